This is an optimization exercise on Yosys and OpenROAD, whose aim is small area, not a production implementation.
At most, simulation tests tie the RTL to the original design; equivalence was not proved.
Runs are listed by start time; runs that overlapped did not see each other's results, and the first one shown may already differ from the original design.
Some runs may be left out. An edit can pass the tests and still lose a function that they never use.
No functional check of the RTL was part of runs 1 to 3.
No driver is modelled on the clock port, so clocking that relies on it looks cheaper here than on a real chip.
Power figures rest on the tool's default switching activity, not on a simulated workload.

File: flow/config.mk
export PLATFORM = sky130hd
export DESIGN_NAME = Uart_Wrapper
export DESIGN_NICKNAME = Uart_Wrapper
export VERILOG_FILES = /design/flow/design.v
export SDC_FILE = /design/flow/constraint.sdc
export NUM_CORES = 4
export LEC_CHECK = 0
export CAP_MARGIN = 20
export CORE_MARGIN = 2
export CORE_UTILIZATION = 40
export SLEW_MARGIN = 20
File: flow/constraint.sdc
create_clock -name core_clock -period 10.0 [get_ports {clk}]
set_input_delay 2.0000 -clock core_clock [delete_from_list [all_inputs] [get_ports {clk}]]
set_output_delay 2.0000 -clock core_clock [all_outputs]
set_load 0.01 [all_outputs]
File: flow/design.v
`timescale 1ns / 1ps
module Uart_Wrapper (
    input        clk,
    input        rst,
    input        nwrite_fifo_btn,
    input        nread_fifo_btn,
    input        nreset_button,
    input        rx_i,
    output       tx_o,
    output [6:0] fifo_state_segs,
    output [6:0] Counter_Display,
    output [7:0] Value_out_led
);
    reg [2:0] c_nrst;    
    reg [2:0] c_rf;      
    reg [2:0] c_rd;      
    reg [2:0] c_wr;      
    wire nreset_dbnc = &c_nrst;
    wire ureset      = ~nreset_dbnc;        
    wire reset_fifo  = &c_rf;
    wire rd_db       = &c_rd;
    wire wr_db       = &c_wr;
    always @(posedge clk) begin
        if (rst) begin
            c_nrst <= 3'd0;
            c_rf   <= 3'd0;
            c_rd   <= 3'd0;
            c_wr   <= 3'd0;
        end else begin
            c_nrst <= nreset_button    ? (nreset_dbnc ? 3'd7 : c_nrst + 3'd1) : 3'd0;
            c_rf   <= ureset           ? (reset_fifo  ? 3'd7 : c_rf   + 3'd1) : 3'd0;
            c_rd   <= !nread_fifo_btn  ? (rd_db       ? 3'd7 : c_rd   + 3'd1) : 3'd0;
            c_wr   <= !nwrite_fifo_btn ? (wr_db       ? 3'd7 : c_wr   + 3'd1) : 3'd0;
        end
    end
    reg [3:0] div;
    wire tick = (div == 4'd6);
    always @(posedge clk) begin
        if (rst || div == 4'd11) div <= 4'd0;
        else                     div <= div + 4'd1;
    end
    reg [1:0] stage;
    always @(posedge clk) begin
        if (rst || reset_fifo) stage <= 2'b00;
        else                   stage <= {wr_db, rd_db};
    end
    reg [2:0] cnt;        
    reg [2:0] cnt_d;      
    reg       empty_led, filled_led;
    reg [7:0] vout;
    reg [7:0] mem0, mem1, mem2, mem3, mem4;
    reg [7:0] rx_hold;    
    wire cnt_zero = (cnt == 3'd0);
    wire cnt_full = (cnt == 3'd5);
    wire step     = tick && !reset_fifo;
    wire push     = step && stage == 2'b10 && !cnt_full;
    wire pop      = step && stage == 2'b01 && !cnt_zero;
    reg [7:0] oldest;
    always @(*) begin
        case (cnt)
            3'd1:    oldest = mem0;
            3'd2:    oldest = mem1;
            3'd3:    oldest = mem2;
            3'd4:    oldest = mem3;
            default: oldest = mem4;
        endcase
    end
    always @(posedge clk) begin
        if (push) begin
            mem0 <= rx_hold;
            mem1 <= mem0;
            mem2 <= mem1;
            mem3 <= mem2;
            mem4 <= mem3;
        end
    end
    always @(posedge clk) begin
        if (rst) begin
            cnt        <= 3'd0;
            empty_led  <= 1'b0;
            filled_led <= 1'b0;
            vout       <= 8'd0;
        end else if (tick) begin
            if (reset_fifo) begin
                cnt        <= 3'd0;
                empty_led  <= 1'b1;
                filled_led <= 1'b0;
            end else begin
                if (stage == 2'b11) begin
                    empty_led  <= 1'b0;
                    filled_led <= 1'b0;
                end else begin
                    empty_led  <= cnt_zero;
                    filled_led <= cnt_full;
                end
                if (stage == 2'b00 || (stage == 2'b01 && cnt_zero))
                    vout <= 8'd0;
                else if (pop)
                    vout <= oldest;
                if (push) cnt <= cnt + 3'd1;
                if (pop)  cnt <= cnt - 3'd1;
            end
        end
    end
    always @(posedge clk) begin
        cnt_d <= rst ? 3'd7 : cnt;
    end
    wire just_rst = (cnt_d == 3'd7);
    reg [6:0] cdisp;
    always @(*) begin
        case (cnt_d)
            3'd0:    cdisp = 7'h40;
            3'd1:    cdisp = 7'h79;
            3'd2:    cdisp = 7'h24;
            3'd3:    cdisp = 7'h30;
            3'd4:    cdisp = 7'h19;
            3'd5:    cdisp = 7'h12;
            3'd6:    cdisp = 7'h02;
            default: cdisp = 7'h00;
        endcase
    end
    assign Counter_Display = cdisp;
    reg [6:0] segs;
    always @(*) begin
        if (just_rst) segs = 7'h00;
        else case (stage)
            2'b00: segs = 7'h40;
            2'b01: segs = 7'h79;
            2'b10: segs = 7'h24;
            default: segs = 7'h30;
        endcase
    end
    assign fifo_state_segs = segs;
    assign Value_out_led   = vout;
    localparam [12:0] BAUD_DONE = 13'd5207, BAUD_LAST = 13'd5208;
    reg [12:0] baud;
    wire baud_done = (baud == BAUD_DONE);
    wire baud_last = (baud == BAUD_LAST);
    always @(posedge clk) begin
        if (rst || ureset || baud_last) baud <= 13'd0;
        else                            baud <= baud + 13'd1;
    end
    localparam S_IDLE = 2'd0, S_START = 2'd1, S_DATA = 2'd3, S_STOP = 2'd2;
    reg [1:0] rs;
    reg [2:0] rbc;
    reg [7:0] rbank;
    reg       rcap;
    always @(posedge clk) begin
        if (rst || ureset) rs <= S_IDLE;
        else case (rs)
            S_IDLE:  if (!rx_i)                   rs <= S_START;
            S_START: if (baud_done)               rs <= S_DATA;
            S_DATA:  if (baud_done && rbc == 3'd7) rs <= S_STOP;
            default: if (baud_done)               rs <= S_IDLE;
        endcase
    end
    always @(posedge clk) begin
        if (baud_done) rbc <= (rs == S_DATA) ? rbc + 3'd1 : 3'd0;
        if (rs == S_DATA) rbank[0] <= rx_i;
        if (baud_done && rbc != 3'd7) rbank[7:1] <= rbank[6:0];
        rcap <= !rst && rs == S_STOP && baud_last;
        if (rst)       rx_hold <= 8'd0;
        else if (rcap) rx_hold <= rbank;
    end
    reg       tvalid, tfull;
    reg [1:0] ts;
    reg [2:0] tbc;
    reg       tsel;
    always @(posedge clk) begin
        tvalid <= !rst && (empty_led || filled_led);
        tfull  <= filled_led;
        if (ts == S_IDLE) tsel <= tfull;
        if (baud_done) tbc <= (ts == S_DATA) ? tbc + 3'd1 : 3'd0;
        if (rst || ureset) ts <= S_IDLE;
        else case (ts)
            S_IDLE:  if (tvalid)                  ts <= S_START;
            S_START: if (baud_done)               ts <= S_DATA;
            S_DATA:  if (baud_done && tbc == 3'd7) ts <= S_STOP;
            default: if (baud_done)               ts <= S_IDLE;
        endcase
    end
    reg tx_bit;
    always @(*) begin
        case (tbc)
            3'd0:    tx_bit = !tsel;
            3'd1:    tx_bit = tsel;
            3'd2:    tx_bit = 1'b1;
            3'd6:    tx_bit = 1'b1;
            default: tx_bit = 1'b0;
        endcase
    end
    assign tx_o = (ts == S_START) ? 1'b0 : (ts == S_DATA) ? tx_bit : 1'b1;
endmodule
File: flow/run.sh
#!/bin/bash
# synth_recipe.tcl (not shown) runs the flow's synth.tcl, then flattens the netlist and writes it again
# the make line also repeats each setting of config.mk as NAME=value (left out here)
make -C /OpenROAD-flow-scripts/flow DESIGN_CONFIG=/design/flow/config.mk WORK_HOME=/design/flow/orfs CLKGATE_MAP_FILE= SYNTH_SCRIPT=/design/flow/synth_recipe.tcl finish
==> impl_metrics.ini, run 1 <==
[status]
outcome = complete, no violations

[timing]
rsz0062_at_grt = no
period_share_pct = 40.6
finClkSkew_ns = 0.00698
fmax_mhz = 246
setup_tns_ns = 0
final_hold_viol_count = 0
setup_viol = 0
slew_viol_final = 0
slew_headroom_pct = 39.7
worstMarginPinSlew_ns = 0.903
min_period_ns = 4.06

[synth]
yosysWarnings = 1
yosys.area_share.simple_pct = 15.3
synth_mux_area_share_pct = 2.33
synth_flop_cell = dfxtp_1
yosys_register_bits = 117
synthXorXnorAreaFrac_pct = 2.39
ys_seq_area_share_pct = 60.7
async_flop_share_pct = 0
synth_nets = 440
synth_compound_area_share_pct = 10.5
synth.avg_cell_area_um2 = 11.5
syn_inst = 413
synthAdderAreaFrac_pct = 5.51
yosysUniqueCellTypes = 52
netlist_area_um2 = 4770
synth_top_family_by_area = simple AND/OR/NAND/NOR gates
synth_edf_count = 55

[floorplanning]
dieArea_um2 = 12800
initial_core_util_pct = 41.4
die_h_um = 113
die_w_um = 113
fp.coreArea_um2 = 11500
rows = 39
top_level_ports = 29

[critical_path]
critPathSlowestCell = clkdlybuf4s50_1
endpoint_kind = output pin
path_class = reg2out
required_ns = 8.00
worstPathArrival_ns = 2.06
cp_max_fo = 4
cp_cell_sequence = inv_1, ha_1, mux2_2, o2111ai_1, nand2_1, clkdlybuf4s50_1
reg2reg_depth = 3
r2r_slack_ns = 7.55
r2r-start = baud[10]$_SDFF_PP0_
startpoint = tbc[0]$_SDFFCE_PP0P_
startpoint_type = flop
max_stage_delay_ns = 0.48

[flow_run]
maxCapViolations = 0

[global_route]
overflow = 0
antenna_found_initial = 0
grt_pass1_vias = 3063
grtUsageTotal_pct = 14.1
grt_max_degree = 41
grt_pass1_wl_mm = 14.3

[routing]
via_count = 3099
remaining_drc_errors = 0
routed_wirelength_mm = 8.32
first_pass_iters = 16
wl_per_cell_um = 13.9
ant_nets = 0
drt_iter0_markers = 169
via_per_inst = 5.17

[layout]
multi_input_area_um2 = 1730
n_fill_cell = 988
area_delta_synth_final_pct = 21.9
n_antenna_cell = 0
drive_above_1_share_pct = 8.97
area.sequential_um2 = 2890
fin_nets = 471

[clocking]
clk_latency_ns = 0.41
clk_pin_slew_ns = 0.05
cts.htree.levels = 4
cts_setup_buffers = 0
cts_tree = yes
cts_root_buf = clkbuf_16
hold_buffers = 0
cts_buffers = 17
cts_num_sinks = 117
ctsResizeCount = 0
cts_buffer_depth = 2

[worst_hold_path]
hold-path-cell-count = 0
hold_start = filled_led$_SDFFE_PP0N_
worst_hold_path_type = reg2reg

[placement]
hpwl_mm = 5.53
place.gp.congestion = 0.774
port_buffers = 27

[pwr]
vdd_drop_max_mv = 0.195
power.total_mw = 1.20
leakagePower_nw = 2.02
power_density_nw_per_um2 = 207
-- Yosys cell counts (2+ instances only) --
master / count / share of area [%]
nand3_1: 9 / 0.94
nand2_1: 27 / 2.1
nor2_1: 55 / 4.3
o32ai_1: 8 / 1.5
buf_1: 3 / 0.24
and3_1: 10 / 1.3
nor2b_1: 8 / 1.0
o21a_1: 2 / 0.31
a21oi_1: 20 / 2.1
buf_2: 2 / 0.21
nand3b_1: 4 / 0.63
inv_1: 19 / 1.5
a211oi_1: 14 / 2.2
a31o_2: 2 / 0.37
nand4_1: 3 / 0.39
xnor2_1: 9 / 1.7
buf_4: 3 / 0.47
edfxtp_1: 55 / 35
dfxtp_1: 62 / 26
and2_1: 3 / 0.39
a2111oi_0: 2 / 0.37
clkbuf_1: 8 / 0.63
nor3_1: 14 / 1.5
mux2i_1: 10 / 2.1
a221oi_1: 8 / 1.5
ha_1: 21 / 5.5
a31oi_1: 2 / 0.26
xor2_1: 4 / 0.73
nand2b_1: 3 / 0.39
-- cells by family (layout without fill, tap and decap cells) --
logic type	Yosys count	after routing
compound gates	68	68
flops	117	117
other cells	1	1
mux	11	11
fa+ha+maj	21	21
simple gates	146	146
xor+xnor	13	13
buf+inv	36	80
-- worst max-delay path, delay by kind of cell (launching register included) --
family / cells / cell delay [ns]
AOI/OAI and AO/OA: 1 / 0.17
DFF: 1 / 0.40
buffers and inverters: 2 / 0.57
muxes: 1 / 0.25
and+or+nand+nor: 1 / 0.07
adders and majority gates: 1 / 0.20
-- state kept, by name (all words and copies together) (netlist names), 4 cells and up --
register  count
baud         13
div           4
mem0          8
mem1          8
mem2          8
mem3          8
mem4          8
rbank         8
rx_hold       8
vout          8
-- report_power, final --
part | leakage (nW) | switching, mW | total (mW) | internal (mW)
Clock | 0.301 | 0.209 | 0.647 | 0.438
Combinational | 0.731 | 0.0282 | 0.0497 | 0.0214
Sequential | 0.990 | 0.00407 | 0.506 | 0.502
-- stage by stage --
stage	utilization, %	setup slack, ns	instance area (um2)	hold slack (ns)	std cells
after detailed placement	44.7	6.28	5150	0.389	567
after floorplan	-	6.80	4770	0.352	413
after CTS	50.2	5.91	5790	0.399	599
after global routing	50.5	5.80	5810	0.403	600
final	50.5	5.94	5810	0.396	600
after global placement	44.7	6.36	5150	0.379	567
-- cell usage in the layout (no fill, tap or decap), drive strengths merged, types with 5 or more instances in the layout --
cell           Yosys  final
clkdlybuf4s50      0     27
ha                21     21
nand2             28     28
clkbuf             8     17
clkinv             0      7
nand3              9      9
dfxtp             62     62
o32ai              8      8
a21oi             20     20
edfxtp            55     55
a221oi             8      8
mux2i             10     10
nor2b              8      8
and3              10     10
bufinv             0      5
nor2              55     55
a211oi            14     14
inv               19     19
xnor2              9      9
nor3              14     14
-- path summary, 6_finish.rpt --
path	endpoint
max reg2reg	rbank[5]$_DFFE_PP_
max	tx_o
min reg2reg	tfull$_DFF_P_
min	tfull$_DFF_P_
-- layer usage --
| layer | GRT usage (%) | vias up | share of wire [%] |
|---|---|---|---|
| li1 | - | 1561 | - |
| met1 | 17.5 | 1456 | 47 |
| met2 | 21.7 | 69 | 47 |
| met3 | 4.39 | 13 | 4.2 |
| met4 | 8.05 | 0 | 1.7 |
| met5 | 0 | - | 0 |
-- cell type report --
class                           instances  area share (%)
Multi-Input combinational cell        260            29.7
Sequential cell                       117            49.8
Clock inverter                         15            3.64
Tap cell                              143            3.08
Inverter                               19            1.23
Timing Repair Buffer                   29            5.25
Clock buffer                           17            7.32
==> run 2, diff against run 1 <==
--- a/flow/design.v
+++ b/flow/design.v
@@ -132,14 +132,8 @@
     end
     assign fifo_state_segs = segs;
     assign Value_out_led   = vout;
-    localparam [12:0] BAUD_DONE = 13'd5207, BAUD_LAST = 13'd5208;
-    reg [12:0] baud;
-    wire baud_done = (baud == BAUD_DONE);
-    wire baud_last = (baud == BAUD_LAST);
-    always @(posedge clk) begin
-        if (rst || ureset || baud_last) baud <= 13'd0;
-        else                            baud <= baud + 13'd1;
-    end
+    wire baud_done, baud_last;
+    baud_timer baud_timer (.clk(clk), .clr(rst || ureset), .done(baud_done), .last(baud_last));
     localparam S_IDLE = 2'd0, S_START = 2'd1, S_DATA = 2'd3, S_STOP = 2'd2;
     reg [1:0] rs;
     reg [2:0] rbc;
@@ -191,3 +185,19 @@
     end
     assign tx_o = (ts == S_START) ? 1'b0 : (ts == S_DATA) ? tx_bit : 1'b1;
 endmodule
+module baud_timer (
+    input  clk,
+    input  clr,
+    output done,      
+    output last       
+);
+    localparam [12:0] SEED = 13'd2413;
+    reg [12:0] b;
+    wire run0 = ~|{b[9:3]};
+    assign done = run0 & b[0] & ~b[2];
+    assign last = run0 & b[1] & ~b[10];
+    always @(posedge clk) begin
+        if (clr || last) b <= SEED;
+        else             b <= {b[11:0], b[12] ^ b[10] ^ b[1] ^ b[0]};
+    end
+endmodule
--- a/flow/config.mk
+++ b/flow/config.mk
@@ -8,4 +8,7 @@
 export CAP_MARGIN = 20
 export CORE_MARGIN = 2
 export CORE_UTILIZATION = 40
+export CTS_BUF_LIST = sky130_fd_sc_hd__clkbuf_4
+export CTS_CLUSTER_DIAMETER = 100
+export CTS_CLUSTER_SIZE = 40
 export SLEW_MARGIN = 20
==> run 2 against run 1 <==
Effect of this change: still clean on timing, DRC and antenna; synthesized cell count fell by 8.5%; sequential share of layout area up 4.8 points; flip-flop and latch count unchanged; critical path type unchanged; highest routed layer unchanged.
==> impl_metrics.ini, run 2 <==
[status]
outcome = complete, no violations

[pwr]
power_density_nw_per_um2 = 165
vdd_drop_max_mv = 0.0944
leakagePower_nw = 1.92

[synth]
syn_inst = 378
synth_flop_cell = dfxtp_1
synthAdderAreaFrac_pct = 5.12
yosysWarnings = 2
yosys_register_bits = 117
yosys.area_share.simple_pct = 13.2
async_flop_share_pct = 0
synth_compound_area_share_pct = 11.6
synthTopCellsByArea = edfxtp_1, dfxtp_1, ha_1, nor2_1, o32ai_2
yosysUniqueCellTypes = 51
netlist.area_leader.share_pct = 35.6
yosysMostFrequentCell = dfxtp_1
synth_mux_area_share_pct = 3.10
synth_edf_count = 55
ys_seq_area_share_pct = 62.4
netlist_area_um2 = 4640
yosysTopAreaCell = edfxtp_1
synth.avg_cell_area_um2 = 12.3
synth_common_cells = dfxtp_1, edfxtp_1, nor2_1
synth_nets = 403
synth_top_family_by_area = simple AND/OR/NAND/NOR gates
synthXorXnorAreaFrac_pct = 1.13

[timing]
slew_viol_final = 0
finClkSkew_ns = 0.0115
min_period_ns = 4.18
fmax_mhz = 239
setup_tns_ns = 0
setup_ws_ns = 5.82
worstMarginPinSlew_ns = 0.875
setup_viol = 0
period_share_pct = 41.8
final_hold_viol_count = 0
whs_ns = 0.398
rsz0062_at_grt = no
slew_headroom_pct = 41.6

[layout]
area_delta_synth_final_pct = 14.2
layout.cells.most_common_list = dfxtp_1, edfxtp_1, nor2_1
fin_nets = 434
n_antenna_cell = 0
fin_area_um2 = 5300
multi_input_area_um2 = 1590
n_fill_cell = 1051
area.sequential_um2 = 2890
final_common_cell = dfxtp_1
drive_above_1_share_pct = 12.3
regMostFlops = baud_timer.b
largest_reg_flops = 13

[floorplanning]
top_level_ports = 29
die_h_um = 112
dieArea_um2 = 12500
rows = 39
initial_core_util_pct = 40.8
fp.coreArea_um2 = 11400
die_w_um = 112

[routing]
routed_wirelength_mm = 7.58
wl_per_cell_um = 13.4
drt_iter0_markers = 134
first_pass_iters = 4
via_per_inst = 5.00
via_count = 2827
remaining_drc_errors = 0
ant_nets = 0

[placement]
hpwl_mm = 4.92
place.gp.congestion = 0.758
dp_slack_ns = 6.16
post_dp_cell_area_um2 = 5020
port_buffers = 27

[global_route]
grt_pass1_vias = 2657
grt_pass1_wl_mm = 12.8
grtUsageTotal_pct = 13.0
antenna_found_initial = 0
grt_max_degree = 41
overflow = 0

[critical_path]
startpoint_type = flop
max_stage_delay_ns = 0.48
cp_top_family = buffers and inverters
cp_cell_sequence = inv_1, ha_1, mux2_2, o2111ai_1, nand2_1, clkdlybuf4s50_1
cp_max_fo = 4
path_class = reg2out
worstPathArrival_ns = 2.18
endpoint_kind = output pin
required_ns = 8.00
critPathSlowestCell = clkdlybuf4s50_1
cp.buffers_inverters = 2

[flow_run]
maxCapViolations = 0

[clocking]
cts_buffers = 17
cts_buffer_depth = 2
cts_setup_buffers = 0
hold_buffers = 0
clk_latency_ns = 0.50
cts_tree = yes
cts_root_buf = clkbuf_4
cts_num_sinks = 117
cts.htree.levels = 4
clk_pin_slew_ns = 0.10
ctsResizeCount = 0

[worst_hold_path]
worst_hold_path_type = reg2reg
## run 2: cell type report
| cell class | instances | share of cell area (%) |
|---|---|---|
| clock inverter | 13 | 2.17 |
| timing repair buffer | 29 | 5.62 |
| clock buffer | 19 | 2.69 |
| sequential | 117 | 54.6 |
| tap | 143 | 3.38 |
| multi-input combinational | 223 | 30.1 |
| inverter | 21 | 1.49 |
## run 2: routing by layer
layer	up-vias	GRT usage, %	routed length (um)
met2	47	19.2	3470
met4	0	6.34	95
met1	1347	16.9	3710
met3	7	4.95	305
met5	-	0	0
li1	1426	-	-
## run 2: per-stage QoR
| stage | total power [mW] | instances | utilization (%) |
|---|---|---|---|
| 3_5_place_dp | 0.569 | 532 | 44.2 |
| 6_report | 0.874 | 565 | 46.6 |
| 2_1_floorplan | 0.552 | 378 | - |
| 5_1_grt | 0.916 | 565 | 46.6 |
| 3_3_place_gp | 0.567 | 532 | 44.2 |
| 4_1_cts | 0.887 | 564 | 46.4 |
## run 2: worst paths after layout
path / from / to / slack (ns) / depth (start not counted)
max: tbc[0]$_SDFFCE_PN0P_ / tx_o / 5.82 / 6
min: filled_led$_SDFFE_PP0N_ / tfull$_DFF_P_ / 0.40 / 0
max reg2reg: cnt[2]$_SDFFE_PP0P_ / vout[0]$_SDFFE_PP0P_ / 7.63 / 4
min reg2reg: filled_led$_SDFFE_PP0N_ / tfull$_DFF_P_ / 0.40 / 0
## run 2: where the power goes
part	switching (mW)	internal (mW)	leakage, nW	total (mW)
combinational	0.0288	0.0227	0.780	0.0514
sequential	0.00483	0.501	0.995	0.506
clock	0.168	0.148	0.142	0.317
total	0.202	0.672	1.92	0.874
## run 2: cells by family after synthesis
group                      count (synthesis)
other                                      1
adders and majority gates                 19
buffers and inverters                     38
xor gates and xnor gates                   6
DFF                                      117
muxes                                     14
AOI/OAI and AO/OA                         64
and+or+nand+nor                          119
==> run 3, diff against run 2 <==
--- a/flow/config.mk
+++ b/flow/config.mk
@@ -8,7 +8,7 @@
 export CAP_MARGIN = 20
 export CORE_MARGIN = 2
 export CORE_UTILIZATION = 40
-export CTS_BUF_LIST = sky130_fd_sc_hd__clkbuf_4
-export CTS_CLUSTER_DIAMETER = 100
-export CTS_CLUSTER_SIZE = 40
+export CTS_BUF_LIST = sky130_fd_sc_hd__clkbuf_8
+export CTS_CLUSTER_DIAMETER = 200
+export CTS_CLUSTER_SIZE = 100
 export SLEW_MARGIN = 20
==> run 3 against run 2 <==
Effect of this change: power up 8.7%; sequential share of layout area shrank 1.0 points; die area stayed put; critical path depth stayed put; non-clock buffer count is the same; largest cell class unchanged.
==> impl_metrics.ini, run 3 <==
[floorplanning]
die_w_um = 112
initial_core_util_pct = 40.8
rows = 39
die_h_um = 112
top_level_ports = 29
dieArea_um2 = 12500
fp.coreArea_um2 = 11400

[critical_path]
endpoint_kind = output pin
worstPathArrival_ns = 2.10
startpoint_type = flop
required_ns = 8.00
cp_max_fo = 4
critPathSlowestCell = clkdlybuf4s50_1
max_stage_delay_ns = 0.48
path_class = reg2out
cp_cell_sequence = inv_1, ha_1, mux2_2, o2111ai_1, nand2_1, clkdlybuf4s50_1
r2r_slack_ns = 7.69

[clocking]
cts_tree = yes
cts_setup_buffers = 0
cts_buffer_depth = 2
cts_num_sinks = 117
cts_root_buf = clkbuf_8
ctsResizeCount = 0
hold_buffers = 0
clk_latency_ns = 0.42
cts.htree.levels = 4
clk_pin_slew_ns = 0.07
cts_buffers = 17

[synth]
async_flop_share_pct = 0
syn_inst = 378
ys_seq_area_share_pct = 62.4
synth_edf_count = 55
synth_flop_cell = dfxtp_1
synth_common_cells = dfxtp_1, edfxtp_1, nor2_1
yosysMostFrequentCell = dfxtp_1
yosys_register_bits = 117
netlist.area_leader.share_pct = 35.6
yosysUniqueCellTypes = 51
synth_nets = 403
synth.avg_cell_area_um2 = 12.3
synthTopCellsByArea = edfxtp_1, dfxtp_1, ha_1, nor2_1, o32ai_2
yosysWarnings = 2
netlist_area_um2 = 4640
yosysTopAreaCell = edfxtp_1

[placement]
place.gp.congestion = 0.758
placed_cells = 532
port_buffers = 27
hpwl_mm = 4.92

[pwr]
p_int_mw = 0.737
power_frac_seq_pct = 53.3
power_density_nw_per_um2 = 176
pwr-share-comb_pct = 5.4
power.switching_mw = 0.212
leakagePower_nw = 1.96
switching_share_pct = 22.4
vdd_drop_max_mv = 0.111
clkPwrFrac_pct = 41.3

[routing]
routed_wirelength_mm = 7.65
remaining_drc_errors = 0
via_per_inst = 4.93
ant_nets = 0
wl_per_cell_um = 13.5
drt_iter0_markers = 112
via_count = 2786
first_pass_iters = 4

[timing]
slew_headroom_pct = 43.5
min_period_ns = 4.10
slew_viol_final = 0
rsz0062_at_grt = no
period_share_pct = 41.0
setup_tns_ns = 0
worstMarginPinSlew_ns = 0.846
fmax_mhz = 244
finClkSkew_ns = 0.00617
final_hold_viol_count = 0
setup_viol = 0

[global_route]
antenna_found_initial = 0
grt_pass1_vias = 2642
grtUsageTotal_pct = 13.0
overflow = 0
grt_max_degree = 41
grt_pass1_wl_mm = 12.8

[layout]
n_fill_cell = 1041
drive_above_1_share_pct = 11.8
final_common_cell = dfxtp_1
largest_reg_flops = 13
area_delta_synth_final_pct = 16.3
final_cells = 565
layout.cells.most_common_list = dfxtp_1, edfxtp_1, nor2_1
fin_nets = 434
n_antenna_cell = 0
regMostFlops = baud_timer.b

[status]
outcome = complete, no violations

[flow_run]
maxCapViolations = 0

[worst_hold_path]
worst_hold_path_type = reg2reg
## run 3: cell count changes in the layout (fill, tap and decap cells not counted), sizes merged
cell	change
clkbuf	-2
inv	+2
## run 3: kinds of logic after synthesis
family          after synthesis  synth area share [%]
compound gates               64                  11.6
xor+xnor                      6                  1.13
fa+ha+maj                    19                  5.12
buf+inv                      38                  3.48
flops                       117                  62.4
mux                          14                  3.10
other cells                   1                0.0808
simple gates                119                  13.2
## run 3: metal layers
| metal | routed length (um) | global-route usage, % | vias to the layer above |
|---|---|---|---|
| li1 | - | - | 1422 |
| met1 | 3780 | 16.8 | 1326 |
| met2 | 3550 | 19.3 | 34 |
| met3 | 262 | 4.95 | 4 |
| met4 | 59 | 6.09 | 0 |
| met5 | 0 | 0 | - |
## run 3: layout make-up
cell class,count,area [um2],share of cell area (%)
clock buffers,17,234,4.33
well taps,143,179,3.31
clock inverters,15,123,2.27
repair buffers,29,298,5.52
multi-input cells,223,1590,29.5
inverters,21,78.8,1.46
flip-flops and latches,117,2890,53.6
## run 3: final timing paths
path | start | to | cells past startpoint
worst max-delay path | tbc[0]$_SDFFCE_PN0P_ | tx_o | 6
worst max register to register | cnt[2]$_SDFFE_PP0P_ | vout[0]$_SDFFE_PP0P_ | 4
worst min-delay path | filled_led$_SDFFE_PP0N_ | tfull$_DFF_P_ | 0
worst min register to register | filled_led$_SDFFE_PP0N_ | tfull$_DFF_P_ | 0
## run 3: worst max-delay path, delay by kind of cell, from the launching register on
kind	cells	cell delay, ns
adder cells (fa/ha/maj)	1	0.20
AO/OA/AOI/OAI	1	0.17
multiplexers	1	0.26
buffers and inverters	2	0.58
AND/OR/NAND/NOR	1	0.07
flip-flops	1	0.40
## run 3: power groups by stage
| stage | sequential, mW | combinational, mW | clock (mW) |
|---|---|---|---|
| 2_1_floorplan | 0.515 | 0.0364 | 0 |
| 3_3_place_gp | 0.517 | 0.0504 | 0 |
| 3_5_place_dp | 0.517 | 0.0518 | 0 |
| 4_1_cts | 0.506 | 0.0520 | 0.406 |
| 5_1_grt | 0.507 | 0.0576 | 0.425 |
| 6_report | 0.506 | 0.0513 | 0.392 |
## run 3: stage by stage
step | setup slack (ns) | power (mW) | utilization, % | area [um2] | hold slack [ns]
6_report | 5.90 | 0.950 | 47.5 | 5400 | 0.390
3_5_place_dp | 6.16 | 0.569 | 44.2 | 5020 | 0.379
4_1_cts | 5.87 | 0.964 | 47.3 | 5380 | 0.392
5_1_grt | 5.80 | 0.990 | 47.5 | 5400 | 0.402
2_1_floorplan | 6.79 | 0.552 | - | 4640 | 0.352
3_3_place_gp | 6.24 | 0.567 | 44.2 | 5020 | 0.379
==> run 4, diff against run 3 <==
--- a/flow/design.v
+++ b/flow/design.v
@@ -33,31 +33,38 @@
             c_wr   <= !nwrite_fifo_btn ? (wr_db       ? 3'd7 : c_wr   + 3'd1) : 3'd0;
         end
     end
-    reg [3:0] div;
-    wire tick = (div == 4'd6);
-    always @(posedge clk) begin
-        if (rst || div == 4'd11) div <= 4'd0;
-        else                     div <= div + 4'd1;
+    reg [1:0] m3;    
+    reg [1:0] m4;    
+    wire tick = (m3 == 2'b00) && (m4 == 2'b11);
+    always @(posedge clk) begin
+        if (rst) begin
+            m3 <= 2'b00;
+            m4 <= 2'b00;
+        end else begin
+            m3 <= {m3[0], ~(m3[0] | m3[1])};
+            m4 <= {m4[0], ~m4[1]};
+        end
     end
     reg [1:0] stage;
     always @(posedge clk) begin
         if (rst || reset_fifo) stage <= 2'b00;
         else                   stage <= {wr_db, rd_db};
     end
-    reg [2:0] cnt;        
-    reg [2:0] cnt_d;      
+    reg [2:0] cnt_d;
+    reg [1:0] op;         
+    localparam OP_NONE = 2'd0, OP_INC = 2'd1, OP_DEC = 2'd2, OP_CLR = 2'd3;
     reg       empty_led, filled_led;
     reg [7:0] vout;
     reg [7:0] mem0, mem1, mem2, mem3, mem4;
     reg [7:0] rx_hold;    
-    wire cnt_zero = (cnt == 3'd0);
-    wire cnt_full = (cnt == 3'd5);
+    wire cnt_zero = (cnt_d == 3'd0);
+    wire cnt_full = (cnt_d == 3'd5);
     wire step     = tick && !reset_fifo;
     wire push     = step && stage == 2'b10 && !cnt_full;
     wire pop      = step && stage == 2'b01 && !cnt_zero;
     reg [7:0] oldest;
     always @(*) begin
-        case (cnt)
+        case (cnt_d)
             3'd1:    oldest = mem0;
             3'd2:    oldest = mem1;
             3'd3:    oldest = mem2;
@@ -75,14 +82,26 @@
         end
     end
     always @(posedge clk) begin
+        if (rst)                   op <= OP_CLR;
+        else if (tick && reset_fifo) op <= OP_CLR;
+        else if (push)             op <= OP_INC;
+        else if (pop)              op <= OP_DEC;
+        else                       op <= OP_NONE;
+        if (rst) cnt_d <= 3'd7;
+        else case (op)
+            OP_INC:  cnt_d <= cnt_d + 3'd1;
+            OP_DEC:  cnt_d <= cnt_d - 3'd1;
+            OP_CLR:  cnt_d <= 3'd0;
+            default: ;
+        endcase
+    end
+    always @(posedge clk) begin
         if (rst) begin
-            cnt        <= 3'd0;
             empty_led  <= 1'b0;
             filled_led <= 1'b0;
             vout       <= 8'd0;
         end else if (tick) begin
             if (reset_fifo) begin
-                cnt        <= 3'd0;
                 empty_led  <= 1'b1;
                 filled_led <= 1'b0;
             end else begin
@@ -97,13 +116,8 @@
                     vout <= 8'd0;
                 else if (pop)
                     vout <= oldest;
-                if (push) cnt <= cnt + 3'd1;
-                if (pop)  cnt <= cnt - 3'd1;
             end
         end
-    end
-    always @(posedge clk) begin
-        cnt_d <= rst ? 3'd7 : cnt;
     end
     wire just_rst = (cnt_d == 3'd7);
     reg [6:0] cdisp;
@@ -134,48 +148,46 @@
     assign Value_out_led   = vout;
     wire baud_done, baud_last;
     baud_timer baud_timer (.clk(clk), .clr(rst || ureset), .done(baud_done), .last(baud_last));
-    localparam S_IDLE = 2'd0, S_START = 2'd1, S_DATA = 2'd3, S_STOP = 2'd2;
-    reg [1:0] rs;
-    reg [2:0] rbc;
+    localparam [3:0] S_IDLE = 4'b0000, S_START = 4'b0001, S_STOP = 4'b0010, S_DATA0 = 4'b1000;
+    reg [3:0] rs;
     reg [7:0] rbank;
     reg       rcap;
     always @(posedge clk) begin
-        if (rst || ureset) rs <= S_IDLE;
-        else case (rs)
-            S_IDLE:  if (!rx_i)                   rs <= S_START;
-            S_START: if (baud_done)               rs <= S_DATA;
-            S_DATA:  if (baud_done && rbc == 3'd7) rs <= S_STOP;
-            default: if (baud_done)               rs <= S_IDLE;
-        endcase
-    end
-    always @(posedge clk) begin
-        if (baud_done) rbc <= (rs == S_DATA) ? rbc + 3'd1 : 3'd0;
-        if (rs == S_DATA) rbank[0] <= rx_i;
-        if (baud_done && rbc != 3'd7) rbank[7:1] <= rbank[6:0];
+        if (rst || ureset)  rs <= S_IDLE;
+        else if (rs == S_IDLE) begin
+            if (!rx_i) rs <= S_START;
+        end else if (baud_done) begin
+            if (rs[3])      rs <= (rs[2:0] == 3'd7) ? S_STOP : rs + 4'd1;
+            else if (rs[0]) rs <= S_DATA0;
+            else            rs <= S_IDLE;
+        end
+    end
+    always @(posedge clk) begin
+        if (rs[3]) rbank[0] <= rx_i;
+        if (baud_done && rs[2:0] != 3'd7) rbank[7:1] <= rbank[6:0];
         rcap <= !rst && rs == S_STOP && baud_last;
         if (rst)       rx_hold <= 8'd0;
         else if (rcap) rx_hold <= rbank;
     end
     reg       tvalid, tfull;
-    reg [1:0] ts;
-    reg [2:0] tbc;
+    reg [3:0] ts;
     reg       tsel;
     always @(posedge clk) begin
         tvalid <= !rst && (empty_led || filled_led);
         tfull  <= filled_led;
         if (ts == S_IDLE) tsel <= tfull;
-        if (baud_done) tbc <= (ts == S_DATA) ? tbc + 3'd1 : 3'd0;
-        if (rst || ureset) ts <= S_IDLE;
-        else case (ts)
-            S_IDLE:  if (tvalid)                  ts <= S_START;
-            S_START: if (baud_done)               ts <= S_DATA;
-            S_DATA:  if (baud_done && tbc == 3'd7) ts <= S_STOP;
-            default: if (baud_done)               ts <= S_IDLE;
-        endcase
+        if (rst || ureset)  ts <= S_IDLE;
+        else if (ts == S_IDLE) begin
+            if (tvalid) ts <= S_START;
+        end else if (baud_done) begin
+            if (ts[3])      ts <= (ts[2:0] == 3'd7) ? S_STOP : ts + 4'd1;
+            else if (ts[0]) ts <= S_DATA0;
+            else            ts <= S_IDLE;
+        end
     end
     reg tx_bit;
     always @(*) begin
-        case (tbc)
+        case (ts[2:0])
             3'd0:    tx_bit = !tsel;
             3'd1:    tx_bit = tsel;
             3'd2:    tx_bit = 1'b1;
@@ -183,7 +195,7 @@
             default: tx_bit = 1'b0;
         endcase
     end
-    assign tx_o = (ts == S_START) ? 1'b0 : (ts == S_DATA) ? tx_bit : 1'b1;
+    assign tx_o = ts[3] ? tx_bit : !ts[0];
 endmodule
 module baud_timer (
     input  clk,
==> flow/flow/run.sh (new file) <==
#!/bin/bash
# Standard ORFS layout (standard.sh, unchanged synthesis), with two changes:
# the port buffers are the smallest buffer cell, and the clock tree uses
# clkbuf_4 cells without dummy load cells.
set -euo pipefail
export BUFFER_PORTS_ARGS="-buffer_cell sky130_fd_sc_hd__buf_1"
export CTS_ARGS="-sink_clustering_enable -repair_clock_nets -buf_list sky130_fd_sc_hd__clkbuf_4 -root_buf sky130_fd_sc_hd__clkbuf_4 -dont_use_dummy_load"
bash standard.sh > standard.log 2>&1
==> flow/standard.sh (new file) <==
#!/bin/bash
# synth_recipe.tcl (not shown) runs the flow's synth.tcl, then flattens the netlist and writes it again
# the make line also repeats each setting of config.mk as NAME=value (left out here)
make -C /OpenROAD-flow-scripts/flow DESIGN_CONFIG=/design/flow/config.mk WORK_HOME=/design/flow/orfs CLKGATE_MAP_FILE= SYNTH_SCRIPT=/design/flow/synth_recipe.tcl "${@:-finish}"
--- a/flow/config.mk
+++ b/flow/config.mk
@@ -7,8 +7,5 @@
 export LEC_CHECK = 0
 export CAP_MARGIN = 20
 export CORE_MARGIN = 2
-export CORE_UTILIZATION = 40
-export CTS_BUF_LIST = sky130_fd_sc_hd__clkbuf_8
-export CTS_CLUSTER_DIAMETER = 200
-export CTS_CLUSTER_SIZE = 100
+export CORE_UTILIZATION = 60
 export SLEW_MARGIN = 20
removed: flow/run.sh
==> run 4 against run 3 <==
Effect of this change: count of clock-buffer cells in the layout unchanged; flip-flop and latch count decreased by 3; via count is 1.3% higher; setup slack got worse by 0.63 ns; cell count is 10% lower; critical path type unchanged; highest routed layer unchanged.
==> impl_metrics.ini, run 4 <==
[layout]
area.sequential_um2 = 2770
utilization_pct = 65.5
area_delta_synth_final_pct = 5.86
drive_above_1_share_pct = 7.13
multi_input_area_um2 = 1560
fin_nets = 435
layout.cells.most_common_list = dfxtp_1, edfxtp_1, nor2_1
n_antenna_cell = 0
final_common_cell = dfxtp_1
n_fill_cell = 583
regMostFlops = baud_timer.b
largest_reg_flops = 13

[clocking]
clk_latency_ns = 0.49
clk_pin_slew_ns = 0.07
cts_root_buf = clkbuf_4
cts_setup_buffers = 0
cts_buffers = 17
hold_buffers = 0
cts_num_sinks = 114
ctsResizeCount = 0
cts.htree.levels = 4
cts_tree = yes
cts_buffer_depth = 2

[synth]
synth_flop_cell = dfxtp_1
synth_common_cells = dfxtp_1, edfxtp_1, nor2_1
async_flop_share_pct = 0
yosys_register_bits = 114
yosysWarnings = 2
netlist.area_leader.share_pct = 33.0
syn_inst = 382
yosysMostFrequentCell = dfxtp_1
synth.avg_cell_area_um2 = 11.7
synth_nets = 408
yosysUniqueCellTypes = 49
netlist_area_um2 = 4460
synth_edf_count = 49
ys_seq_area_share_pct = 62.1
synthTopCellsByArea = edfxtp_1, dfxtp_1, ha_1, a21oi_1, nor2_1
yosysTopAreaCell = edfxtp_1

[pwr]
vdd_drop_max_mv = 0.0696
power_density_nw_per_um2 = 159
leakagePower_nw = 1.65
power.total_mw = 0.751

[placement]
dp_slack_ns = 5.78
port_buffers = 27
place.gp.congestion = 0.778
hpwl_mm = 4.99

[critical_path]
path_class = reg2out
startpoint_type = flop
required_ns = 8.00
worstPathArrival_ns = 2.73
endpoint_kind = output pin
cp_max_fo = 25

[timing]
setup_ws_ns = 5.27
finClkSkew_ns = 0.0340
period_share_pct = 47.3
fmax_mhz = 212
slew_viol_final = 0
setup_tns_ns = 0
final_hold_viol_count = 0
rsz0062_at_grt = no
min_period_ns = 4.73
slew_headroom_pct = 45.2
worstMarginPinSlew_ns = 0.823
setup_viol = 0

[routing]
routed_wirelength_mm = 7.32
remaining_drc_errors = 0
wl_per_cell_um = 14.5
drt_iter0_markers = 143
via_count = 2823
ant_nets = 0
via_per_inst = 5.58
first_pass_iters = 5

[flow_run]
maxCapViolations = 0

[global_route]
grt_pass1_vias = 2684
overflow = 0
grtUsageTotal_pct = 19.4
antenna_found_initial = 0
grt_pass1_wl_mm = 12.4
grt_max_degree = 43

[floorplanning]
top_level_ports = 29
dieArea_um2 = 8140
initial_core_util_pct = 61.9
rows = 31
die_h_um = 90.2
fp.coreArea_um2 = 7210
die_w_um = 90.2

[status]
outcome = complete, no violations

[worst_hold_path]
worst_hold_path_type = reg2reg
run 4: changes by cell type after synthesis, moves of 7 or more:
cell,change
o211ai_1,+11
a21oi_1,+10
inv_1,-13
nand3_1,+9
a221oi_1,-7
a211oi_1,-7
a22oi_1,+8
o21ai_0,+9
o32ai_2,-8
run 4: final timing paths:
path / startpoint / end / slack (ns) / cells past startpoint
setup reg to reg: cnt_d[2]$_SDFFE_PP1P_ / vout[6]$_SDFFE_PP0P_ / 7.52 / 6
setup / recovery: cnt_d[2]$_SDFFE_PP1P_ / Counter_Display[5] / 5.27 / 5
hold reg to reg: filled_led$_SDFFE_PP0N_ / tfull$_DFF_P_ / 0.38 / 0
hold / removal: filled_led$_SDFFE_PP0N_ / tfull$_DFF_P_ / 0.38 / 0
run 4: cells by family after synthesis:
group,Yosys count,share of synthesized area [%]
adder cells (fa/ha/maj),20,5.61
other,1,0.0840
AO/OA/AOI/OAI,80,11.7
XOR/XNOR,5,0.981
buffers and inverters,29,3.08
flip-flops,114,62.1
AND/OR/NAND/NOR,123,14.2
multiplexers,10,2.30
run 4: stage by stage:
step | area [um2] | hold WS, ns | instances
3_3_place_gp | 4590 | 0.366 | 489
6_report | 4720 | 0.377 | 506
3_5_place_dp | 4590 | 0.364 | 489
2_1_floorplan | 4460 | 0.351 | 382
4_1_cts | 4720 | 0.376 | 506
5_1_grt | 4720 | 0.383 | 506
run 4: layout make-up:
type | count | share of cell area (%)
multi-input cells | 239 | 32.9
inverters | 9 | 0.715
repair buffers | 28 | 2.33
flip-flops and latches | 114 | 58.7
well taps | 99 | 2.62
clock buffers | 17 | 2.70
run 4: power by group:
| group | internal, mW | switching [mW] |
|---|---|---|
| registers | 0.486 | 0.00689 |
| clock network | 0.0776 | 0.132 |
| logic | 0.0175 | 0.0308 |
| total | 0.582 | 0.170 |
run 4: critical path, stage by stage, from the launching register on:
cell,delay (ns)
dfxtp_1,0.84
clkinv_1,0.46
ha_1,0.45
a211oi_1,0.22
o21ai_0,0.12
buf_1,0.17
run 4: routing by layer:
metal	track usage [%]	vias to the layer above	wire (um)
li1	-	1433	-
met5	0	-	0
met1	24.7	1312	3490
met4	8.85	0	146
met3	6.04	13	290
met2	30.4	65	3390
==> run 5, diff against run 4 <==
--- a/flow/design.v
+++ b/flow/design.v
@@ -62,24 +62,18 @@
     wire step     = tick && !reset_fifo;
     wire push     = step && stage == 2'b10 && !cnt_full;
     wire pop      = step && stage == 2'b01 && !cnt_zero;
-    reg [7:0] oldest;
-    always @(*) begin
-        case (cnt_d)
-            3'd1:    oldest = mem0;
-            3'd2:    oldest = mem1;
-            3'd3:    oldest = mem2;
-            3'd4:    oldest = mem3;
-            default: oldest = mem4;
-        endcase
-    end
-    always @(posedge clk) begin
-        if (push) begin
-            mem0 <= rx_hold;
-            mem1 <= mem0;
-            mem2 <= mem1;
-            mem3 <= mem2;
-            mem4 <= mem3;
-        end
+    wire [3:0] k = {1'b0, cnt_d} + {3'b000, op == OP_INC};
+    wire en1 = pop || k <= 4'd4;
+    wire en2 = pop || k <= 4'd3;
+    wire en3 = pop || k <= 4'd2;
+    wire en4 = pop || k <= 4'd1;
+    wire [7:0] oldest = mem4;
+    always @(posedge clk) begin
+        if (push) mem0 <= rx_hold;
+        if (en1)  mem1 <= mem0;
+        if (en2)  mem2 <= mem1;
+        if (en3)  mem3 <= mem2;
+        if (en4)  mem4 <= mem3;
     end
     always @(posedge clk) begin
         if (rst)                   op <= OP_CLR;
==> run 5 against run 4 <==
Effect of this change: sequential power up 4.5%; synthesized cell count shrank 9.7%; wire length down 10%; global-route usage shrank 0.25 points; sequential share of layout area up 2.2 points; synthesized area decreased by 4.7%; critical path depth unchanged; cell area is 3.7% lower; combinational power down 16%; critical endpoint unchanged; still clean; highest routed layer unchanged; non-clock buffer count is the same; power up 1.6%; setup slack better by 0.67 ns.
==> impl_metrics.ini, run 5 <==
[status]
outcome = complete, no violations

[timing]
min_period_ns = 4.06
slew_headroom_pct = 27.8
setup_viol = 0
rsz0062_at_grt = no
slew_viol_final = 0
worstMarginPinSlew_ns = 1.07
period_share_pct = 40.6
fmax_mhz = 247
setup_tns_ns = 0
setup_ws_ns = 5.94
finClkSkew_ns = 0.0196
final_hold_viol_count = 0

[pwr]
power.total_mw = 0.763
leakagePower_nw = 1.62
clkPwrFrac_pct = 27.2
pwr-share-comb_pct = 5.3
power_density_nw_per_um2 = 168
p_int_mw = 0.598
vdd_drop_max_mv = 0.103
power.switching_mw = 0.165
switching_share_pct = 21.6
power_frac_seq_pct = 67.4

[floorplanning]
rows = 30
dieArea_um2 = 7780
fp.coreArea_um2 = 6830
top_level_ports = 29
die_w_um = 88.2
initial_core_util_pct = 62.2
die_h_um = 88.2

[clocking]
hold_buffers = 0
cts_tree = yes
cts.htree.levels = 4
ctsResizeCount = 0
cts_buffer_depth = 2
cts_setup_buffers = 0
cts_buffers = 17
clk_latency_ns = 0.47
cts_root_buf = clkbuf_4
cts_num_sinks = 114
clk_pin_slew_ns = 0.08

[placement]
dp_slack_ns = 6.43
place.gp.congestion = 0.813
hpwl_mm = 4.50
port_buffers = 27

[critical_path]
reg2reg_depth = 6
endpoint_kind = output pin
required_ns = 8.00
worstPathArrival_ns = 2.06
cp_max_fo = 15
path_class = reg2out
startpoint_type = flop
r2r_slack_ns = 7.50

[synth]
synthTopCellsByArea = edfxtp_1, dfxtp_1, ha_1, nor2_1, a21oi_1
yosysMostFrequentCell = dfxtp_1
synth.avg_cell_area_um2 = 12.3
ys_seq_area_share_pct = 65.2
synth_nets = 373
yosysUniqueCellTypes = 44
yosys_register_bits = 114
synth_common_cells = dfxtp_1, edfxtp_1, nor2_1
synth_edf_count = 49
async_flop_share_pct = 0
netlist.area_leader.share_pct = 34.6
yosysWarnings = 2
syn_inst = 345
yosysTopAreaCell = edfxtp_1
synth_flop_cell = dfxtp_1
netlist_area_um2 = 4250

[routing]
drt_iter0_markers = 127
ant_nets = 0
remaining_drc_errors = 0
via_per_inst = 5.40
wl_per_cell_um = 13.9
first_pass_iters = 4
routed_wirelength_mm = 6.58
via_count = 2560

[layout]
largest_reg_flops = 13
area_delta_synth_final_pct = 7.03
layout.cells.most_common_list = dfxtp_1, edfxtp_1, nor2_1
drive_above_1_share_pct = 6.35
fin_nets = 408
final_common_cell = dfxtp_1
n_antenna_cell = 0
n_fill_cell = 553
regMostFlops = baud_timer.b

[global_route]
grt_max_degree = 37
grt_pass1_wl_mm = 11.1
grt_pass1_vias = 2364
antenna_found_initial = 0
overflow = 0
grtUsageTotal_pct = 19.1

[worst_hold_path]
hold-path-cell-count = 0
worst_hold_path_type = reg2reg

[flow_run]
maxCapViolations = 0
-- run 5: metrics by stage --
stage	instances	hold WS, ns	utilization (%)	area [um2]
2_1_floorplan	345	0.352	-	4250
4_1_cts	474	0.408	66.6	4550
3_5_place_dp	457	0.398	64.7	4420
6_report	474	0.405	66.6	4550
3_3_place_gp	457	0.394	64.7	4420
5_1_grt	474	0.422	66.6	4550
-- run 5: cell families (layout without fill, tap and decap cells) --
family / Yosys count / count (layout) / share of synthesized area (%)
other: 1 / 1 / 0.0882
buffers and inverters: 20 / 53 / 2.06
XOR/XNOR: 4 / 4 / 0.824
flip-flops: 114 / 114 / 65.2
multiplexers: 11 / 11 / 2.68
adder cells (fa/ha/maj): 22 / 22 / 6.47
AND/OR/NAND/NOR: 114 / 114 / 13.9
AO/OA/AOI/OAI: 59 / 59 / 8.71
-- run 5: layer usage --
layer	share of wire, %	track usage, %	vias up
li1	-	-	1304
met3	3.6	6.50	2
met2	46	28.0	46
met1	50	26.5	1208
met4	0.49	7.44	0
met5	0	0	-
-- run 5: worst paths after layout --
check | from | end
worst max-delay path | cnt_d[2]$_SDFFE_PP1P_ | Counter_Display[5]
worst min register to register | filled_led$_SDFFE_PP0N_ | tfull$_DFF_P_
worst max register to register | op[0]$_SDFF_PP1_ | mem3[6]$_DFFE_PP_
worst min-delay path | filled_led$_SDFFE_PP0N_ | tfull$_DFF_P_
-- run 5: power groups by stage --
stage                     combinational, mW  clock (mW)  sequential, mW
after global routing                 0.0470       0.236           0.517
after global placement               0.0402           0           0.524
after floorplan                      0.0328           0           0.521
after detailed placement             0.0408           0           0.526
final                                0.0407       0.208           0.515
after CTS                            0.0410       0.217           0.515
-- run 5: critical path, stage by stage, from the launching register on --
cell and delay, ns:
dfxtp_1 0.61, inv_1 0.18, ha_1 0.28, o41ai_1 0.27, a22oi_1 0.12, buf_1 0.15
-- run 5: final cells by class --
cell class | count | area, um2 | share of cell area (%)
Multi-Input combinational cell | 211 | 1390 | 30.6
Inverter | 8 | 30.0 | 0.660
Sequential cell | 114 | 2770 | 60.9
Tap cell | 96 | 120 | 2.64
Timing Repair Buffer | 28 | 109 | 2.39
Clock buffer | 17 | 128 | 2.80
==> run 6, diff against run 5 <==
==> flow/flow/run.sh (replaced) <==
#!/bin/bash
# The standard layout (standard.sh), with three changes:
#  1. after the standard synthesis, the combinational logic between the
#     registers is mapped again by ABC for area (flow/reopt.tcl); registers,
#     their names and cells, ports, tie and port-feedthrough cells are kept
#     as they are. The new netlist is used only if Yosys proves it equivalent
#     to the standard one.
#  2. port buffers are the smallest buffer cell;
#  3. the clock tree uses clkbuf_4 cells without dummy load cells.
# Each tool's output goes to a log file in this folder.
set -euo pipefail
export BUFFER_PORTS_ARGS="-buffer_cell sky130_fd_sc_hd__buf_1"
export CTS_ARGS="-sink_clustering_enable -repair_clock_nets -buf_list sky130_fd_sc_hd__clkbuf_4 -root_buf sky130_fd_sc_hd__clkbuf_4 -dont_use_dummy_load"

bash standard.sh synth > synth.log 2>&1

YOSYS=$FLOW_HOME/../tools/install/yosys/bin/yosys
export REOPT_LIB=$FLOW_HOME/platforms/$FLOW_PLATFORM/lib/sky130_fd_sc_hd__tt_025C_1v80.lib
export REOPT_RES=orfs/results/$FLOW_PLATFORM/Uart_Wrapper/base
export REOPT_FLOW=flow
cp $REOPT_RES/1_2_yosys.v std_1_2_yosys.v
if $YOSYS -c flow/reopt.tcl > reopt.log 2>&1 && grep -q "REOPT_EQUIVALENT" reopt.log; then
    cp reopt_1_2_yosys.v $REOPT_RES/1_2_yosys.v
    rm -f $REOPT_RES/1_synth.odb $REOPT_RES/1_synth.sdc
    echo "using the re-mapped netlist" >> reopt.log
else
    echo "re-mapping failed or not proven; keeping the standard netlist" >> reopt.log
fi

bash standard.sh > layout.log 2>&1
==> flow/flow/ffmodels.v (new file) <==
module sky130_fd_sc_hd__dfxtp_1(input CLK, input D, output reg Q); always @(posedge CLK) Q <= D; endmodule
module sky130_fd_sc_hd__edfxtp_1(input CLK, input D, input DE, output reg Q); always @(posedge CLK) if (DE) Q <= D; endmodule
module sky130_fd_sc_hd__conb_1(output HI, output LO); assign HI = 1'b1; assign LO = 1'b0; endmodule
==> flow/flow/reopt.tcl (new file) <==
# Re-map the combinational logic of the standard synthesis netlist for area.
yosys -import
set lib $::env(REOPT_LIB)
set res $::env(REOPT_RES)
set keep {sky130_fd_sc_hd__dfxtp_1 sky130_fd_sc_hd__edfxtp_1 sky130_fd_sc_hd__conb_1 sky130_fd_sc_hd__buf_4}

# gate functions from the library; registers, tie and feedthrough cells stay cells
read_liberty -ignore_miss_func $lib
blackbox {*}$keep
read_verilog $res/1_2_yosys.v
hierarchy -top $::env(FLOW_TOP)
flatten
yosys rename -hide w:*.*
opt_clean -purge
set f [open reopt_abc.constr w]
puts $f "set_driving_cell sky130_fd_sc_hd__buf_1"
puts $f "set_load 5"
close $f
abc -liberty $lib -constr reopt_abc.constr -D 10000 -dont_use sky130_fd_sc_hd__lpflow_* -dont_use sky130_fd_sc_hd__probe* \
    -script "+strash;dc2;&get,-n;&dch,-f;&nf,-R,1000;&put"
opt_clean -purge
splitnets
opt_clean -purge
tee -o reopt_stat.txt stat -liberty $lib
write_verilog -noattr -nohex -nodec reopt_1_2_yosys.v

# prove it equivalent to the standard netlist (registers as plain flip-flops)
design -reset
read_liberty -ignore_miss_func $lib
read_verilog -overwrite $::env(REOPT_FLOW)/ffmodels.v
read_verilog $res/1_2_yosys.v
yosys rename $::env(FLOW_TOP) gold
read_verilog reopt_1_2_yosys.v
yosys rename $::env(FLOW_TOP) gate
yosys proc
flatten gold gate
opt_clean
equiv_make gold gate eq
hierarchy -top eq
equiv_simple -undef
equiv_induct -undef
equiv_status -assert
puts "REOPT_EQUIVALENT"
==> run 6 against run 5 <==
Effect of this change: still clean on timing, DRC and antenna; utilization barely moved; synthesized cell count fell by 9.3%; sequential power fell by 1%; first-iteration DRC count fell by 4.7%; setup slack improved by 0.40 ns; synthesized area fell by 8.4%; sequential share of layout area rose by 5.0 points; critical path type unchanged; largest cell class unchanged.
==> impl_metrics.ini, run 6 <==
[pwr]
power.switching_mw = 0.153
power_frac_seq_pct = 68.8
power_density_nw_per_um2 = 176
leakagePower_nw = 1.41
vdd_drop_max_mv = 0.132
pwr-share-comb_pct = 3.8
p_int_mw = 0.586
switching_share_pct = 20.7
clkPwrFrac_pct = 27.5

[placement]
hpwl_mm = 3.46
place.gp.congestion = 0.775
placed_cells = 415
port_buffers = 27
dp_slack_ns = 6.46

[critical_path]
max_stage_delay_ns = 0.43
startpoint_type = flop
cp_cell_sequence = or2_0, o21ai_0, buf_1
required_ns = 8.00
worstPathArrival_ns = 1.66
endpoint_kind = output pin
path_class = reg2out
cp_max_fo = 14
critPathSlowestCell = dfxtp_1

[layout]
utilization_pct = 66.6
area_delta_synth_final_pct = 7.97
regMostFlops = baud_timer.b
layout.cells.most_common_list = dfxtp_1, edfxtp_1, nor2_1
drive_above_1_share_pct = 5.07
n_antenna_cell = 0
n_fill_cell = 492
final_common_cell = dfxtp_1
fin_nets = 363
largest_reg_flops = 13
final_cells = 432

[clocking]
cts_num_sinks = 114
clk_pin_slew_ns = 0.06
hold_buffers = 0
ctsResizeCount = 0
cts_root_buf = clkbuf_4
cts_setup_buffers = 0
cts_buffer_depth = 2
cts.htree.levels = 4
cts_tree = yes
clk_latency_ns = 0.48
cts_buffers = 17

[routing]
first_pass_iters = 4
wl_per_cell_um = 12.1
remaining_drc_errors = 0
ant_nets = 0
via_per_inst = 5.38
drt_iter0_markers = 121
routed_wirelength_mm = 5.21
via_count = 2322

[timing]
fmax_mhz = 273
setup_tns_ns = 0
finClkSkew_ns = 0.0462
min_period_ns = 3.66
final_hold_viol_count = 0
worstMarginPinSlew_ns = 0.787
slew_headroom_pct = 47.3
rsz0062_at_grt = no
period_share_pct = 36.6
slew_viol_final = 0
setup_ws_ns = 6.34
setup_viol = 0

[floorplanning]
rows = 29
dieArea_um2 = 7150
die_w_um = 84.6
die_h_um = 84.6
top_level_ports = 29
initial_core_util_pct = 61.7
fp.coreArea_um2 = 6310

[synth]
netlist_area_um2 = 3890
synth.avg_cell_area_um2 = 12.4
synth_nets = 319
syn_inst = 313
yosysWarnings = 2

[global_route]
grt_max_degree = 36
grtUsageTotal_pct = 16.2
antenna_found_initial = 0
grt_pass1_vias = 2024
grt_pass1_wl_mm = 8.91
overflow = 0

[flow_run]
maxCapViolations = 0

[worst_hold_path]
worst_hold_path_type = reg2reg

[status]
outcome = complete, no violations
-- run 6: final timing paths --
check	depth (start not counted)	startpoint	slack [ns]	endpoint
worst min register to register	0	filled_led$_SDFFE_PP0N_	0.37	tfull$_DFF_P_
worst max-delay path	3	cnt_d[2]$_SDFFE_PP1P_	6.34	Counter_Display[0]
worst max register to register	6	baud_timer.b[7]$_SDFF_PP0_	7.10	rs[2]$_SDFFE_PP0P_
worst min-delay path	0	filled_led$_SDFFE_PP0N_	0.37	tfull$_DFF_P_
-- run 6: power by group through the flow --
stage               logic (mW)  clock network, mW  registers (mW)
detailed placement      0.0281                  0           0.519
global route            0.0318              0.230           0.510
finish                  0.0279              0.203           0.508
floorplan               0.0198                  0           0.516
CTS                     0.0283              0.212           0.508
global placement        0.0275                  0           0.518
-- run 6: through the flow --
| stage | instance area, um2 | hold slack, ns | power [mW] |
|---|---|---|---|
| after floorplan | 3890 | 0.351 | 0.536 |
| after global routing | 4200 | 0.395 | 0.772 |
| after CTS | 4200 | 0.374 | 0.748 |
| after global placement | 4080 | 0.363 | 0.546 |
| final | 4200 | 0.374 | 0.739 |
| after detailed placement | 4080 | 0.365 | 0.547 |
-- run 6: area by class of cell --
cell class	count	area [um2]	area share [%]
sequential	114	2770	66.0
tap	77	96.3	2.29
inverter	7	26.3	0.625
multi-input combinational	189	1070	25.5
clock buffer	17	128	3.04
timing repair buffer	28	109	2.59
-- run 6: worst max-delay path, delay by kind of cell, from the launching register on --
kind	cells	cell delay, ns
buffers and inverters	1	0.18
flip-flops	1	0.43
AND/OR/NAND/NOR	1	0.36
AO/OA/AOI/OAI	1	0.25
-- run 6: metal layers --
metal	track usage [%]	vias up	part of all wire, %	wire, um
met5	0	-	0	0
met1	21.7	1049	50	2600
met3	8.06	5	5.4	280
met2	22.7	56	44	2270
li1	-	1212	-	-
met4	6.78	0	0.98	51
==> run 7, diff against run 6 <==
--- a/flow/design.v
+++ b/flow/design.v
@@ -50,6 +50,7 @@
         if (rst || reset_fifo) stage <= 2'b00;
         else                   stage <= {wr_db, rd_db};
     end
+    localparam [2:0] C0 = 3'd7, C1 = 3'd3, C2 = 3'd2, C3 = 3'd6, C4 = 3'd1, C5 = 3'd0, CR = 3'd4;
     reg [2:0] cnt_d;
     reg [1:0] op;         
     localparam OP_NONE = 2'd0, OP_INC = 2'd1, OP_DEC = 2'd2, OP_CLR = 2'd3;
@@ -57,16 +58,29 @@
     reg [7:0] vout;
     reg [7:0] mem0, mem1, mem2, mem3, mem4;
     reg [7:0] rx_hold;    
-    wire cnt_zero = (cnt_d == 3'd0);
-    wire cnt_full = (cnt_d == 3'd5);
+    wire cnt_zero = (cnt_d == C0);
+    wire cnt_full = (cnt_d == C5);
     wire step     = tick && !reset_fifo;
     wire push     = step && stage == 2'b10 && !cnt_full;
     wire pop      = step && stage == 2'b01 && !cnt_zero;
-    wire [3:0] k = {1'b0, cnt_d} + {3'b000, op == OP_INC};
-    wire en1 = pop || k <= 4'd4;
-    wire en2 = pop || k <= 4'd3;
-    wire en3 = pop || k <= 4'd2;
-    wire en4 = pop || k <= 4'd1;
+    reg [4:1] free;
+    reg [2:0] cnt_inc, cnt_dec;
+    always @(*) begin
+        case (cnt_d)
+            C5: begin free = 4'b0000; cnt_inc = 3'd0; cnt_dec = C4; end
+            C4: begin free = (op == OP_INC) ? 4'b0000 : 4'b0001; cnt_inc = C5; cnt_dec = C3; end
+            C2: begin free = (op == OP_INC) ? 4'b0011 : 4'b0111; cnt_inc = C3; cnt_dec = C1; end
+            C1: begin free = (op == OP_INC) ? 4'b0111 : 4'b1111; cnt_inc = C2; cnt_dec = C0; end
+            3'd4: begin free = 4'b0000; cnt_inc = 3'd4; cnt_dec = 3'd4; end
+            3'd5: begin free = 4'b0000; cnt_inc = 3'd5; cnt_dec = 3'd5; end
+            C3: begin free = (op == OP_INC) ? 4'b0001 : 4'b0011; cnt_inc = C4; cnt_dec = C2; end
+            C0: begin free = 4'b1111; cnt_inc = C1; cnt_dec = 3'd7; end
+        endcase
+    end
+    wire en1 = pop || free[1];
+    wire en2 = pop || free[2];
+    wire en3 = pop || free[3];
+    wire en4 = pop || free[4];
     wire [7:0] oldest = mem4;
     always @(posedge clk) begin
         if (push) mem0 <= rx_hold;
@@ -81,11 +95,11 @@
         else if (push)             op <= OP_INC;
         else if (pop)              op <= OP_DEC;
         else                       op <= OP_NONE;
-        if (rst) cnt_d <= 3'd7;
+        if (rst) cnt_d <= CR;
         else case (op)
-            OP_INC:  cnt_d <= cnt_d + 3'd1;
-            OP_DEC:  cnt_d <= cnt_d - 3'd1;
-            OP_CLR:  cnt_d <= 3'd0;
+            OP_INC:  cnt_d <= cnt_inc;
+            OP_DEC:  cnt_d <= cnt_dec;
+            OP_CLR:  cnt_d <= C0;
             default: ;
         endcase
     end
@@ -113,17 +127,16 @@
             end
         end
     end
-    wire just_rst = (cnt_d == 3'd7);
+    wire just_rst = (cnt_d == CR);
     reg [6:0] cdisp;
     always @(*) begin
         case (cnt_d)
-            3'd0:    cdisp = 7'h40;
-            3'd1:    cdisp = 7'h79;
-            3'd2:    cdisp = 7'h24;
-            3'd3:    cdisp = 7'h30;
-            3'd4:    cdisp = 7'h19;
-            3'd5:    cdisp = 7'h12;
-            3'd6:    cdisp = 7'h02;
+            C0: cdisp = 7'h40;
+            C1: cdisp = 7'h79;
+            C2: cdisp = 7'h24;
+            C3: cdisp = 7'h30;
+            C4: cdisp = 7'h19;
+            C5: cdisp = 7'h12;
             default: cdisp = 7'h00;
         endcase
     end
--- a/flow/flow/run.sh
+++ b/flow/flow/run.sh
@@ -6,11 +6,16 @@
 #     as they are. The new netlist is used only if Yosys proves it equivalent
 #     to the standard one.
 #  2. port buffers are the smallest buffer cell;
-#  3. the clock tree uses clkbuf_4 cells without dummy load cells.
+#  3. the clock tree is built by flow/clock_tree.tcl before ORFS's CTS step:
+#     the flip-flops are split into 3 x 2 groups by position, each group
+#     is driven by a clkbuf_8 at its centre, and the six by one clkbuf_4 on
+#     the clock port's net. TritonCTS then finds nothing left to do on that
+#     net (it only repairs long clock wires).
 # Each tool's output goes to a log file in this folder.
 set -euo pipefail
 export BUFFER_PORTS_ARGS="-buffer_cell sky130_fd_sc_hd__buf_1"
-export CTS_ARGS="-sink_clustering_enable -repair_clock_nets -buf_list sky130_fd_sc_hd__clkbuf_4 -root_buf sky130_fd_sc_hd__clkbuf_4 -dont_use_dummy_load"
+export PRE_CTS_TCL=$PWD/flow/clock_tree.tcl
+export CTS_ARGS="-clk_nets clk -sink_clustering_enable -repair_clock_nets -buf_list sky130_fd_sc_hd__clkbuf_4 -root_buf sky130_fd_sc_hd__clkbuf_4 -dont_use_dummy_load"
 
 bash standard.sh synth > synth.log 2>&1
 
==> flow/flow/clock_tree.tcl (new file) <==
# Manual two-level clock tree: one leaf buffer per group of nearby
# flip-flops (split by the median x and y of their positions), one root.
proc build_clock_tree { leaf_cell root_cell nx ny } {
  set block [ord::get_db_block]
  set pins [get_pins -of_objects [get_nets clk] -filter "direction==input"]
  set pts {}
  foreach p $pins {
    set inst [[sta::sta_to_db_inst [$p instance]] getLocation]
    lappend pts [list [lindex $inst 0] [lindex $inst 1] [get_full_name $p]]
  }
  # split into nx columns by x, then each column into ny rows by y
  set sorted [lsort -integer -index 0 $pts]
  set n [llength $sorted]
  set groups {}
  for {set i 0} {$i < $nx} {incr i} {
    set col [lrange $sorted [expr {$i*$n/$nx}] [expr {($i+1)*$n/$nx - 1}]]
    set col [lsort -integer -index 1 $col]
    set m [llength $col]
    for {set j 0} {$j < $ny} {incr j} {
      lappend groups [lrange $col [expr {$j*$m/$ny}] [expr {($j+1)*$m/$ny - 1}]]
    }
  }
  set dbu [$block getDbUnitsPerMicron]
  set k 0
  foreach g $groups {
    set sx 0; set sy 0; set names {}
    foreach p $g { set sx [expr {$sx + [lindex $p 0]}]; set sy [expr {$sy + [lindex $p 1]}]; lappend names [lindex $p 2] }
    set cx [expr {double($sx) / [llength $g] / $dbu}]
    set cy [expr {double($sy) / [llength $g] / $dbu}]
    insert_buffer -buffer_cell $leaf_cell -net clk -load_pins [get_pins $names] -location [list $cx $cy] -buffer_name clkleaf_$k -net_name clknet_leaf_$k
    incr k
  }
  insert_buffer -buffer_cell $root_cell -net clk -buffer_name clkroot -net_name clknet_root
}

# 6 leaf buffers (3 x 2 groups of flip-flops) under one root buffer
build_clock_tree sky130_fd_sc_hd__clkbuf_8 sky130_fd_sc_hd__clkbuf_4 3 2
==> run 7 against run 6 <==
Effect of this change: highest routed layer unchanged; utilization is 0.67 points lower; hold slack gained 0.014 ns; setup slack hardly changed; cell area fell by 1.6%; critical endpoint is now fifo_state_segs[3]; combinational power shrank 51%; flip-flop and latch count unchanged.
==> impl_metrics.ini, run 7 <==
[critical_path]
cp_max_fo = 11
max_stage_delay_ns = 0.53
startpoint = cnt_d[2]$_SDFFE_PP1P_
path_class = reg2out
critPathSlowestCell = dfxtp_1
reg2reg_depth = 7
endpoint_kind = output pin
startpoint_type = flop
worstPathArrival_ns = 1.66
required_ns = 8.00
cp_cell_sequence = nand2b_1, o21ai_0, nor2_1, buf_1
r2r-start = baud_timer.b[7]$_SDFF_PP0_

[layout]
area_delta_synth_final_pct = 7.06
drive_above_1_share_pct = 2.33
final_cells = 420
layout.cells.most_common_list = dfxtp_1, nor2_1, edfxtp_1
n_antenna_cell = 0
fin_nets = 351
final_common_cell = dfxtp_1
regMostFlops = baud_timer.b
largest_reg_flops = 13
utilization_pct = 65.9

[routing]
drt_iter0_markers = 55
ant_nets = 0
wl_per_cell_um = 12.6
via_count = 2238
first_pass_iters = 4
routed_wirelength_mm = 5.30
via_per_inst = 5.33
remaining_drc_errors = 0

[clocking]
hold_buffers = 0
clk_latency_ns = 0.42
cts_setup_buffers = 0
clk_pin_slew_ns = 0.11
ctsResizeCount = 0

[pwr]
vdd_drop_max_mv = 0.164
leakagePower_nw = 1.38
power_density_nw_per_um2 = 165

[floorplanning]
initial_core_util_pct = 61.6
rows = 29
die_h_um = 84.3
fp.coreArea_um2 = 6280
dieArea_um2 = 7100
die_w_um = 84.3
top_level_ports = 29

[timing]
fmax_mhz = 273
period_share_pct = 36.6
setup_tns_ns = 0
whs_ns = 0.388
rsz0062_at_grt = no
setup_viol = 0
finClkSkew_ns = 0.0134
min_period_ns = 3.66
slew_viol_final = 0
slew_headroom_pct = 34.9
worstMarginPinSlew_ns = 0.967
final_hold_viol_count = 0

[global_route]
antenna_found_initial = 0
grt_max_degree = 36
overflow = 0
grtUsageTotal_pct = 15.0
use_met3_pct = 1.77
met2_usage_pct = 26.6
grt_util_met1_pct = 21.0
grt_pass1_wl_mm = 9.17
grt_busiest_layer = met2
grt_pass1_vias = 2055

[placement]
placed_cells = 413
port_buffers = 27
hpwl_mm = 3.73
place.gp.congestion = 0.731

[synth]
syn_inst = 311
synth_nets = 317
yosysWarnings = 2
synth.avg_cell_area_um2 = 12.4
netlist_area_um2 = 3860

[worst_hold_path]
worst_hold_path_type = reg2reg
hold_start = filled_led$_SDFFE_PP0N_
hold-path-cell-count = 0

[flow_run]
maxCapViolations = 0

[status]
outcome = complete, no violations
run 7: layout make-up, without the clock buffers:
| class | instances | area, um2 |
|---|---|---|
| Timing Repair Buffer | 28 | 109 |
| Tap cell | 77 | 96.3 |
| Fill cell | 520 | 2140 |
| Multi-Input combinational cell | 191 | 1060 |
| Inverter | 3 | 11.3 |
| Sequential cell | 114 | 2770 |
run 7: report_power, final:
group	total [mW]	switching, mW	internal, mW
clock network	0.178	0.119	0.0589
registers	0.490	0.00430	0.486
logic	0.0136	0.00844	0.00511
total	0.682	0.132	0.550
run 7: per-stage QoR:
stage / power, mW / area [um2] / setup slack (ns)
3_3_place_gp: 0.514 / 4050 / 6.55
6_report: 0.682 / 4140 / 6.34
3_5_place_dp: 0.515 / 4050 / 6.53
5_1_grt: 0.709 / 4140 / 6.06
4_1_cts: 0.651 / 4140 / 6.52
2_1_floorplan: 0.509 / 3860 / 6.85
run 7: critical path, delay by kind of cell (launching register included):
kind | cells | cell delay (ns)
buf+inv | 1 | 0.14
compound gates | 1 | 0.30
flops | 1 | 0.53
simple gates | 2 | 0.27
run 7: final timing paths:
kind,to,slack [ns]
max,fifo_state_segs[3],6.34
min,tfull$_DFF_P_,0.39
max reg2reg,rs[2]$_SDFFE_PP0P_,7.58
min reg2reg,tfull$_DFF_P_,0.39
run 7: routing by layer:
layer	wire length, um	vias up
li1	-	1185
met1	2600	1019
met2	2450	31
met3	200	3
met4	53	0
met5	0	-
==> run 8, diff against run 7 <==
--- a/flow/flow/run.sh
+++ b/flow/flow/run.sh
@@ -1,9 +1,9 @@
 #!/bin/bash
 # The standard layout (standard.sh), with three changes:
 #  1. after the standard synthesis, the combinational logic between the
-#     registers is mapped again by ABC for area (flow/reopt.tcl); registers,
-#     their names and cells, ports, tie and port-feedthrough cells are kept
-#     as they are. The new netlist is used only if Yosys proves it equivalent
+#     registers is mapped again by ABC for area (flow/reopt.tcl keeps the
+#     smallest result of a few ABC scripts); registers, their names and
+#     cells, ports, tie and port-feedthrough cells are kept as they are. The new netlist is used only if Yosys proves it equivalent
 #     to the standard one.
 #  2. port buffers are the smallest buffer cell;
 #  3. the clock tree is built by flow/clock_tree.tcl before ORFS's CTS step:
--- a/flow/flow/reopt.tcl
+++ b/flow/flow/reopt.tcl
@@ -16,13 +16,38 @@
 puts $f "set_driving_cell sky130_fd_sc_hd__buf_1"
 puts $f "set_load 5"
 close $f
-abc -liberty $lib -constr reopt_abc.constr -D 10000 -dont_use sky130_fd_sc_hd__lpflow_* -dont_use sky130_fd_sc_hd__probe* \
-    -script "+strash;dc2;&get,-n;&dch,-f;&nf,-R,1000;&put"
-opt_clean -purge
-splitnets
-opt_clean -purge
-tee -o reopt_stat.txt stat -liberty $lib
-write_verilog -noattr -nohex -nodec reopt_1_2_yosys.v
+# several ABC scripts; the smallest result is kept
+set scripts {
+    "+strash;dc2;&get,-n;&dch,-f;&nf,-R,1000;&put"
+    "+strash;&get,-n;&dch,-f;&nf,-R,1000;&put"
+    "+strash;dc2;resub,-K,8;dc2;&get,-n;&dch,-f;&nf,-R,1000;&put"
+    "+strash;dch,-f;amap"
+    "+strash;drw;drf;dc2;&get,-n;&dch,-f;&nf,-R,1000;&put"
+}
+design -save pre
+set best_area 1e18
+set best_i -1
+set i 0
+foreach s $scripts {
+    design -load pre
+    abc -liberty $lib -constr reopt_abc.constr -D 10000 -dont_use sky130_fd_sc_hd__lpflow_* -dont_use sky130_fd_sc_hd__probe* -script $s
+    opt_clean -purge
+    splitnets
+    opt_clean -purge
+    tee -o reopt_stat_$i.txt stat -liberty $lib
+    write_verilog -noattr -nohex -nodec reopt_cand_$i.v
+    set fh [open reopt_stat_$i.txt r]
+    set txt [read $fh]
+    close $fh
+    if {[regexp {Chip area for module[^:]*:\s*([0-9.]+)} $txt -> a]} {
+        puts "REOPT_SCRIPT $i area $a"
+        if {$a < $best_area} { set best_area $a; set best_i $i }
+    }
+    incr i
+}
+if {$best_i < 0} { error "no ABC result" }
+puts "REOPT_BEST $best_i area $best_area"
+file copy -force reopt_cand_$best_i.v reopt_1_2_yosys.v
 
 # prove it equivalent to the standard netlist (registers as plain flip-flops)
 design -reset
==> run 8 against run 7 <==
Effect of this change: fmax fell by 1.3%; power barely moved; wire length rose by 3.8%; synthesized area fell by 0.42%; flip-flop and latch count did not move; utilization fell by 0.060 points.
==> impl_metrics.ini, run 8 <==
[layout]
fin_nets = 367
largest_reg_flops = 13
regMostFlops = baud_timer.b
n_antenna_cell = 0
layout.cells.most_common_list = dfxtp_1, nor2_1, edfxtp_1
n_fill_cell = 524
area_delta_synth_final_pct = 7.41
final_common_cell = dfxtp_1
drive_above_1_share_pct = 2.79

[synth]
syn_inst = 327
synth.avg_cell_area_um2 = 11.8
netlist_area_um2 = 3850
yosysWarnings = 2
synth_nets = 333

[floorplanning]
die_w_um = 84.1
die_h_um = 84.1
rows = 29
initial_core_util_pct = 61.3
dieArea_um2 = 7070
top_level_ports = 29
fp.coreArea_um2 = 6280

[placement]
hpwl_mm = 3.97
port_buffers = 27
place.gp.congestion = 0.803
dp_slack_ns = 6.64

[timing]
setup_viol = 0
slew_headroom_pct = 30.6
fmax_mhz = 270
worstMarginPinSlew_ns = 1.03
final_hold_viol_count = 0
finClkSkew_ns = 0.00586
min_period_ns = 3.70
slew_viol_final = 0
setup_tns_ns = 0
period_share_pct = 37.0
setup_ws_ns = 6.30
rsz0062_at_grt = no

[routing]
ant_nets = 0
drt_iter0_markers = 77
first_pass_iters = 4
wl_per_cell_um = 12.6
routed_wirelength_mm = 5.50
via_per_inst = 5.33
via_count = 2324
remaining_drc_errors = 0

[clocking]
hold_buffers = 0
clk_pin_slew_ns = 0.10
ctsResizeCount = 0
clk_latency_ns = 0.43
cts_setup_buffers = 0

[global_route]
grt_pass1_vias = 2183
antenna_found_initial = 0
overflow = 0
grtUsageTotal_pct = 16.0
grt_pass1_wl_mm = 9.60
grt_max_degree = 27

[critical_path]
endpoint_kind = output pin
required_ns = 8.00
worstPathArrival_ns = 1.70
path_class = reg2out
cp_max_fo = 8
startpoint_type = flop

[pwr]
power_density_nw_per_um2 = 165
leakagePower_nw = 1.39
vdd_drop_max_mv = 0.152

[status]
outcome = complete, no violations

[flow_run]
maxCapViolations = 0

[worst_hold_path]
worst_hold_path_type = reg2reg
## run 8: changes by cell type in the layout (fill, tap and decap cells not counted), sizes merged, moves of 5 or more
cell / before / now
nor2: 49 / 58
clkinv: 3 / 29
nand2b: 5 / 0
and2: 7 / 0
o22ai: 0 / 14
mux2i: 8 / 0
a22o: 9 / 0
a32o: 0 / 9
or2: 2 / 9
## run 8: metrics by stage
stage               cell area, um2  total power [mW]  instances  utilization [%]  hold slack (ns)
CTS                           4130             0.652        436             65.8            0.395
global placement              4030             0.515        429             64.2            0.387
global route                  4130             0.711        436             65.9            0.428
floorplan                     3850             0.509        327                -            0.351
detailed placement            4040             0.515        429             64.3            0.395
finish                        4130             0.682        436             65.9            0.411
## run 8: final cells by class, without the clock buffers
class | count | area (um2) | share of cell area [%]
Multi-Input combinational cell | 181 | 957 | 23.2
Sequential cell | 114 | 2770 | 67.1
Tap cell | 77 | 96.3 | 2.33
Timing Repair Buffer | 28 | 109 | 2.63
Inverter | 29 | 109 | 2.63
## run 8: path summary, 6_finish.rpt
kind	slack, ns	to	from	depth (start not counted)
max	6.30	fifo_state_segs[3]	cnt_d[0]$_SDFFE_PP0P_	5
min	0.41	m4[0]$_SDFF_PP0_	m4[1]$_SDFF_PP0_	1
max reg2reg	7.34	rs[2]$_SDFFE_PP0P_	baud_timer.b[5]$_SDFF_PP1_	7
min reg2reg	0.41	m4[0]$_SDFF_PP0_	m4[1]$_SDFF_PP0_	1
## run 8: layer usage
metal  GRT usage, %  wire length, um
met5              0                0
met4           1.91               73
met3           1.98              202
met2           27.6             2630
met1           22.4             2590
## run 8: worst max-delay path, cell delays in order, from the launching register on
cell,delay (ns)
dfxtp_1,0.40
clkinv_1,0.24
nand2_1,0.18
nor2_1,0.10
nor3_1,0.19
buf_1,0.17
## run 8: report_power, final
part | switching [mW] | internal (mW)
combinational | 0.0103 | 0.00504
sequential | 0.00340 | 0.486
clock | 0.119 | 0.0588
total | 0.132 | 0.550

what the ideal ports hide:
No port has a modelled driver above. Below, the same layouts with a new extraction and two added sets of constraints. Step 1: set_driving_cell puts a clkbuf_16 on clk and a buf_2 on each other input, an assumption about the parent block. Step 2, shift: input delay + t, output delay - t, t = (earliest + latest rising clock arrival at the registers) / 2. This alone moves slack from input paths to output paths. a / b / c = ideal ports / drivers / drivers and shift; a / b = the first two.
run | t (ns) | setup WS [ns] | worst setup path at the end | clock arrival spread, ns | worst slew at a driven data input, ns
run 1 | 0.438 | 5.937 / 5.901 / 6.251 | input to register | 0.008 / 0.008 | 0.03
run 2 | 0.524 | 5.819 / 5.788 / 6.186 | input to register | 0.012 / 0.012 | 0.03
run 3 | 0.446 | 5.905 / 5.873 / 6.185 | input to register | 0.007 / 0.007 | 0.03
run 4 | 0.508 | 5.274 / 5.243 / 5.751 | register to output | 0.035 / 0.035 | 0.03
run 5 | 0.484 | 5.944 / 5.916 / 6.401 | register to output | 0.020 / 0.021 | 0.03
run 6 | 0.487 | 6.342 / 6.316 / 6.482 | input to register | 0.047 / 0.046 | 0.03
run 7 | 0.427 | 6.342 / 6.329 / 6.557 | input to register | 0.013 / 0.013 | 0.03
run 8 | 0.437 | 6.295 / 6.283 / 6.666 | input to register | 0.006 / 0.006 | 0.03
After both steps every run listed still meets setup and hold.
